This is an optimization exercise on Yosys and OpenROAD, whose aim is small area, not a production implementation.
Only simulation tests tie the RTL to the original design; equivalence was not proved.
Order is by start time. A run may have started before the one above it ended, and the first run may already hold edits.
Not every run is shown, and edits may drop behaviour that the tests do not exercise.
The clock cells of run 9 come from the design's own scripts or RTL, not from TritonCTS.
The flow treats the clock pin as an ideal source. Dropping or thinning the clock tree relies on that and would not hold on a real chip.
Power is estimated from default activity; no workload was simulated.

<file path="flow/run.sh">
#!/bin/bash
# synth_recipe.tcl (not shown) runs the flow's synth.tcl, then flattens the netlist and writes it again
# the make line also repeats each setting of config.mk as NAME=value (left out here)
make -C /OpenROAD-flow-scripts/flow DESIGN_CONFIG=/design/flow/config.mk WORK_HOME=/design/flow/orfs CLKGATE_MAP_FILE= SYNTH_SCRIPT=/design/flow/synth_recipe.tcl finish
</file>
<file path="flow/config.mk">
export PLATFORM = sky130hd
export DESIGN_NAME = UART
export DESIGN_NICKNAME = UART
export VERILOG_FILES = /design/flow/design.v
export SDC_FILE = /design/flow/constraint.sdc
export NUM_CORES = 4
export LEC_CHECK = 0
export CAP_MARGIN = 20
export CORE_MARGIN = 2
export CORE_UTILIZATION = 40
export SLEW_MARGIN = 20
</file>
<file path="flow/design.v">
`timescale 1ns / 1ps
module clockDiv(
    input logic clock_in,
    input logic rst,
    output logic clock_out,
    output logic tick
);
    parameter baud_rate = 9600;
    logic[27:0] counter;
    always @(posedge clock_in) begin
        if (rst) begin
            counter <= 0;
            clock_out <= 0;
        end else begin
            counter <= counter + 1;
            if(counter>=(100_000_000)/baud_rate)begin
                counter <= 0;
                clock_out <= ~clock_out;
            end
        end
    end
    assign tick = (counter>=(100_000_000)/baud_rate) && !clock_out;
endmodule
`timescale 1ns / 1ps
module TXBUF(
    input logic clk,
    input logic rst,
    input logic [7:0] sw,
    input logic btnC,
    input logic btnD,
    output logic done,
    output logic tx,
    output logic [7:0] led,
    output logic [3:0][7:0] Tdatas
);
    typedef enum logic {idle, transmit} typename;
    typename state;
    logic [3:0] bitcntr;
    logic [10:0]data_hold;
    logic parity;
    logic btnD_prev;
    logic btnC_prev;
    logic clock_out;
    logic tick;
    clockDiv div(clk,rst,clock_out,tick);
    always_ff @(posedge clk) begin
        if (rst) begin
        state <= idle;
        bitcntr <= 0;
        data_hold <= 0;
        parity <= 0;
        btnD_prev <= 0;
        btnC_prev <= 0;
        Tdatas <= 0;
        done <= 0;
        tx <= 1'b1;
        end else if (tick) begin
        btnD_prev <= btnD;
        btnC_prev <= btnC;
        case (state)
        idle: begin
            bitcntr <=0;
            done <= 1'b0;
            tx <= 1'b1;
            if(btnD && ~btnD_prev) begin
                Tdatas [3:1] <= Tdatas [2:0];
                Tdatas[0] <= sw;
                state <= idle;
            end
            if(btnC && ~btnC_prev) begin
                parity <= ^Tdatas[3];
                data_hold <= {1'b1, ~parity, Tdatas[3], 1'b0};
                state <= transmit;
                bitcntr <=0;
            end
        end
        transmit: begin
            tx <= data_hold[bitcntr];
            bitcntr<=bitcntr+1;
            if(bitcntr==10) begin
            done <= 1'b1;
            state <= idle;
            end
        end
        endcase
        end
    end
    assign led = Tdatas[0];
endmodule
`timescale 1ns / 1ps
module RXBUF(
    input logic clk,
    input logic rst,
    input logic rxbit,
    output logic done,
    output logic [7:0] led2,
    output logic [3:0][7:0] Rdatas
);
    typedef enum logic [1:0]{idle, receive, shift} tstate;
    tstate state;
    logic [3:0] bitcntr;
    logic clock_out;
    logic tick;
    logic parity;
    logic [8:0] takenValue;
    clockDiv div(clk,rst,clock_out,tick);
    always_ff @(posedge clk) begin
        if (rst) begin
        state <= idle;
        bitcntr <= 0;
        parity <= 0;
        takenValue <= 0;
        Rdatas <= 0;
        done <= 0;
        end else if (tick) begin
        case (state)
        idle: begin
            done <= 1'b0;
            bitcntr <=0;
            if(!rxbit) begin
                state<=receive;
            end
        end
        receive: begin
            takenValue[bitcntr] <= rxbit;
            bitcntr<=bitcntr+1;
            if(bitcntr==8) begin
                done <= 1'b1;
                state <= shift;
            end
        end
        shift: begin
            Rdatas[3:1] <= Rdatas[2:0];
            parity <= ^takenValue;
            if(parity) Rdatas[0] <= takenValue[7:0];
            else Rdatas[0] <= 0;
            state <= idle;
        end
        default: state <= idle;
        endcase
        end
    end
    assign led2 = Rdatas[3];
endmodule
`timescale 1ns / 1ps
module btn_debouncer(
    input logic clk, rst, button,
    output logic buttonDebounced
);
    integer timer;
    typedef enum logic [1:0] {idleState, debounceState, stabilizeState} stateType;
    stateType state;
    always_ff @(posedge clk) begin
        if (rst) begin
            timer <= 0;
            state <= idleState;
            buttonDebounced <= 0;
        end else
        case (state)
        idleState: begin
            buttonDebounced <= 0;
            if(button) begin
                state <= debounceState;
            end
        end
        debounceState: begin
            timer <= timer+1;
            if(timer >= 25000)begin
                timer <= 0;
                buttonDebounced <= 1;
                state <= stabilizeState;
            end
        end
        stabilizeState: begin
            buttonDebounced <= 0;
            if(~button) begin
                state <= idleState;
            end
        end
        default: state <= idleState;
        endcase
    end
endmodule
`timescale 1ns / 1ps
module bcd_to_7_segment(
    input logic clk,
    input logic rst,
    input logic [3:0] bcd,
    output logic [0:6] seg 
);
    always @(posedge clk) begin
        if (rst) seg = 7'b1111111;
        else
        case(bcd)
        4'b0000: seg = 7'b0000001;  
        4'b0001: seg = 7'b1001111;  
        4'b0010: seg = 7'b0010010;  
        4'b0011: seg = 7'b0000110;  
        4'b0100: seg = 7'b1001100;  
        4'b0101: seg = 7'b0100100;  
        4'b0110: seg = 7'b0100000;  
        4'b0111: seg = 7'b0001111;  
        4'b1000: seg = 7'b0000000;  
        4'b1001: seg = 7'b0000100;  
        4'b1010: seg = 7'b0001000;  
        4'b1011: seg = 7'b1100000;  
        4'b1100: seg = 7'b0110001;  
        4'b1101: seg = 7'b1000010;  
        4'b1110: seg = 7'b0110000;  
        4'b1111: seg = 7'b0111000;  
        default: seg = 7'b1111111;
        endcase
    end
endmodule
`timescale 1ns / 1ps
module segment_display(
    input logic clk,
    input logic rst,
    input logic btnU,
    input logic btnR,
    input logic btnL,
    input logic [3:0][7:0] Tdatas,
    input logic [3:0][7:0] Rdatas,
    output logic [3:0]an,
    output logic [0:6]seg
);
    logic [0:6] showTorR;
    logic [0:6] showIndex;
    logic [3:0] data1;
    logic [3:0] data2;
    logic [0:6] showData1;
    logic [0:6] showData2;
    logic [3:0] index;
    logic isT;
    logic btnU_db;
    logic btnR_db;
    logic btnL_db;
    reg [1:0] active_digit;
    integer refresh_counter;
    always @(posedge clk) begin
        if (rst) begin
            refresh_counter <= 0;
            active_digit <= 0;
        end else begin
        refresh_counter <= refresh_counter + 1;
        if (refresh_counter == 250000) begin
            refresh_counter <= 0;
            active_digit <= active_digit + 1;
            if (active_digit == 3) active_digit <= 0;
        end
        end
    end
    always @(*) begin
        case (active_digit)
        2'b00: begin
        seg = showData1;
        an = 4'b1110;
        end
        2'b01: begin
        seg = showData2;
        an = 4'b1101;
        end
        2'b10: begin
        seg = showIndex;
        an = 4'b1011;
        end
        2'b11: begin
        seg = showTorR;
        an = 4'b0111;
        end
        endcase
    end
    always_ff@(posedge clk) begin
        if (rst) begin
            index <= 0;
            isT <= 1;
            data1 <= 0;
            data2 <= 0;
            showTorR <= 7'b1111111;
        end else begin
        if(btnU_db) begin
            isT <= ~isT;
        end
        if (btnR_db) begin
        if (index == 3)
            index <= 0;
        else
            index <= index + 1;
        end
        if (btnL_db) begin
            if (index == 0)
                index <= 3;
            else
                index <= index - 1;
        end
        if(isT)begin
            if(index != 3) begin
                showTorR <= 7'b1110000;
                data1 <= Tdatas[index[1:0]][3:0];
                data2 <= Tdatas[index[1:0]][7:4];
            end 
            else begin
                showTorR <= 7'b1110000;
                data1 <= Tdatas[3][3:0];
                data2 <= Tdatas[3][7:4];
            end
        end
        else begin
            showTorR <= 7'b1111010;
            data1 <= Rdatas[index[1:0]][3:0];
            data2 <= Rdatas[index[1:0]][7:4];
        end
        end
    end 
    btn_debouncer b1(clk, rst, btnU, btnU_db);
    btn_debouncer b2(clk, rst, btnR, btnR_db);
    btn_debouncer b3(clk, rst, btnL, btnL_db);
    bcd_to_7_segment bcd1(clk, rst, index, showIndex);
    bcd_to_7_segment bcd2(clk, rst, data1, showData1);
    bcd_to_7_segment bcd3(clk, rst, data2, showData2);
endmodule
`timescale 1ns / 1ps
module UART(
    input logic clk,
    input logic rst,
    input logic [7:0] sw,
    input logic btnC,
    input logic btnD,
    input logic btnU,
    input logic btnR,
    input logic btnL,
    input logic received,
    output logic transmitted,
    output logic [7:0] led2,
    output logic [7:0] led,
    output logic [0:6] seg,
    output logic [3:0] an
);
    logic Rdone, Tdone;
    logic [3:0][7:0]Rdatas;
    logic [3:0][7:0]Tdatas;
    TXBUF transmitter(clk, rst, sw, btnC, btnD, Tdone, transmitted, led, Tdatas);
    RXBUF receiver(clk, rst, received, Rdone, led2, Rdatas);
    segment_display display(clk, rst, btnU, btnR, btnL, Tdatas, Rdatas, an, seg);
endmodule
</file>
<file path="flow/constraint.sdc">
create_clock -name core_clock -period 10.0 [get_ports {clk}]
set_input_delay 2.0000 -clock core_clock [delete_from_list [all_inputs] [get_ports {clk}]]
set_output_delay 2.0000 -clock core_clock [all_outputs]
set_load 0.01 [all_outputs]
</file>
==> results of run 1 <==
per-layer routing:
metal	up-vias	share of wire
met5	-	0
met4	0	0.017
met3	43	0.044
met2	209	0.43
met1	5931	0.51
li1	6346	-
flip-flops by register name, summed over array words and instances (netlist names), 7 cells and up:
register / cells
transmitter.Tdatas: 32
display.refresh_counter: 32
display.b3.timer: 32
receiver.div.counter: 28
display.bcd3.seg: 7
display.bcd2.seg: 7
display.bcd1.seg: 7
receiver.Rdatas: 32
transmitter.div.counter: 28
receiver.takenValue: 9
display.b2.timer: 32
transmitter.data_hold: 10
display.b1.timer: 32
through the flow:
| stage | setup slack [ps] | power, W |
|---|---|---|
| detailed placement | 5605 | 0.001504 |
| finish | 5531 | 0.003046 |
| global route | 5384 | 0.003154 |
| CTS | 5555 | 0.003081 |
| global placement | 5642 | 0.001502 |
| floorplan | 6613 | 0.001466 |
cells by family after synthesis:
group,Yosys count
AOI/OAI and AO/OA,327
DFF,332
muxes,31
xor gates and xnor gates,159
other,1
and+or+nand+nor,699
buffers and inverters,201
adders and majority gates,42
synthesized netlist by cell type, types with 11 or more instances:
master and instances:
dfxtp_1 332, nand3_1 132, a21oi_1 120, nor3_1 117, o21ai_0 117, nor2_1 113
clkbuf_1 97, nand2_1 97, xnor2_1 94, inv_1 65, xor2_1 64, nand4_1 58
nor4_1 46, ha_1 42, mux2i_1 21, and3_1 20, nand2b_1 19, buf_4 16
buf_2 13, a211oi_1 11, nor3_2 11, or3_1 11
how the worst max path moves through the flow:
stage	from	endpoint	slack, ps	cells past startpoint
floorplan	display.active_digit[0]$_SDFFE_PP0P_	seg[2]	6610	6
global placement	rst	transmitter.parity$_SDFFE_PP0P_	5640	4
detailed placement	rst	transmitter.parity$_SDFFE_PP0P_	5600	4
CTS	display.active_digit[0]$_SDFFE_PP0P_	seg[5]	5550	5
global route	display.active_digit[0]$_SDFFE_PP0P_	seg[2]	5380	5
finish	display.active_digit[0]$_SDFFE_PP0P_	seg[5]	5530	5
cell usage in the layout (no fill, tap or decap), types with 6 or more instances in the layout:
cell type | synthesis | routed
nor3_1 | 117 | 117
xnor2_1 | 94 | 94
and2_1 | 7 | 7
nand3_1 | 132 | 132
nand2b_1 | 19 | 19
nand2_1 | 97 | 96
a21oi_1 | 120 | 119
mux4_2 | 10 | 10
bufinv_16 | 0 | 9
conb_1 | 1 | 28
o311ai_0 | 6 | 6
o211ai_1 | 7 | 7
or3_1 | 11 | 11
nor2b_1 | 10 | 10
nand4_1 | 58 | 58
mux2i_1 | 21 | 21
nor2_1 | 113 | 113
or4_1 | 9 | 9
and4_1 | 10 | 10
dfxtp_1 | 332 | 332
a31oi_1 | 10 | 10
a211oi_1 | 11 | 9
xor2_1 | 64 | 64
buf_4 | 16 | 18
nor4_1 | 46 | 45
clkbuf_1 | 97 | 6
clkbuf_16 | 0 | 41
clkdlybuf4s50_1 | 0 | 42
and3_1 | 20 | 19
inv_1 | 65 | 65
o21ai_0 | 117 | 117
ha_1 | 42 | 42
nor3_2 | 11 | 11
area by class of cell:
type | instances | share of cell area
multi-input combinational | 1286 | 0.4627
sequential | 332 | 0.3731
clock buffer | 51 | 0.06196
tap | 518 | 0.03639
timing repair buffer | 62 | 0.03266
clock inverter | 19 | 0.01925
inverter | 66 | 0.01391
critical path: stages (launching register included):
cell	delay (ps)
dfxtp_1	420
inv_1	90
ha_1	300
a222oi_1	500
a21oi_1	130
clkdlybuf4s50_1	500
power breakdown:
| part | switching [W] | internal [W] |
|---|---|---|
| combinational | 0.0000633 | 0.0000421 |
| sequential | 0.0000231 | 0.00135 |
| clock | 0.000558 | 0.00101 |
| total | 0.000644 | 0.00240 |
==> metrics.md, run 1 <==
| Metric | Value |
|---|---|
| Critical Path AT | `2470 ps` |
| Post-synth cell types | `76` |
| Routed vias/inst | `5.368` |
| Setup tns final | `0 ps` |
| CP endpoint kind | `output pin` |
| Synth Area in Compound Gates | `0.1255` |
| YS warnings | `6` |
| Diodes inserted | `0` |
| Dpl cells | `2263` |
| CTS Hold Bufs | `0` |
| M1 GR Usage | `0.2372` |
| Filler cells | `3713` |
| Post-synth top area share | `0.4271` |
| Chip height | `201.2 um` |
| Die Wd | `201.2 um` |
| Post-route cell area | `0.01781 mm^2` |
| Util after Layout | `0.4620` |
| XOR/XNOR Fraction of Synth Area | `0.09038` |
| Syn_area_per_cell | `8.684 um^2` |
| Post-synthesis cell area | `0.01556 mm^2` |
| WHS | `472.0 ps` |
| CTS resizes | `0` |
| FF/Latch Area | `0.006646 mm^2` |
| Fin crit period | `4469 ps` |
| Die ar. | `0.04050 mm^2` |
| Final Hold Violating Endpoints | `0` |
| Initial antenna violation count | `0` |
| Part of the Yosys area used for sequential elements | `0.4271` |
| Placer Congestion | `0.8113` |
| Yosys reg bits | `332` |
| Worst-path clk slew | `60 ps` |
| Synth Area in Simple Gates | `0.2411` |
| Antenna Nets Post-Route | `0` |
| IO Pins | `44` |
| Synth Area in Adders | `0.03377` |
| FF-to-FF End | `receiver.takenValue[7]$_SDFFE_PP0P_` |
| CTS buffer count | `38` |
| Main combinational cell family by area after synthesis | `simple AND/OR/NAND/NOR gates` |
| NumNets Final | `1844` |
| Post-synth EDFFs | `0` |
| RSZ-0062 raised after global routing | `no` |
| Status | `complete, no violations` |
| WHS Endpoint | `transmitter.data_hold[10]$_SDFFE_PP0P_` |
| Post-synth ARST share | `0` |
| Drt first pass iters | `5` |
| Worst r2r src | `receiver.bitcntr[0]$_SDFFE_PP0P_` |
| Largest net degree at the start of global routing | `95` |
| DRC viols | `0` |
| Core ar. | `0.03856 mm^2` |
| Initial Util | `0.4036` |
| Root Driver | `clkbuf_16` |
| Area delta synth->final | `14.47%` |
| Startpoint types | `flop` |
| Vias in the first global route | `11490` |
| Slew headroom | `0.2959` |
| Most used routing layer in global routing | `met2` |
| Post-Place Cell Area | `0.01635 mm^2` |
| Port bufs | `43` |
| Synth Flop Type | `dfxtp_1` |
| Yosys top cell by area | `dfxtp_1` |
| Synth top area cells | `dfxtp_1, xnor2_1, nand3_1` |
| Aggregate global-route resource usage | `0.1643` |
| First-pass GRT wire length | `57210 um` |
| Worst Path Required | `8000 ps` |
| Met3 track demand over resource | `0.03013` |
| Worst-margin pin slew | `1053 ps` |
| P_leak | `5.922 nW` |
| Max Cap Viol | `0` |
| Setup violators final | `0` |
| Multi-input gate area | `0.008242 mm^2` |
| CTS tree | `built` |
| Final period util | `0.4469` |
| Final Skew | `8.734 ps` |
| PD cells | `171.0 mW/mm^2` |
| CTS H-Tree Depth | `2` |
| Max clock buf depth | `3` |
| Total grt overflow | `0` |
| Worst hold path cell count | `2` |
| Reg2Reg Depth | `6` |
| Wire per inst | `14.60 um` |
| Layout cell share with drive strength beyond 1 | `0.07159` |
| CP Max Fanout | `8` |
| Mapped Cells | `1792` |
| Post-CTS setup buffer count | `0` |
| TritonCTS Sinks | `332` |
| FP Rows | `72` |
| Via count | `12530` |
| Final non-filler cell total | `2334` |
| Mux cell area share after synthesis | `0.02798` |
| Worst-Skew Late Latency | `520 ps` |
| Hold path start | `transmitter.data_hold[10]$_SDFFE_PP0P_` |
| Initial DRC Count | `747` |
| Critical Setup Path Class | `reg2out` |
| R2R setup slack | `7530 ps` |
| GRT met2 Usage | `0.2537` |
| Min-delay worst type | `reg2reg` |
| Final WL | `34070 um` |
| Fin. max-slew vios | `0` |
| Post-DP HPWL | `21980 um` |
| VDD IR max | `0.1054 mV` |
| Fmax | `223.8 MHz` |
==> run 2, diff against run 1 <==
==> flow/design.v (replaced) <==
`timescale 1ns / 1ps
module clockDiv(
    input  logic clk,
    input  logic rst,
    output logic tick
);
    localparam logic [14:0] S0   = 15'h5ef8;    
    localparam logic [14:0] SRST = 15'h28c6;    
    localparam logic [14:0] TERM = 15'h2e8b;    
    localparam logic [14:0] MASK = 15'h7fae;    
    logic [14:0] lfsr;
    assign tick = ((lfsr ^ TERM) & MASK) == 15'd0;
    always_ff @(posedge clk) begin
        if (rst)       lfsr <= SRST;
        else if (tick) lfsr <= S0;
        else           lfsr <= {lfsr[13:0], lfsr[14] ^ lfsr[13]};
    end
endmodule
`timescale 1ns / 1ps
module TXBUF(
    input  logic clk,
    input  logic rst,
    input  logic tick,
    input  logic [7:0] sw,
    input  logic btnC,
    input  logic btnD,
    output logic tx,
    output logic [3:0][7:0] Tdatas
);
    logic [11:0] sr;
    logic parity;
    logic btnD_prev, btnC_prev;
    logic busy;
    assign busy = |sr[11:1];
    assign tx = sr[0];
    always_ff @(posedge clk) begin
        if (rst) begin
            sr <= 12'd1;
            parity <= 1'b0;
            btnD_prev <= 1'b0;
            btnC_prev <= 1'b0;
            Tdatas <= '0;
        end else if (tick) begin
            btnD_prev <= btnD;
            btnC_prev <= btnC;
            if (busy) begin
                sr <= {1'b0, sr[11:1]};
                parity <= parity ^ sr[1];
            end else begin
                if (btnD && !btnD_prev) begin
                    Tdatas[3:1] <= Tdatas[2:0];
                    Tdatas[0] <= sw;
                end
                if (btnC && !btnC_prev)
                    sr <= {1'b1, ~parity, Tdatas[3], 1'b0, 1'b1};
            end
        end
    end
endmodule
`timescale 1ns / 1ps
module RXBUF(
    input  logic clk,
    input  logic rst,
    input  logic tick,
    input  logic rxbit,
    output logic [3:0][7:0] Rdatas
);
    logic [9:0] sr;
    logic parity, pacc;
    logic idle;
    assign idle = ~|sr;
    always_ff @(posedge clk) begin
        if (tick) begin
            if (idle) pacc <= 1'b0;
            else if (!sr[0]) pacc <= pacc ^ rxbit;
        end
        if (rst) begin
            sr <= '0;
            parity <= 1'b0;
            Rdatas <= '0;
        end else if (tick) begin
            if (idle) begin
                if (!rxbit) sr <= 10'b10_0000_0000;
            end else if (!sr[0]) begin
                sr <= {rxbit & parity, sr[9:1]};
            end else begin
                Rdatas[3:1] <= Rdatas[2:0];
                Rdatas[0] <= sr[8:1];
                parity <= pacc;
                sr <= '0;
            end
        end
    end
endmodule
`timescale 1ns / 1ps
module btn_debouncer(
    input  logic clk, rst, button,
    output logic buttonDebounced
);
    localparam logic [14:0] S0   = 15'h22c7;    
    localparam logic [14:0] TERM = 15'h0671;    
    localparam logic [14:0] MASK = 15'h6ddf;    
    logic [14:0] timer;
    logic busy, stab;
    logic term;
    assign term = ((timer ^ TERM) & MASK) == 15'd0;
    assign buttonDebounced = stab & timer[5];
    always_ff @(posedge clk) begin
        if (!busy) timer <= S0;
        else       timer <= {timer[13:0], timer[14] ^ timer[13]};
        if (rst) begin
            busy <= 1'b0;
            stab <= 1'b0;
        end else if (busy) begin
            busy <= !term;
            stab <= term;
        end else begin
            busy <= !stab && button;
            stab <= stab && button;
        end
    end
endmodule
`timescale 1ns / 1ps
module bcd_to_7_segment(
    input  logic [3:0] bcd,
    output logic [0:6] seg
);
    always_comb begin
        case (bcd)
        4'b0000: seg = 7'b0000001;  
        4'b0001: seg = 7'b1001111;  
        4'b0010: seg = 7'b0010010;  
        4'b0011: seg = 7'b0000110;  
        4'b0100: seg = 7'b1001100;  
        4'b0101: seg = 7'b0100100;  
        4'b0110: seg = 7'b0100000;  
        4'b0111: seg = 7'b0001111;  
        4'b1000: seg = 7'b0000000;  
        4'b1001: seg = 7'b0000100;  
        4'b1010: seg = 7'b0001000;  
        4'b1011: seg = 7'b1100000;  
        4'b1100: seg = 7'b0110001;  
        4'b1101: seg = 7'b1000010;  
        4'b1110: seg = 7'b0110000;  
        default: seg = 7'b0111000;  
        endcase
    end
endmodule
`timescale 1ns / 1ps
module segment_display(
    input  logic clk,
    input  logic rst,
    input  logic btnU,
    input  logic btnR,
    input  logic btnL,
    input  logic [3:0][7:0] Tdatas,
    input  logic [3:0][7:0] Rdatas,
    output logic [3:0] an,
    output logic [0:6] seg
);
    localparam logic [17:0] S0 = 18'h22550;    
    localparam logic [17:0] E1 = 18'h26927;    
    logic [17:0] refresh;
    logic e1, e0;                               
    logic [1:0] active_digit, ad_next;
    logic [1:0] index;
    logic isT;
    logic [3:0] D, N;
    logic rflag;
    logic btnU_db, btnR_db, btnL_db;
    logic [7:0] sel;
    logic hi;
    logic [0:6] hex;
    assign e1 = refresh == E1;
    assign ad_next = rst ? 2'd0 : active_digit + {1'b0, e0};
    assign sel = isT ? Tdatas[index] : Rdatas[index];
    assign hi = active_digit[0] ^ (e0 | e1);
    always_ff @(posedge clk) begin
        if (rst | e0) refresh <= S0;
        else          refresh <= {refresh[16:0], refresh[17] ^ refresh[10]};
        e0 <= !rst && e1;
        active_digit <= ad_next;
        rflag <= rst;
        if (rst) begin
            index <= 2'd0;
            isT <= 1'b1;
            D <= 4'd0;
        end else begin
            if (btnU_db) isT <= ~isT;
            if (btnL_db) index <= index - 2'd1;
            else if (btnR_db) index <= index + 2'd1;
            D <= hi ? sel[7:4] : sel[3:0];
        end
        case (ad_next)
        2'd2:    N <= {2'b00, index};
        2'd3:    N <= {3'b000, isT};
        default: N <= D;
        endcase
    end
    bcd_to_7_segment dec(N, hex);
    always_comb begin
        if (rflag)                  seg = 7'b1111111;
        else if (active_digit == 3) seg = N[0] ? 7'b1110000 : 7'b1111010;
        else                        seg = hex;
        case (active_digit)
        2'd0: an = 4'b1110;
        2'd1: an = 4'b1101;
        2'd2: an = 4'b1011;
        default: an = 4'b0111;
        endcase
    end
    btn_debouncer b1(clk, rst, btnU, btnU_db);
    btn_debouncer b2(clk, rst, btnR, btnR_db);
    btn_debouncer b3(clk, rst, btnL, btnL_db);
endmodule
`timescale 1ns / 1ps
module UART(
    input logic clk,
    input logic rst,
    input logic [7:0] sw,
    input logic btnC,
    input logic btnD,
    input logic btnU,
    input logic btnR,
    input logic btnL,
    input logic received,
    output logic transmitted,
    output logic [7:0] led2,
    output logic [7:0] led,
    output logic [0:6] seg,
    output logic [3:0] an
);
    logic tick;
    logic [3:0][7:0] Rdatas;
    logic [3:0][7:0] Tdatas;
    clockDiv div(clk, rst, tick);
    TXBUF transmitter(clk, rst, tick, sw, btnC, btnD, transmitted, Tdatas);
    RXBUF receiver(clk, rst, tick, received, Rdatas);
    segment_display display(clk, rst, btnU, btnR, btnL, Tdatas, Rdatas, an, seg);
    assign led = Tdatas[0];
    assign led2 = Rdatas[3];
endmodule
==> run 2 against run 1 <==
Routed wire length down 55%. Register-to-register slack worse by 380 ps. Area after synthesis down 51%. Combinational power down 61%. Clock skew up 3.2 ps. Setup slack better by 500 ps. Via count down 57%. Cell area down 51%. Sequential share of layout area up 7.5 points. Utilization up 0.21 points.
==> metrics.md, run 2 <==
| Metric | Value |
|---|---|
| Status | `complete, no violations` |
| CTS buffer count | `17` |
| Final Hold Violating Endpoints | `0` |
| Critical Path AT | `1970 ps` |
| FP Rows | `50` |
| Post-synth EDFFs | `1` |
| NumNets Final | `835` |
| Die Wd | `142.1 um` |
| Tot Pwr | `0.001542 W` |
| Fin crit period | `3972 ps` |
| Via count | `5327` |
| RSZ-0062 raised after global routing | `no` |
| Diodes inserted | `0` |
| Post-synth ARST share | `0` |
| Initial DRC Count | `398` |
| Synth top area cells | `dfxtp_1, nand2_1, mux4_2` |
| Dpl cells | `1023` |
| Yosys reg bits | `194` |
| Critical Path Source | `display.active_digit[0]$_DFF_P_` |
| YS warnings | `6` |
| Setup violators final | `0` |
| Post-route cell area | `0.008681 mm^2` |
| R2R setup slack | `7150 ps` |
| Final WL | `15280 um` |
| Initial antenna violation count | `0` |
| PD cells | `177.6 mW/mm^2` |
| Worst-Skew Late Latency | `430 ps` |
| CTS resizes | `0` |
| CTS H-Tree Depth | `4` |
| Min-delay worst type | `reg2reg` |
| Post-CTS setup buffer count | `0` |
| CTS Hold Bufs | `0` |
| Slew headroom | `0.2987` |
| Largest net degree at the start of global routing | `86` |
| CP endpoint kind | `output pin` |
| Final period util | `0.3972` |
| Post-Place Cell Area | `0.008069 mm^2` |
| Worst hold path cell count | `1` |
| Post-synthesis cell area | `0.007629 mm^2` |
| Post-synth cell types | `56` |
| FF-to-FF End | `display.hex[0]$_DFF_P_` |
| Wire per inst | `14.49 um` |
| Regs by FF count | `receiver.Rdatas: 32 flops, transmitter.Tdatas: 32 flops, display.refresh: 18 flops` |
| Worst r2r src | `display.e0$_DFF_P_` |
| P_leak | `3.055 nW` |
| Port bufs | `43` |
| Hold path start | `display.b3.timer[12]$_SDFF_PN0_` |
| Util after Layout | `0.4641` |
| CP Max Fanout | `6` |
| Synth Flop Type | `dfxtp_1` |
| Critical Setup Path Class | `reg2out` |
| Vias in the first global route | `4996` |
| Startpoint types | `flop` |
| Aggregate global-route resource usage | `0.1587` |
| Root Driver | `clkbuf_16` |
| Commonest non-fill, non-tap cell in the layout | `dfxtp_1` |
| Routed vias/inst | `5.049` |
| Drt first pass iters | `4` |
| Post-synth top cells | `dfxtp_1, nand2_1, a21oi_1, nor2_1, nand3_1` |
| Mapped Cells | `803` |
| CTS tree | `built` |
| Initial Util | `0.4078` |
| Post-synth top area share | `0.5065` |
| Area delta synth->final | `13.79%` |
| TritonCTS Sinks | `194` |
| Fin. max-slew vios | `0` |
| Yosys top cell by area | `dfxtp_1` |
| Part of the Yosys area used for sequential elements | `0.5104` |
| IO Pins | `44` |
| WHS Endpoint | `display.b3.timer[13]$_SDFF_PN1_` |
| First-pass GRT wire length | `25710 um` |
| Layout cell share with drive strength beyond 1 | `0.1230` |
| Fmax | `251.7 MHz` |
| Worst Path Required | `8000 ps` |
| VDD IR max | `0.1030 mV` |
| Final non-filler cell total | `1055` |
| Most frequent cells in the layout | `dfxtp_1, nand2_1, a21oi_1` |
| Placer Congestion | `0.7296` |
| Reg2Reg Depth | `9` |
| Final Skew | `11.94 ps` |
| Antenna Nets Post-Route | `0` |
| Worst-margin pin slew | `1052 ps` |
| Core ar. | `0.01871 mm^2` |
| Syn_area_per_cell | `9.500 um^2` |
| Post-DP HPWL | `9576 um` |
| Most common cell in the netlist | `dfxtp_1` |
| DRC viols | `0` |
| Max Cap Viol | `0` |
| Worst-path clk slew | `70 ps` |
| Setup tns final | `0 ps` |
| Total grt overflow | `0` |
| Die ar. | `0.02019 mm^2` |
| Chip height | `142.1 um` |
| Max clock buf depth | `2` |
-- run 2: logic make-up after synthesis --
logic type / after synthesis / synth area share
AO/OA/AOI/OAI: 123 / 0.1061
XOR/XNOR: 6 / 0.006890
adder cells (fa/ha/maj): 11 / 0.01804
buffers and inverters: 81 / 0.05199
flip-flops: 194 / 0.5104
multiplexers: 33 / 0.07053
AND/OR/NAND/NOR: 355 / 0.2360
-- run 2: per-layer routing --
layer | GRT usage | wire length [um] | vias up
li1 | - | - | 2736
met1 | 0.2255 | 7667 | 2490
met2 | 0.2400 | 6858 | 87
met3 | 0.03769 | 579 | 14
met4 | 0.04737 | 178 | 0
met5 | 0 | 0 | -
-- run 2: per-stage QoR --
| stage | hold slack, ps | setup WS [ps] |
|---|---|---|
| floorplan | 386.3 | 6238 |
| global placement | 389.1 | 5566 |
| detailed placement | 392.5 | 5563 |
| CTS | 408.5 | 5999 |
| global route | 416.0 | 5827 |
| finish | 407.2 | 6028 |
-- run 2: cell type report --
class                           instances  area (um^2)
Tap cell                              234        292.8
Clock inverter                         12        145.1
Inverter                               17        63.81
Clock buffer                           20        466.7
Multi-Input combinational cell        528         3338
Sequential cell                       194         3894
Fill cell                            1733        10020
Timing Repair Buffer                   50        480.5
-- run 2: worst max-delay path, stage by stage (launching register included) --
cell and delay [ps]:
dfxtp_1 420, and2_1 200, inv_1 110, o21bai_1 180, a21o_1 100, clkdlybuf4s50_1 520
-- run 2: report_power, final --
part	total [W]	internal (W)	switching, W
combinational	0.0000414	0.0000211	0.0000203
clock	0.000697	0.000394	0.000303
sequential	0.000803	0.000793	0.0000108
-- run 2: how the worst max path moves through the flow --
stage	endpoint	slack [ps]	depth (start not counted)
2_1_floorplan	display.hex[3]$_DFF_P_	6240	10
3_3_place_gp	display.hex[0]$_DFF_P_	5570	9
3_5_place_dp	display.hex[0]$_DFF_P_	5560	9
4_1_cts	seg[5]	6000	5
5_1_grt	display.hex[0]$_DFF_P_	5830	9
6_report	seg[3]	6030	5
==> run 3, diff against run 2 <==
==> flow/design.v (replaced) <==
`timescale 1ns / 1ps
module clockDiv(
    input  logic clk,
    input  logic rst,
    output logic tick
);
    localparam logic [14:0] SRST = 15'h617e;    
    localparam logic [14:0] TERM = 15'h2dd6;    
    localparam logic [14:0] MASK = 15'h6fb7;    
    logic [14:0] lfsr;
    assign tick = ((lfsr ^ TERM) & MASK) == 15'd0;
    always_ff @(posedge clk) begin
        if (rst)       lfsr <= SRST;
        else if (tick) lfsr <= 15'd0;
        else           lfsr <= {~lfsr[13:0], lfsr[14] ^ lfsr[10]};
    end
endmodule
`timescale 1ns / 1ps
module TXBUF(
    input  logic clk,
    input  logic rst,
    input  logic tick,
    input  logic [7:0] sw,
    input  logic btnC,
    input  logic btnD,
    output logic tx,
    output logic [3:0][7:0] Tdatas
);
    logic [11:0] sr;
    logic parity;
    logic btnD_prev, btnC_prev;
    logic busy, act;
    logic s_shift, s_load, s_hold;       
    logic t_shift, t_hold;               
    logic [11:0] frame;
    assign busy = |sr[11:1];
    assign tx = sr[0];
    assign act = tick & !rst;
    assign s_shift = act & busy;
    assign s_load  = act & !busy & btnC & !btnC_prev;
    assign s_hold  = !rst & !(tick & (busy | (btnC & !btnC_prev)));
    assign t_shift = act & !busy & btnD & !btnD_prev;
    assign t_hold  = !rst & !(tick & !busy & btnD & !btnD_prev);
    assign frame = {1'b1, ~parity, Tdatas[3], 1'b0, 1'b1};
    always_ff @(posedge clk) begin
        if (rst) sr <= 12'd1;
        else if (tick) begin
            if (busy) sr <= {1'b0, sr[11:1]};
            else if (btnC && !btnC_prev) sr <= frame;
        end
        Tdatas <= ({Tdatas[2:0], sw} & {32{t_shift}}) | (Tdatas & {32{t_hold}});
        parity <= !rst & (parity ^ (s_shift & sr[1]));
        btnD_prev <= !rst & (tick ? btnD : btnD_prev);
        btnC_prev <= !rst & (tick ? btnC : btnC_prev);
    end
endmodule
`timescale 1ns / 1ps
module RXBUF(
    input  logic clk,
    input  logic rst,
    input  logic tick,
    input  logic rxbit,
    output logic [3:0][7:0] Rdatas
);
    logic [9:0] sr;
    logic parity, pacc;
    logic idle;
    logic s_shift, s_start, s_push, s_hold, r_hold;
    assign idle = ~|sr;
    assign s_shift = tick & !rst & !idle & !sr[0];
    assign s_start = tick & !rst & idle & !rxbit;
    assign s_push  = tick & !rst & sr[0];
    assign s_hold  = !rst & !tick;
    assign r_hold  = !rst & !(tick & sr[0]);
    always_ff @(posedge clk) begin
        if (tick) begin
            if (idle) pacc <= 1'b0;
            else if (!sr[0]) pacc <= pacc ^ rxbit;
        end
        if (rst) sr <= '0;
        else if (tick) begin
            if (idle) begin
                if (!rxbit) sr <= 10'b10_0000_0000;
            end else if (!sr[0]) begin
                sr <= {rxbit & parity, sr[9:1]};
            end else begin
                sr <= '0;
            end
        end
        parity <= (pacc & s_push) | (parity & r_hold);
        Rdatas <= ({Rdatas[2:0], sr[8:1]} & {32{s_push}}) | (Rdatas & {32{r_hold}});
    end
endmodule
`timescale 1ns / 1ps
module btn_debouncer(
    input  logic clk, rst, button,
    output logic buttonDebounced
);
    localparam logic [14:0] TERM = 15'h30ec;    
    localparam logic [14:0] MASK = 15'h3fbf;    
    logic [14:0] timer;
    logic nbusy, stab;                          
    logic term;
    assign term = ((timer ^ TERM) & MASK) == 15'd0;
    assign buttonDebounced = stab & timer[1];
    always_ff @(posedge clk) begin
        if (nbusy) timer <= 15'd0;
        else       timer <= {~timer[13:0], ~(timer[14] ^ timer[3])};
        if (rst) begin
            nbusy <= 1'b1;
            stab <= 1'b0;
        end else if (!nbusy) begin
            nbusy <= term;
            stab <= term;
        end else begin
            nbusy <= stab || !button;
            stab <= stab && button;
        end
    end
endmodule
`timescale 1ns / 1ps
module bcd_to_7_segment(
    input  logic [3:0] bcd,
    output logic [0:6] seg
);
    logic b3, b2, b1, b0;
    assign {b3, b2, b1, b0} = bcd;
    assign seg[0] = (~b3&~b2&~b1&b0) | (~b3&b2&~b1&~b0) | (b3&~b2&b1&b0) | (b3&b2&~b1&b0);
    assign seg[1] = (b2&b1&~b0) | (b3&b1&b0) | (b3&b2&~b0) | (~b3&b2&~b1&b0);
    assign seg[2] = (b3&b2&~b0) | (b3&b2&b1) | (~b3&~b2&b1&~b0);
    assign seg[3] = (b2&b1&b0) | (~b3&~b2&~b1&b0) | (~b3&b2&~b1&~b0) | (b3&~b2&b1&~b0);
    assign seg[4] = (~b2&~b1&b0) | (~b3&b0) | (~b3&b2&~b1);
    assign seg[5] = (~b3&b1&b0) | (~b3&~b2&b0) | (~b3&~b2&b1) | (b3&b2&~b1&b0);
    assign seg[6] = (~b3&~b2&~b1) | (~b3&b2&b1&b0) | (b3&b2&~b1&~b0);
endmodule
`timescale 1ns / 1ps
module segment_display(
    input  logic clk,
    input  logic rst,
    input  logic btnU,
    input  logic btnR,
    input  logic btnL,
    input  logic [3:0][7:0] Tdatas,
    input  logic [3:0][7:0] Rdatas,
    output logic [3:0] an,
    output logic [0:6] seg
);
    localparam logic [17:0] E1 = 18'h20590;    
    localparam logic [17:0] M1 = 18'h3fbff;    
    logic [17:0] refresh;
    logic e1, e0;                               
    logic [1:0] active_digit, ad_next;
    logic [1:0] index;
    logic isT;
    logic [3:0] D, N;
    logic rflag;
    logic btnU_db, btnR_db, btnL_db;
    logic [7:0] sel;
    logic hi;
    logic [0:6] hex;
    assign e1 = ((refresh ^ E1) & M1) == 18'd0;
    assign ad_next = rst ? 2'd0 : active_digit + {1'b0, e0};
    assign sel = isT ? Tdatas[index] : Rdatas[index];
    assign hi = active_digit[0] ^ (e0 | e1);
    always_ff @(posedge clk) begin
        if (rst | e0) refresh <= 18'd0;
        else          refresh <= {~refresh[16:0], ~(refresh[17] ^ refresh[6])};
        e0 <= !rst && e1;
        active_digit <= ad_next;
        rflag <= rst;
        if (rst) begin
            index <= 2'd0;
            isT <= 1'b1;
            D <= 4'd0;
        end else begin
            if (btnU_db) isT <= ~isT;
            if (btnL_db) index <= index - 2'd1;
            else if (btnR_db) index <= index + 2'd1;
            D <= hi ? sel[7:4] : sel[3:0];
        end
        case (ad_next)
        2'd2:    N <= {2'b00, index};
        2'd3:    N <= {3'b000, isT};
        default: N <= D;
        endcase
    end
    bcd_to_7_segment dec(N, hex);
    always_comb begin
        if (rflag)                  seg = 7'b1111111;
        else if (active_digit == 3) seg = N[0] ? 7'b1110000 : 7'b1111010;
        else                        seg = hex;
        case (active_digit)
        2'd0: an = 4'b1110;
        2'd1: an = 4'b1101;
        2'd2: an = 4'b1011;
        default: an = 4'b0111;
        endcase
    end
    btn_debouncer b1(clk, rst, btnU, btnU_db);
    btn_debouncer b2(clk, rst, btnR, btnR_db);
    btn_debouncer b3(clk, rst, btnL, btnL_db);
endmodule
`timescale 1ns / 1ps
module UART(
    input logic clk,
    input logic rst,
    input logic [7:0] sw,
    input logic btnC,
    input logic btnD,
    input logic btnU,
    input logic btnR,
    input logic btnL,
    input logic received,
    output logic transmitted,
    output logic [7:0] led2,
    output logic [7:0] led,
    output logic [0:6] seg,
    output logic [3:0] an
);
    logic tick;
    logic [3:0][7:0] Rdatas;
    logic [3:0][7:0] Tdatas;
    clockDiv div(clk, rst, tick);
    TXBUF transmitter(clk, rst, tick, sw, btnC, btnD, transmitted, Tdatas);
    RXBUF receiver(clk, rst, tick, received, Rdatas);
    segment_display display(clk, rst, btnU, btnR, btnL, Tdatas, Rdatas, an, seg);
    assign led = Tdatas[0];
    assign led2 = Rdatas[3];
endmodule
--- a/flow/config.mk
+++ b/flow/config.mk
@@ -9,3 +9,4 @@
 export CORE_MARGIN = 2
 export CORE_UTILIZATION = 40
+export CTS_BUF_LIST = sky130_fd_sc_hd__clkbuf_8
 export SLEW_MARGIN = 20
==> run 3 against run 2 <==
Non-clock buffer count unchanged. Clock-buffer cell count up 2. Still clean. Via count down 9.6%. Largest power group unchanged. Sequential cell count down 4. Clock skew down 3.1 ps. Cell area down 10%. Critical path type unchanged. Largest cell class unchanged. Clock power down 31%.
==> metrics.md, run 3 <==
| Metric | Value |
|---|---|
| Mapped Cells | `704` |
| Worst-Skew Late Latency | `460 ps` |
| Top Layer Used | `met4` |
| RSZ-0062 raised after global routing | `no` |
| Port bufs | `43` |
| Routed vias/inst | `5.084` |
| Post-synth cell types | `55` |
| VDD IR max | `0.07586 mV` |
| Worst-margin pin slew | `1019 ps` |
| Worst hold path cell count | `1` |
| Initial antenna violation count | `0` |
| FF/Latch Area | `0.003814 mm^2` |
| Fin. max-slew vios | `0` |
| Die ar. | `0.01842 mm^2` |
| NumNets Final | `727` |
| FP Rows | `48` |
| Area delta synth->final | `12.20%` |
| Worst Path Required | `8000 ps` |
| Post-synth top area share | `0.5452` |
| Fin crit period | `4236 ps` |
| Yosys top cell by area | `dfxtp_1` |
| Most frequent cells in the layout | `dfxtp_1, nor2_1, nand2_1` |
| Post-synth EDFFs | `1` |
| Aggregate global-route resource usage | `0.1570` |
| Status | `complete, no violations` |
| P_leak | `2.901 nW` |
| Syn_area_per_cell | `9.859 um^2` |
| Antenna Nets Post-Route | `0` |
| CTS Hold Bufs | `0` |
| Final Skew | `8.868 ps` |
| CP Max Fanout | `13` |
| CTS H-Tree Depth | `4` |
| Layout cell share with drive strength beyond 1 | `0.1011` |
| Worst-path clk slew | `80 ps` |
| Met2 wire len | `6167 um` |
| CTS resizes | `0` |
| Yosys reg bits | `190` |
| Post-synth ARST share | `0` |
| Post-DP HPWL | `8926 um` |
| Vias in the first global route | `4717` |
| Synth top area cells | `dfxtp_1, nor2_1, mux4_2` |
| CTS buffer count | `17` |
| Drt first pass iters | `5` |
| Final Hold Violating Endpoints | `0` |
| Root Driver | `clkbuf_8` |
| WL met1 | `6410 um` |
| Util after Layout | `0.4550` |
| Critical Path AT | `2240 ps` |
| Post-synthesis cell area | `0.006940 mm^2` |
| IO Pins | `44` |
| Max Cap Viol | `0` |
| Reg2Reg Depth | `4` |
| Fmax | `236.1 MHz` |
| Critical Setup Path Class | `reg2out` |
| Setup violators final | `0` |
| Initial Util | `0.4055` |
| Post-synth top cells | `dfxtp_1, nor2_1, nand2_1, a21oi_1, clkbuf_1` |
| Commonest non-fill, non-tap cell in the layout | `dfxtp_1` |
| YS warnings | `5` |
| Regs by FF count | `receiver.Rdatas: 32 flops, transmitter.Tdatas: 32 flops, display.refresh: 18 flops` |
| Wire per inst | `14.10 um` |
| Startpoint types | `flop` |
| First-pass GRT wire length | `22800 um` |
| Die Wd | `135.7 um` |
| Filler cells | `1632` |
| Most common cell in the netlist | `dfxtp_1` |
| Initial DRC Count | `338` |
| Synth Flop Type | `dfxtp_1` |
| Final WL | `13360 um` |
| Multi-input gate area | `0.002813 mm^2` |
| Min-delay worst type | `reg2reg` |
| Diodes inserted | `0` |
| Chip height | `135.7 um` |
| Routed met3 length | `625 um` |
| PD cells | `169.8 mW/mm^2` |
| Placer Congestion | `0.8108` |
| Via count | `4815` |
| DRC viols | `0` |
| Total grt overflow | `0` |
| Setup tns final | `0 ps` |
| Slew headroom | `0.3196` |
| Post-CTS setup buffer count | `0` |
| Core ar. | `0.01712 mm^2` |
| Final period util | `0.4236` |
| CTS tree | `built` |
| CP endpoint kind | `output pin` |
| Largest net degree at the start of global routing | `99` |
| Max clock buf depth | `2` |
| TritonCTS Sinks | `190` |
| Part of the Yosys area used for sequential elements | `0.5495` |
==> run 3: path summary, 6_finish.rpt <==
check | start | slack, ps | endpoint
hold reg to reg | display.b3.timer[6]$_SDFF_PP0_ | 380 | display.b3.timer[7]$_SDFF_PP0_
setup reg to reg | display.index[0]$_SDFFE_PP0P_ | 7760 | display.D[2]$_SDFF_PP0_
setup / recovery | display.N[2]$_DFF_P_ | 5760 | seg[1]
hold / removal | display.b3.timer[6]$_SDFF_PP0_ | 380 | display.b3.timer[7]$_SDFF_PP0_
==> run 3: through the flow <==
step                setup slack [ps]  hold slack, ps  total power, W  cell area, um^2  cells
floorplan                       6789           368.2       0.0008394             6940    704
global placement                5967           371.3       0.0008554             7400    916
detailed placement              5929           372.3       0.0008576             7400    916
CTS                             5735           388.1        0.001339             7786    947
global route                    5597           396.5        0.001380             7787    947
finish                          5764           384.5        0.001323             7787    947
==> run 3: routing by layer <==
metal	global-route usage	vias up
li1	-	2434
met1	0.2090	2286
met2	0.2469	80
met3	0.04564	15
met4	0.04919	0
met5	0	-
==> run 3: area by class of cell <==
| class | instances | area share |
|---|---|---|
| inverter | 4 | 0.001928 |
| tap | 225 | 0.03615 |
| timing repair buffer | 50 | 0.06138 |
| sequential | 190 | 0.4897 |
| multi-input combinational | 447 | 0.3612 |
| clock buffer | 22 | 0.03888 |
| clock inverter | 9 | 0.01076 |
==> run 3: critical path: stages, from the launching register on <==
cell and delay [ps]:
dfxtp_1 570, nor3b_1 400, nand2b_1 160, a211o_1 120, clkdlybuf4s50_1 530
==> run 3: kinds of logic after synthesis <==
group / count (synthesis) / share of synthesized area
xor gates and xnor gates: 13 / 0.01749
buffers and inverters: 67 / 0.04687
and+or+nand+nor: 266 / 0.1826
DFF: 190 / 0.5495
adders and majority gates: 1 / 0.001802
AOI/OAI and AO/OA: 137 / 0.1289
muxes: 30 / 0.07283
==> run 3: power breakdown <==
group	internal [W]	leakage (nW)	total, W	switching, W
Sequential	0.000782	1.56	0.000799	0.0000173
Clock	0.000229	0.201	0.000484	0.000255
Combinational	0.0000193	1.15	0.0000399	0.0000206
==> run 4, diff against run 3 <==
==> flow/flow/run.sh (new file) <==
#!/bin/bash
# Layout flow: the standard ORFS flow, with three changes to how the
# layout is made (the design, clock period and constraints are the standard flow's):
#  - synthesis maps with an area-oriented ABC script (no gate upsizing or
#    buffering in ABC; the placer's repair_design buffers what needs it), and
#    without the pass-through buffers; registers are the standard synthesis's;
#  - every input and output port still gets a buffer, of the smallest size;
#  - clock tree synthesis with the arguments in cts_args.txt (smaller clock
#    buffers, no dummy loads).
set -euo pipefail
W=$PWD
rm -rf "$W/scripts_area"
cp -r "$FLOW_HOME/scripts" "$W/scripts_area"
cp "$W/flow/abc_area.script" "$W/scripts_area/abc_speed.script"
bash standard.sh SCRIPTS_DIR="$W/scripts_area" SYNTH_INSBUF=0 synth > "$W/synth.log" 2>&1
bash standard.sh "BUFFER_PORTS_ARGS=-buffer_cell sky130_fd_sc_hd__buf_1" \
    "CTS_ARGS=$(cat "$W/flow/cts_args.txt")" finish > "$W/layout.log" 2>&1
==> flow/flow/abc_area.script (new file) <==
&get -n
&st
&dch
&nf -a
&st
&dch
&nf -a
&put
topo
==> flow/flow/cts_args.txt (new file) <==
-sink_clustering_enable -repair_clock_nets -buf_list sky130_fd_sc_hd__clkbuf_8 -dont_use_dummy_load
==> flow/standard.sh (new file) <==
#!/bin/bash
# synth_recipe.tcl (not shown) runs the flow's synth.tcl, then flattens the netlist and writes it again
# the make line also repeats each setting of config.mk as NAME=value (left out here)
make -C /OpenROAD-flow-scripts/flow DESIGN_CONFIG=/design/flow/config.mk WORK_HOME=/design/flow/orfs CLKGATE_MAP_FILE= SYNTH_SCRIPT=/design/flow/synth_recipe.tcl "${@:-finish}"
--- a/flow/config.mk
+++ b/flow/config.mk
@@ -9,4 +9,3 @@
 export CORE_MARGIN = 2
 export CORE_UTILIZATION = 40
-export CTS_BUF_LIST = sky130_fd_sc_hd__clkbuf_8
 export SLEW_MARGIN = 20
removed: flow/run.sh
==> run 4 against run 3 <==
Setup slack gained 460 ps. Area after synthesis shrank 8.4%. Critical endpoint is now seg[5]. Synthesized cell count shrank 18%. First-iteration DRC count shrank 15%. Highest routed layer unchanged. Global-route usage grew 0.30 points. Register-to-register slack lost 340 ps. Routed wire length shrank 5.3%. Sequential cell count is the same. Clock skew grew 20 ps.
==> metrics.md, run 4 <==
| Metric | Value |
|---|---|
| Chip height | `130.1 um` |
| Die ar. | `0.01692 mm^2` |
| Main combinational cell family by area after synthesis | `compound AO/OA/AOI/OAI gates` |
| CTS resizes | `0` |
| CTS H-Tree Depth | `4` |
| Synth Area in Simple Gates | `0.1523` |
| Setup ws final | `6228 ps` |
| Aggregate global-route resource usage | `0.1600` |
| Part of the Yosys area used for sequential elements | `0.5998` |
| R2R setup slack | `7420 ps` |
| CTS tree | `built` |
| Worst Path Required | `8000 ps` |
| Mapped Cells | `575` |
| Fin crit period | `3772 ps` |
| Post-DP HPWL | `8568 um` |
| TritonCTS Sinks | `190` |
| Initial DRC Count | `287` |
| RSZ-0062 raised after global routing | `no` |
| Power Internal | `0.0009457 W` |
| Routed vias/inst | `5.320` |
| First-pass GRT wire length | `21170 um` |
| Area delta synth->final | `11.43%` |
| Synth Area in Compound Gates | `0.1582` |
| FF/Latch Area | `0.003814 mm^2` |
| Status | `complete, no violations` |
| Sw frac | `0.2114` |
| VDD IR max | `0.1057 mV` |
| Wire per inst | `14.76 um` |
| Max clock buf depth | `2` |
| Multi-input gate area | `0.002530 mm^2` |
| DRC viols | `0` |
| Max Cap Viol | `0` |
| Post-Place Cell Area | `0.006852 mm^2` |
| Synth top area cells | `dfxtp_1, a22o_1, nor2_1` |
| Layout cell share with drive strength beyond 1 | `0.06708` |
| Syn_area_per_cell | `11.06 um^2` |
| Port bufs | `43` |
| Worst-margin pin slew | `1086 ps` |
| Placer Congestion | `0.7617` |
| Critical Setup Path Class | `reg2out` |
| Startpoint types | `flop` |
| PD cells | `169.3 mW/mm^2` |
| Initial Util | `0.4047` |
| Final non-filler cell total | `857` |
| CTS Hold Bufs | `0` |
| Initial antenna violation count | `0` |
| Yosys top cell by area | `dfxtp_1` |
| Most frequent cells in the layout | `dfxtp_1, nor2_1, a22o_1` |
| Worst-path clk slew | `90 ps` |
| Vias in the first global route | `4338` |
| Regs by FF count | `receiver.Rdatas: 32 flops, transmitter.Tdatas: 32 flops, display.refresh: 18 flops` |
| Commonest non-fill, non-tap cell in the layout | `dfxtp_1` |
| Final Skew | `28.77 ps` |
| Via count | `4559` |
| Post-synth top cells | `dfxtp_1, nor2_1, a22o_1, nand2_1, o21ai_0` |
| Min-delay worst type | `reg2reg` |
| Die Wd | `130.1 um` |
| Sw Pwr | `0.0002535 W` |
| XOR/XNOR Fraction of Synth Area | `0.009642` |
| Yosys reg bits | `190` |
| Post-synth cell types | `41` |
| IO Pins | `44` |
| Post-CTS setup buffer count | `0` |
| Fmax | `265.1 MHz` |
| Dpl cells | `840` |
| Setup tns final | `0 ps` |
| Setup violators final | `0` |
| CP endpoint kind | `output pin` |
| Final Hold Violating Endpoints | `0` |
| Post-synth EDFFs | `1` |
| Final period util | `0.3772` |
| Post-synthesis cell area | `0.006359 mm^2` |
| Pre-CTS setup slack | `6361 ps` |
| Root Driver | `clkbuf_8` |
| Slew headroom | `0.2748` |
| Clk pwr share | `0.306` |
| Drt first pass iters | `4` |
| Seq pwr share | `0.665` |
| Post-synth ARST share | `0` |
| CP Max Fanout | `7` |
| P_leak | `2.631 nW` |
| Power share of the combinational group | `0.028` |
| Mux cell area share after synthesis | `0.07340` |
| Post-route cell area | `0.007086 mm^2` |
| Diodes inserted | `0` |
| Antenna Nets Post-Route | `0` |
| Total grt overflow | `0` |
| Util after Layout | `0.4509` |
| Filler cells | `1501` |
| Largest net degree at the start of global routing | `41` |
| Core ar. | `0.01571 mm^2` |
| Fin. max-slew vios | `0` |
| YS warnings | `5` |
| Worst-Skew Late Latency | `450 ps` |
| CTS buffer count | `17` |
| Final WL | `12650 um` |
| FP Rows | `46` |
| NumNets Final | `660` |
| Synth Flop Type | `dfxtp_1` |
| Most common cell in the netlist | `dfxtp_1` |
| Post-synth top area share | `0.5950` |
| Critical Path AT | `1770 ps` |
| Synth Area in Adders | `0.001968` |
[run 4: cell count changes in the layout (fill, tap and decap cells not counted), sizes merged, moves of 10 or more]
| cell | previous run | this run |
|---|---|---|
| nand2b | 15 | 5 |
| nand2 | 86 | 28 |
| a22o | 33 | 67 |
| o21ai | 8 | 24 |
| clkdlybuf4s50 | 42 | 0 |
| buf | 8 | 48 |
| a21oi | 68 | 16 |
[run 4: cell families after synthesis]
group,after synthesis
multiplexers,26
adder cells (fa/ha/maj),1
flip-flops,190
buffers and inverters,8
AO/OA/AOI/OAI,136
AND/OR/NAND/NOR,207
XOR/XNOR,7
[run 4: worst max-delay path, stage by stage (launching register included)]
cell and delay, ps:
dfxtp_1 450, and2_0 270, clkinv_1 180, nor2_1 130, nor2_1 60, o31ai_1 70
buf_1 180
[run 4: path summary, 6_finish.rpt]
path | start | endpoint | depth (start not counted)
worst max-delay path | display.active_digit[0]$_DFF_P_ | seg[5] | 6
worst min-delay path | div.lfsr[6]$_SDFF_PP1_ | div.lfsr[7]$_SDFF_PP0_ | 1
worst max register to register | div.lfsr[10]$_SDFF_PP0_ | transmitter.sr[2]$_SDFFE_PP0P_ | 6
worst min register to register | div.lfsr[6]$_SDFF_PP1_ | div.lfsr[7]$_SDFF_PP0_ | 1
[run 4: power groups by stage]
stage	clock, W	sequential (W)	combinational [W]
2_1_floorplan	0	0.000811	0.0000214
3_3_place_gp	0	0.000815	0.0000333
3_5_place_dp	0	0.000815	0.0000347
4_1_cts	0.000385	0.000798	0.0000347
5_1_grt	0.000414	0.000802	0.0000394
6_report	0.000367	0.000798	0.0000339
[run 4: per-layer routing]
metal / vias up / share of wire / GRT usage
li1: 2250 / - / -
met3: 10 / 0.046 / 0.05289
met5: - / 0 / 0
met4: 0 / 0.012 / 0.05629
met1: 2216 / 0.47 / 0.2059
met2: 83 / 0.47 / 0.2535
[run 4: final cells by class]
cell class,count,area share
multi-input combinational,377,0.3571
inverter,8,0.004238
sequential,190,0.5382
tap,216,0.03814
clock buffer,17,0.03302
timing repair buffer,49,0.02931
[run 4: metrics by stage]
step                      hold slack [ps]  power [W]
after detailed placement            372.1  0.0008502
after global placement              368.3  0.0008483
final                               369.5   0.001199
after global routing                395.6   0.001255
after floorplan                     361.2  0.0008324
after CTS                           373.4   0.001218
==> run 5, diff against run 4 <==
--- a/flow/design.v
+++ b/flow/design.v
@@ -99,22 +99,17 @@
     localparam logic [14:0] TERM = 15'h30ec;    
     localparam logic [14:0] MASK = 15'h3fbf;    
+    localparam logic [14:0] STAB = 15'h0001;
     logic [14:0] timer;
-    logic nbusy, stab;                          
-    logic term;
+    logic nbusy;
+    logic term, stab;
     assign term = ((timer ^ TERM) & MASK) == 15'd0;
-    assign buttonDebounced = stab & timer[1];
-    always_ff @(posedge clk) begin
-        if (nbusy) timer <= 15'd0;
-        else       timer <= {~timer[13:0], ~(timer[14] ^ timer[3])};
-        if (rst) begin
-            nbusy <= 1'b1;
-            stab <= 1'b0;
-        end else if (!nbusy) begin
-            nbusy <= term;
-            stab <= term;
-        end else begin
-            nbusy <= stab || !button;
-            stab <= stab && button;
-        end
+    assign stab = nbusy & (timer[0] | timer[1]);
+    assign buttonDebounced = nbusy & timer[1];
+    always_ff @(posedge clk) begin
+        if (rst | nbusy) timer <= (stab && button && !rst) ? STAB : 15'd0;
+        else             timer <= {~timer[13:0], ~(timer[14] ^ timer[3])};
+        if (rst)         nbusy <= 1'b1;
+        else if (nbusy)  nbusy <= stab || !button;
+        else             nbusy <= term;
     end
 endmodule
@@ -156,10 +151,23 @@
     logic rflag;
     logic btnU_db, btnR_db, btnL_db;
-    logic [7:0] sel;
+    logic [3:0] dsel;
+    logic [15:0] onehot;
+    logic [15:0][3:0] nib;
     logic hi;
     logic [0:6] hex;
     assign e1 = ((refresh ^ E1) & M1) == 18'd0;
     assign ad_next = rst ? 2'd0 : active_digit + {1'b0, e0};
-    assign sel = isT ? Tdatas[index] : Rdatas[index];
+    always_comb begin
+        for (int k = 0; k < 4; k++) begin
+            nib[k]      = Rdatas[k][3:0];
+            nib[4 + k]  = Rdatas[k][7:4];
+            nib[8 + k]  = Tdatas[k][3:0];
+            nib[12 + k] = Tdatas[k][7:4];
+        end
+        onehot = 16'd1 << {isT, hi, index};
+        dsel = 4'd0;
+        for (int k = 0; k < 16; k++)
+            dsel = dsel | (nib[k] & {4{onehot[k]}});
+    end
     assign hi = active_digit[0] ^ (e0 | e1);
     always_ff @(posedge clk) begin
@@ -177,9 +185,9 @@
             if (btnL_db) index <= index - 2'd1;
             else if (btnR_db) index <= index + 2'd1;
-            D <= hi ? sel[7:4] : sel[3:0];
+            D <= dsel;
         end
         case (ad_next)
         2'd2:    N <= {2'b00, index};
-        2'd3:    N <= {3'b000, isT};
+        2'd3:    N <= {3'b111, ~isT};            
         default: N <= D;
         endcase
@@ -188,5 +196,5 @@
     always_comb begin
         if (rflag)                  seg = 7'b1111111;
-        else if (active_digit == 3) seg = N[0] ? 7'b1110000 : 7'b1111010;
+        else if (active_digit == 3) seg = {1'b1, hex[1:4], N[0], hex[6]};
         else                        seg = hex;
         case (active_digit)
==> run 5 against run 4 <==
Global-route usage up 0.54 points. Die area fell by 1.3%. Register-to-register slack got worse by 590 ps. Sequential power barely moved. Worst hold slack got worse by 10 ps. Routed wire length rose by 2.2%. Sequential share of layout area decreased by 0.17 points. Critical path depth unchanged. Largest power group unchanged. Synthesized cell count increased by 5.2%. Cell area fell by 1.3%. Cell count is 2.7% higher. Via count grew 4.6%.
==> metrics.md, run 5 <==
| Metric | Value |
|---|---|
| Status | `complete, no violations` |
| Setup violators final | `0` |
| Worst-Skew Late Latency | `450 ps` |
| Min-delay worst type | `reg2reg` |
| Mapped Cells | `605` |
| Diodes inserted | `0` |
| Sw frac | `0.2233` |
| CP endpoint kind | `output pin` |
| Dpl cells | `863` |
| Initial antenna violation count | `0` |
| Yosys top cell by area | `dfxtp_1` |
| Sw Pwr | `0.0002713 W` |
| Multi-input gate area | `0.002511 mm^2` |
| CP Max Fanout | `8` |
| Part of the Yosys area used for sequential elements | `0.5983` |
| Routed vias/inst | `5.420` |
| Drt first pass iters | `7` |
| Worst-margin pin slew | `905.3 ps` |
| Seq pwr share | `0.656` |
| Worst Path Required | `8000 ps` |
| Synth Flop Type | `dfxtp_1` |
| Post-synth top cells | `dfxtp_1, nor2_1, a22o_1, nand2_1, a21oi_1` |
| Post-synth cell types | `39` |
| R2R setup slack | `6830 ps` |
| Syn_area_per_cell | `10.37 um^2` |
| Critical Path End | `seg[5]` |
| P_leak | `2.603 nW` |
| TritonCTS Sinks | `187` |
| DRC viols | `0` |
| Via count | `4770` |
| Initial DRC Count | `340` |
| VDD IR max | `0.08155 mV` |
| Antenna Nets Post-Route | `0` |
| Met2 wire len | `5886 um` |
| Regs by FF count | `receiver.Rdatas: 32 flops, transmitter.Tdatas: 32 flops, display.refresh: 18 flops` |
| WL met1 | `6243 um` |
| Critical Setup Path Class | `reg2out` |
| Final WL | `12920 um` |
| Critical Path Source | `display.N[0]$_DFF_P_` |
| YS warnings | `5` |
| First-pass GRT wire length | `21910 um` |
| Post-synth top area share | `0.5935` |
| WHS | `359.1 ps` |
| PD cells | `173.6 mW/mm^2` |
| Power share of the combinational group | `0.042` |
| IO Pins | `44` |
| Clk pwr share | `0.302` |
| NumNets Final | `688` |
| Max clock buf depth | `2` |
| Post-CTS setup buffer count | `0` |
| Final non-filler cell total | `880` |
| Chip height | `129.2 um` |
| Core ar. | `0.01526 mm^2` |
| Die ar. | `0.01670 mm^2` |
| Post-synth EDFFs | `1` |
| FP Rows | `45` |
| Die Wd | `129.2 um` |
| Final Hold Violating Endpoints | `0` |
| Root Driver | `clkbuf_8` |
| Post-synth ARST share | `0` |
| Largest net degree at the start of global routing | `45` |
| Slew headroom | `0.3965` |
| RSZ-0062 raised after global routing | `no` |
| CTS Hold Bufs | `0` |
| Post-route cell area | `0.006997 mm^2` |
| Post-Place Cell Area | `0.006754 mm^2` |
| CTS buffer count | `17` |
| Final period util | `0.3900` |
| Worst r2r src | `display.refresh[16]$_SDFF_PP0_` |
| Startpoint types | `flop` |
| FF/Latch Area | `0.003754 mm^2` |
| Fmax | `256.4 MHz` |
| Max Cap Viol | `0` |
| Critical Path AT | `1900 ps` |
| Post-DP HPWL | `9165 um` |
| CTS resizes | `0` |
| Final Skew | `29.67 ps` |
| Top Layer Used | `met4` |
| Routed met3 length | `593 um` |
| Most frequent cells in the layout | `dfxtp_1, nor2_1, a22o_1` |
| Placer Congestion | `0.8066` |
| CTS H-Tree Depth | `4` |
| Layout cell share with drive strength beyond 1 | `0.04036` |
| Aggregate global-route resource usage | `0.1654` |
| Synth top area cells | `dfxtp_1, a22o_1, nor2_1` |
| Setup tns final | `0 ps` |
| Initial Util | `0.4112` |
| Reg2Reg Depth | `8` |
| Port bufs | `43` |
| FF-to-FF End | `display.D[2]$_SDFF_PP0_` |
| Yosys reg bits | `187` |
| Area delta synth->final | `11.53%` |
| CTS tree | `built` |
| Fin crit period | `3900 ps` |
| Commonest non-fill, non-tap cell in the layout | `dfxtp_1` |
| Filler cells | `1453` |
| Worst-path clk slew | `90 ps` |
| Most common cell in the netlist | `dfxtp_1` |
| Vias in the first global route | `4626` |
| Post-synthesis cell area | `0.006274 mm^2` |
| Fin. max-slew vios | `0` |
| Total grt overflow | `0` |
| Wire per inst | `14.68 um` |
| Power Internal | `0.0009436 W` |
run 5: cell type report:
class,instances,share of cell area
timing repair buffer,47,0.02754
clock buffer,17,0.03344
inverter,11,0.005901
sequential,187,0.5365
tap,211,0.03773
multi-input combinational,407,0.3589
run 5: how the worst min path moves through the flow:
stage	startpoint	to	slack, ps	cells past startpoint
final	div.lfsr[4]$_SDFF_PP1_	div.lfsr[5]$_SDFF_PP1_	360	1
after global placement	display.refresh[10]$_SDFF_PP0_	display.refresh[11]$_SDFF_PP0_	370	1
after CTS	div.lfsr[4]$_SDFF_PP1_	div.lfsr[5]$_SDFF_PP1_	360	1
after global routing	div.lfsr[4]$_SDFF_PP1_	div.lfsr[5]$_SDFF_PP1_	370	1
after detailed placement	display.b2.timer[6]$_SDFF_PN0_	display.b2.timer[7]$_SDFF_PN0_	380	1
after floorplan	div.lfsr[1]$_SDFF_PP1_	div.lfsr[2]$_SDFF_PP1_	370	1
run 5: metal layers:
metal,track usage,up-vias
li1,-,2393
met1,0.2142,2260
met2,0.2632,100
met3,0.04996,17
met4,0.05882,0
met5,0,-
run 5: cells by family after synthesis:
group	synth area share
AND/OR/NAND/NOR	0.1623
flip-flops	0.5983
AO/OA/AOI/OAI	0.2120
buffers and inverters	0.006582
multiplexers	0.01316
XOR/XNOR	0.005584
adder cells (fa/ha/maj)	0.001994
run 5: power by group through the flow:
stage,Sequential (W),Clock [W],Combinational (W)
2_1_floorplan,0.000807,0,0.0000350
5_1_grt,0.000801,0.000409,0.0000597
6_report,0.000796,0.000367,0.0000513
4_1_cts,0.000796,0.000380,0.0000520
3_5_place_dp,0.000814,0,0.0000518
3_3_place_gp,0.000813,0,0.0000499
run 5: worst max-delay path: stages, from the launching register on:
cell and delay [ps]:
dfxtp_1 460, clkinv_1 160, or3_1 410, o211ai_1 110
a21oi_1 80, o21ai_0 70, buf_1 170
run 5: through the flow:
stage	setup slack, ps	power [W]	util
floorplan	5933	0.0008421	-
global placement	6084	0.0008624	0.4426
detailed placement	6039	0.0008654	0.4426
CTS	6074	0.001229	0.4580
global route	5896	0.001270	0.4585
finish	6100	0.001215	0.4585
==> run 6, diff against run 5 <==
--- a/flow/design.v
+++ b/flow/design.v
@@ -31,5 +31,5 @@
     logic btnD_prev, btnC_prev;
     logic busy, act;
-    logic s_shift, s_load, s_hold;       
+    logic s_shift, s_load;               
     logic t_shift, t_hold;               
     logic [11:0] frame;
@@ -39,14 +39,11 @@
     assign s_shift = act & busy;
     assign s_load  = act & !busy & btnC & !btnC_prev;
-    assign s_hold  = !rst & !(tick & (busy | (btnC & !btnC_prev)));
     assign t_shift = act & !busy & btnD & !btnD_prev;
     assign t_hold  = !rst & !(tick & !busy & btnD & !btnD_prev);
     assign frame = {1'b1, ~parity, Tdatas[3], 1'b0, 1'b1};
     always_ff @(posedge clk) begin
-        if (rst) sr <= 12'd1;
-        else if (tick) begin
-            if (busy) sr <= {1'b0, sr[11:1]};
-            else if (btnC && !btnC_prev) sr <= frame;
-        end
+        sr[11:1] <= ({1'b0, sr[11:2]} & {11{s_shift}}) | (frame[11:1] & {11{s_load}}) |
+                    (sr[11:1] & {11{!rst && !tick}});
+        sr[0] <= rst | (sr[1] & s_shift) | s_load | (sr[0] & !(tick & busy));
         Tdatas <= ({Tdatas[2:0], sw} & {32{t_shift}}) | (Tdatas & {32{t_hold}});
         parity <= !rst & (parity ^ (s_shift & sr[1]));
@@ -78,14 +75,6 @@
             else if (!sr[0]) pacc <= pacc ^ rxbit;
         end
-        if (rst) sr <= '0;
-        else if (tick) begin
-            if (idle) begin
-                if (!rxbit) sr <= 10'b10_0000_0000;
-            end else if (!sr[0]) begin
-                sr <= {rxbit & parity, sr[9:1]};
-            end else begin
-                sr <= '0;
-            end
-        end
+        sr <= ({rxbit & parity, sr[9:1]} & {10{s_shift}}) | {s_start, 9'd0} |
+              (sr & {10{s_hold}});
         parity <= (pacc & s_push) | (parity & r_hold);
         Rdatas <= ({Rdatas[2:0], sr[8:1]} & {32{s_push}}) | (Rdatas & {32{r_hold}});
==> run 6 against run 5 <==
Global-route usage rose by 0.10 points. Area after synthesis fell by 1.5%. First-iteration DRC count rose by 1.5%. Non-clock buffer count increased by 2. Die area shrank 1.4%. Clock-buffer cell count did not move. Synthesized cell count fell by 3.5%. Critical path type unchanged. Largest cell class unchanged. Highest routed layer unchanged.
==> metrics.md, run 6 <==
| Metric | Value |
|---|---|
| Mapped Cells | `584` |
| Most common cell in the netlist | `dfxtp_1` |
| Regs by FF count | `receiver.Rdatas: 32 flops, transmitter.Tdatas: 32 flops, display.refresh: 18 flops` |
| Post-synth ARST share | `0` |
| Post-route cell area | `0.006878 mm^2` |
| Max clock buf depth | `2` |
| Post-DP HPWL | `9220 um` |
| Post-synth EDFFs | `1` |
| PD cells | `177.3 mW/mm^2` |
| CTS buffer count | `17` |
| Hold path start | `display.refresh[7]$_SDFF_PP0_` |
| FP Rows | `45` |
| Yosys reg bits | `187` |
| IO Pins | `44` |
| Worst r2r src | `display.refresh[13]$_SDFF_PP0_` |
| Vias in the first global route | `4286` |
| Post-synth top area share | `0.6026` |
| Post-synthesis cell area | `0.006180 mm^2` |
| Antenna Nets Post-Route | `0` |
| Total grt overflow | `0` |
| Largest net degree at the start of global routing | `34` |
| Worst Path Required | `8000 ps` |
| DRC viols | `0` |
| Clk pwr share | `0.304` |
| Commonest non-fill, non-tap cell in the layout | `dfxtp_1` |
| Seq pwr share | `0.653` |
| Fin crit period | `3916 ps` |
| Initial antenna violation count | `0` |
| TritonCTS Sinks | `187` |
| VDD IR max | `0.1089 mV` |
| Post-synth top cells | `dfxtp_1, a22o_1, nor2_1, nand2_1, a22oi_1` |
| Aggregate global-route resource usage | `0.1665` |
| Met3 track demand over resource | `0.04466` |
| Synth Flop Type | `dfxtp_1` |
| Setup tns final | `0 ps` |
| Sw Pwr | `0.0002756 W` |
| Final period util | `0.3916` |
| Core ar. | `0.01515 mm^2` |
| Layout cell share with drive strength beyond 1 | `0.04308` |
| Final Skew | `30.10 ps` |
| NumNets Final | `669` |
| Synth top area cells | `dfxtp_1, a22o_1, nor2_1` |
| Syn_area_per_cell | `10.58 um^2` |
| Worst-path clk slew | `90 ps` |
| GRT met2 Usage | `0.2685` |
| Slew headroom | `0.3142` |
| Root Driver | `clkbuf_8` |
| Critical Setup Path Class | `reg2out` |
| Diodes inserted | `0` |
| YS warnings | `5` |
| Max Cap Viol | `0` |
| Most used routing layer in global routing | `met2` |
| Fin. max-slew vios | `0` |
| Placer Congestion | `0.8153` |
| Sw frac | `0.2260` |
| Yosys top cell by area | `dfxtp_1` |
| Routed vias/inst | `5.444` |
| Drt first pass iters | `4` |
| Final WL | `13160 um` |
| Power Internal | `0.0009438 W` |
| RSZ-0062 raised after global routing | `no` |
| First-pass GRT wire length | `21500 um` |
| Setup violators final | `0` |
| Die ar. | `0.01646 mm^2` |
| Post-Place Cell Area | `0.006638 mm^2` |
| Fmax | `255.3 MHz` |
| CTS tree | `built` |
| Critical Path Source | `display.N[0]$_DFF_P_` |
| Port bufs | `43` |
| Initial DRC Count | `345` |
| Post-CTS setup buffer count | `0` |
| M1 GR Usage | `0.2134` |
| CTS resizes | `0` |
| Min-delay worst type | `reg2reg` |
| CP endpoint kind | `output pin` |
| Via count | `4562` |
| Area delta synth->final | `11.30%` |
| R2R setup slack | `6360 ps` |
| Chip height | `128.3 um` |
| Post-synth cell types | `41` |
| Part of the Yosys area used for sequential elements | `0.6074` |
| Worst-Skew Late Latency | `460 ps` |
| WHS | `384.5 ps` |
| Initial Util | `0.4080` |
| Most frequent cells in the layout | `dfxtp_1, nor2_1, a22o_1` |
| CTS H-Tree Depth | `4` |
| Worst-margin pin slew | `1021 ps` |
| Final Hold Violating Endpoints | `0` |
| P_leak | `2.585 nW` |
| CTS Hold Bufs | `0` |
| Die Wd | `128.3 um` |
| Critical Path AT | `1920 ps` |
| CP Max Fanout | `8` |
| Startpoint types | `flop` |
| Power share of the combinational group | `0.043` |
| Status | `complete, no violations` |
| Wire per inst | `15.70 um` |
-- run 6: cell count changes in the layout (fill, tap and decap cells not counted), moves of 6 or more --
cell,change
mux2i_1,-6
nor3_1,-6
a21oi_1,-10
a31oi_1,-8
a22oi_1,+11
nor2_1,-12
-- run 6: power by group through the flow --
stage / clock network (W) / registers (W) / logic (W)
2_1_floorplan: 0 / 0.000807 / 0.0000359
3_3_place_gp: 0 / 0.000813 / 0.0000504
3_5_place_dp: 0 / 0.000814 / 0.0000521
4_1_cts: 0.000382 / 0.000797 / 0.0000522
5_1_grt: 0.000412 / 0.000800 / 0.0000602
6_report: 0.000371 / 0.000797 / 0.0000518
-- run 6: logic make-up (layout without fill, tap and decap cells) --
kind of cell | count (synthesis) | in the layout | share of synthesized area
XOR/XNOR | 4 | 4 | 0.005669
adder cells (fa/ha/maj) | 1 | 1 | 0.002024
buffers and inverters | 11 | 77 | 0.006682
AND/OR/NAND/NOR | 203 | 203 | 0.1589
multiplexers | 2 | 2 | 0.003644
flip-flops | 187 | 187 | 0.6074
AO/OA/AOI/OAI | 176 | 176 | 0.2156
-- run 6: area by class of cell --
class	instances	area, um^2
Clock buffer	17	234.0
Timing Repair Buffer	49	206.4
Inverter	11	41.29
Fill cell	1423	8268
Sequential cell	187	3754
Multi-Input combinational cell	386	2407
Tap cell	188	235.2
-- run 6: critical path, cell delays in order (launching register included) --
cell and delay [ps]:
dfxtp_1 460, clkinv_1 180, or3_1 420, o211ai_1 100, a21oi_1 80, o21ai_0 70, buf_1 170
-- run 6: worst paths after layout --
check,endpoint,cells after the start
max,seg[5],6
min,display.refresh[8]$_SDFF_PP0_,1
max reg2reg,display.D[0]$_SDFF_PP0_,8
min reg2reg,display.refresh[8]$_SDFF_PP0_,1
-- run 6: per-stage QoR --
stage               instances  total power [W]  worst slack [ps]    util
floorplan                 584        0.0008428              5470       -
global placement          821        0.0008631              6011  0.4382
detailed placement        821        0.0008658              5912  0.4382
CTS                       838         0.001231              6065  0.4537
global route              838         0.001272              5947  0.4541
finish                    838         0.001219              6084  0.4541
-- run 6: per-layer routing --
layer	vias to the layer above	wire, um
li1	2326	-
met1	2137	6177
met2	81	6256
met3	18	523
met4	0	200
met5	-	0
==> run 7, diff against run 6 <==
--- a/flow/flow/run.sh
+++ b/flow/flow/run.sh
@@ -7,5 +7,7 @@
 #  - every input and output port still gets a buffer, of the smallest size;
 #  - clock tree synthesis with the arguments in cts_args.txt (smaller clock
-#    buffers, no dummy loads).
+#    buffers, no dummy loads), then each clock buffer is tried at smaller
+#    sizes and kept at the smallest that keeps every register clock pin's
+#    slew under 110 ps (clock_downsize.tcl, run at the end of the CTS step).
 set -euo pipefail
 W=$PWD
@@ -15,3 +17,4 @@
 bash standard.sh SCRIPTS_DIR="$W/scripts_area" SYNTH_INSBUF=0 synth > "$W/synth.log" 2>&1
 bash standard.sh "BUFFER_PORTS_ARGS=-buffer_cell sky130_fd_sc_hd__buf_1" \
-    "CTS_ARGS=$(cat "$W/flow/cts_args.txt")" finish > "$W/layout.log" 2>&1
+    "CTS_ARGS=$(cat "$W/flow/cts_args.txt")" \
+    "POST_CTS_TCL=$W/flow/clock_downsize.tcl" finish > "$W/layout.log" 2>&1
==> flow/flow/clock_downsize.tcl (new file) <==
# Clock buffer downsizing: after clock tree synthesis, try each clock buffer
# at smaller sizes (smallest first) and keep the first size with which every
# register clock pin's slew stays under CLK_SLEW_LIMIT_NS and the hold and
# setup slacks stay above CLK_SLACK_LIMIT_NS (placement parasitics).
proc clk_worst_slew {} {
  set worst 0
  foreach p [get_pins -hierarchical */CLK] {
    foreach prop {slew_max_rise slew_max_fall} {
      set v [get_property $p $prop]
      if {$v > $worst} { set worst $v }
    }
  }
  return $worst
}
proc clk_ok {slew_limit slack_limit} {
  if {[clk_worst_slew] > $slew_limit} { return 0 }
  if {[sta::worst_slack -max] < $slack_limit} { return 0 }
  if {[sta::worst_slack -min] < $slack_limit} { return 0 }
  return 1
}
proc downsize_clock_buffers {sizes slew_limit slack_limit} {
  set db [ord::get_db]
  set block [ord::get_db_block]
  estimate_parasitics -placement
  puts "clock downsizing: start worst clock slew [clk_worst_slew]"
  foreach inst [$block getInsts] {
    set m [[$inst getMaster] getName]
    if {![string match "sky130_fd_sc_hd__clkbuf_*" $m]} { continue }
    set net [[$inst findITerm X] getNet]
    if {$net eq "NULL" || [$net getSigType] ne "CLOCK"} { continue }
    set name [$inst getName]
    foreach s $sizes {
      set cand "sky130_fd_sc_hd__clkbuf_$s"
      if {$cand eq $m} { break }
      replace_cell [get_cells $name] $cand
      estimate_parasitics -placement
      if {[clk_ok $slew_limit $slack_limit]} {
        puts "clock downsizing: $name $m -> $cand"
        set m $cand
        break
      }
      replace_cell [get_cells $name] $m
      estimate_parasitics -placement
    }
  }
  puts "clock downsizing: end worst clock slew [clk_worst_slew]"
}

downsize_clock_buffers {1 2 4} 0.11 0.1
==> run 7 against run 6 <==
Still clean. Worst hold slack better by 3.9 ps. Clock-buffer cell count stayed put. Via count is essentially flat. Area after synthesis did not move. Sequential share of layout area rose by 0.20 points. Power fell by 1.8%. Cell count is 0.12% higher. Synthesized cell count unchanged. Clock skew rose by 11 ps. Register-to-register slack gained 100 ps. Combinational power about the same. First-iteration DRC count decreased by 6.1%. Critical endpoint unchanged.
==> metrics.md, run 7 <==
| Metric | Value |
|---|---|
| Status | `complete, no violations` |
| DRC viols | `0` |
| Dpl cells | `821` |
| Yosys top cell by area | `dfxtp_1` |
| Initial DRC Count | `324` |
| Worst hold path cell count | `1` |
| Slew headroom | `0.3537` |
| Fin crit period | `4288 ps` |
| Largest net degree at the start of global routing | `34` |
| FP Rows | `45` |
| Mux cell area share after synthesis | `0.003644` |
| PD cells | `174.7 mW/mm^2` |
| TritonCTS Sinks | `187` |
| Die ar. | `0.01646 mm^2` |
| Worst-path clk slew | `100 ps` |
| YS warnings | `5` |
| Max Cap Viol | `0` |
| Reg2Reg Depth | `8` |
| RSZ-0062 raised after global routing | `no` |
| CP endpoint kind | `output pin` |
| Setup tns final | `0 ps` |
| Fmax | `233.2 MHz` |
| Core ar. | `0.01515 mm^2` |
| Startpoint types | `flop` |
| Synth Area in Adders | `0.002025` |
| Hold path start | `display.refresh[10]$_SDFF_PP0_` |
| Sw Pwr | `0.0002737 W` |
| Via count | `4566` |
| Clk pwr share | `0.292` |
| Worst-margin pin slew | `962.6 ps` |
| Most common cell in the netlist | `dfxtp_1` |
| Final Hold Violating Endpoints | `0` |
| WHS Endpoint | `display.refresh[11]$_SDFF_PP0_` |
| Area delta synth->final | `10.89%` |
| Seq pwr share | `0.665` |
| P_leak | `2.574 nW` |
| Crit path cell chain | `clkinv_1 -> or3_1 -> o211ai_1 -> a21oi_1 -> o21ai_0 -> buf_1` |
| Final WL | `13150 um` |
| Post-synth top area share | `0.6026` |
| Synth Area in Simple Gates | `0.1589` |
| Commonest non-fill, non-tap cell in the layout | `dfxtp_1` |
| Synth Flop Type | `dfxtp_1` |
| Setup violators final | `0` |
| Routed vias/inst | `5.442` |
| Fin. max-slew vios | `0` |
| Regs by FF count | `receiver.Rdatas: 32 flops, transmitter.Tdatas: 32 flops, display.refresh: 18 flops` |
| Worst r2r src | `display.refresh[13]$_SDFF_PP0_` |
| Critical Setup Path Class | `reg2out` |
| CP Max Fanout | `8` |
| Min-delay worst type | `reg2reg` |
| Routed met3 length | `532 um` |
| Antenna Nets Post-Route | `0` |
| Sw frac | `0.2286` |
| Synth top area cells | `dfxtp_1, a22o_1, nor2_1` |
| Post-synthesis cell area | `0.006180 mm^2` |
| CP Buf/Inv Count | `2` |
| Yosys reg bits | `187` |
| First-pass GRT wire length | `21490 um` |
| Die Wd | `128.3 um` |
| Mapped Cells | `584` |
| VDD IR max | `0.1091 mV` |
| R2R setup slack | `6460 ps` |
| Post-DP HPWL | `9220 um` |
| Final period util | `0.4288` |
| Top Layer Used | `met4` |
| Final Skew | `41.45 ps` |
| Initial Util | `0.4080` |
| Power Internal | `0.0009238 W` |
| Post-synth top cells | `dfxtp_1, a22o_1, nor2_1, nand2_1, a22oi_1` |
| Chip height | `128.3 um` |
| WL met1 | `6060 um` |
| Layout cell share with drive strength beyond 1 | `0.04308` |
| Worst Path Required | `8000 ps` |
| NumNets Final | `669` |
| Drt first pass iters | `4` |
| Port bufs | `43` |
| CTS tree | `built` |
| Vias in the first global route | `4284` |
| Worst-Skew Late Latency | `800 ps` |
| Aggregate global-route resource usage | `0.1664` |
| Synth Area in Compound Gates | `0.2156` |
| Initial antenna violation count | `1` |
| IO Pins | `44` |
| Part of the Yosys area used for sequential elements | `0.6074` |
| Main combinational cell family by area after synthesis | `compound AO/OA/AOI/OAI gates` |
| Final non-filler cell total | `839` |
| Power share of the combinational group | `0.043` |
| Syn_area_per_cell | `10.58 um^2` |
| XOR/XNOR Fraction of Synth Area | `0.005669` |
| Post-synth EDFFs | `1` |
| CP delay by family, top | `flip-flops` |
| Worst path max stage delay | `470 ps` |
| Total grt overflow | `0` |
| Post-synth ARST share | `0` |
| FF-to-FF End | `display.D[0]$_SDFF_PP0_` |
| Met2 wire len | `6350 um` |
| Post-synth cell types | `41` |
| Slowest cell on the critical path | `dfxtp_1` |
| Most frequent cells in the layout | `dfxtp_1, nor2_1, a22o_1` |
| Critical Path AT | `2290 ps` |
| Placer Congestion | `0.8153` |
| Wire per inst | `15.67 um` |
-- run 7: cell count changes in the layout (fill, tap and decap cells not counted), sizes merged --
cell | before | now
diode | 0 | 1
-- run 7: power groups by stage --
stage | registers [W] | logic [W] | clock network [W]
after global placement | 0.000813 | 0.0000504 | 0
after global routing | 0.000800 | 0.0000602 | 0.000390
final | 0.000796 | 0.0000518 | 0.000349
after floorplan | 0.000807 | 0.0000359 | 0
after detailed placement | 0.000814 | 0.0000521 | 0
-- run 7: stage by stage --
step	worst slack, ps	utilization	area, um^2	hold WS (ps)	power, W
2_1_floorplan	5470	-	6180	366.3	0.0008428
3_3_place_gp	6011	0.4382	6638	371.2	0.0008631
3_5_place_dp	5912	0.4382	6638	376.9	0.0008658
5_1_grt	5526	0.4525	6853	403.0	0.001250
6_report	5712	0.4525	6853	388.4	0.001197
-- run 7: worst max path at each step --
stage | start | slack [ps] | cells after the start | end
2_1_floorplan | rst | 5470 | 3 | receiver.Rdatas[0]$_DFF_P_
3_3_place_gp | rst | 6010 | 7 | transmitter.sr[10]$_DFF_P_
3_5_place_dp | rst | 5910 | 7 | transmitter.sr[3]$_DFF_P_
5_1_grt | display.N[0]$_DFF_P_ | 5530 | 6 | seg[5]
6_report | display.N[0]$_DFF_P_ | 5710 | 6 | seg[5]
-- run 7: per-layer routing --
layer / global-route usage / vias up
met5: 0 / -
met1: 0.2132 / 2148
met4: 0.06399 / 0
met3: 0.04466 / 17
li1: - / 2323
met2: 0.2685 / 78
-- run 7: cells by family (layout without fill, tap and decap cells) --
logic type | after synthesis | after routing
buffers and inverters | 11 | 77
AND/OR/NAND/NOR | 203 | 203
adder cells (fa/ha/maj) | 1 | 1
AO/OA/AOI/OAI | 176 | 176
flip-flops | 187 | 187
other | 0 | 1
XOR/XNOR | 4 | 4
multiplexers | 2 | 2
-- run 7: worst reg2reg max path, delay by kind of cell, from the launching register on --
| kind | cells | cell delay, ps |
|---|---|---|
| simple gates | 4 | 1780 |
| xor+xnor | 1 | 790 |
| compound gates | 3 | 570 |
| flops | 1 | 320 |
-- run 7: area by class of cell --
class	instances	area [um^2]
Sequential cell	187	3754
Fill cell	1421	8293
Inverter	11	41.29
Clock buffer	17	206.4
Tap cell	188	235.2
Timing Repair Buffer	49	206.4
Multi-Input combinational cell	386	2407
Antenna cell	1	2.502
==> run 8, diff against run 7 <==
--- a/flow/design.v
+++ b/flow/design.v
@@ -71,8 +71,5 @@
     assign r_hold  = !rst & !(tick & sr[0]);
     always_ff @(posedge clk) begin
-        if (tick) begin
-            if (idle) pacc <= 1'b0;
-            else if (!sr[0]) pacc <= pacc ^ rxbit;
-        end
+        pacc <= (pacc & !(tick & idle)) ^ (s_shift & rxbit);
         sr <= ({rxbit & parity, sr[9:1]} & {10{s_shift}}) | {s_start, 9'd0} |
               (sr & {10{s_hold}});
--- a/flow/flow/run.sh
+++ b/flow/flow/run.sh
@@ -7,5 +7,5 @@
 #  - every input and output port still gets a buffer, of the smallest size;
 #  - clock tree synthesis with the arguments in cts_args.txt (smaller clock
-#    buffers, no dummy loads), then each clock buffer is tried at smaller
+#    buffers, no dummy loads), then each leaf clock buffer is tried at smaller
 #    sizes and kept at the smallest that keeps every register clock pin's
 #    slew under 110 ps (clock_downsize.tcl, run at the end of the CTS step).
--- a/flow/flow/clock_downsize.tcl
+++ b/flow/flow/clock_downsize.tcl
@@ -1,4 +1,5 @@
-# Clock buffer downsizing: after clock tree synthesis, try each clock buffer
-# at smaller sizes (smallest first) and keep the first size with which every
+# Clock buffer downsizing: after clock tree synthesis, try each leaf clock
+# buffer (one that drives register clock pins) at smaller sizes (smallest
+# first) and keep the first size with which every
 # register clock pin's slew stays under CLK_SLEW_LIMIT_NS and the hold and
 # setup slacks stay above CLK_SLACK_LIMIT_NS (placement parasitics).
@@ -29,4 +30,9 @@
     set net [[$inst findITerm X] getNet]
     if {$net eq "NULL" || [$net getSigType] ne "CLOCK"} { continue }
+    set leaf 0
+    foreach it [$net getITerms] {
+      if {[[$it getMTerm] getName] eq "CLK"} { set leaf 1; break }
+    }
+    if {!$leaf} { continue }
     set name [$inst getName]
     foreach s $sizes {
==> run 8 against run 7 <==
Routed wire length shrank 3.0%. Worst hold slack got worse by 19 ps. Register-to-register slack improved by 260 ps. First-iteration DRC count increased by 25%. Sequential share of layout area about the same. Still clean. Setup slack better by 190 ps. Non-clock buffer count unchanged. Area after synthesis about the same. Critical path depth increased by 2. Combinational power about the same. Synthesized cell count shrank 0.34%. Fmax grew 4.6%.
==> metrics.md, run 8 <==
| Metric | Value |
|---|---|
| Total grt overflow | `0` |
| Worst-Skew Late Latency | `440 ps` |
| Fin crit period | `4099 ps` |
| Wire per inst | `15.26 um` |
| Setup ws final | `5901 ps` |
| Dpl cells | `819` |
| CP endpoint kind | `flop` |
| Commonest non-fill, non-tap cell in the layout | `dfxtp_1` |
| Setup violators final | `0` |
| Diodes inserted | `0` |
| Slew headroom | `0.4139` |
| Initial DRC Count | `406` |
| Final WL | `12760 um` |
| Area delta synth->final | `10.72%` |
| CP Max Fanout | `24` |
| PD cells | `173.0 mW/mm^2` |
| Layout cell share with drive strength beyond 1 | `0.04475` |
| Regs by FF count | `receiver.Rdatas: 32 flops, transmitter.Tdatas: 32 flops, display.refresh: 18 flops` |
| Final Hold Violating Endpoints | `0` |
| Post-synthesis cell area | `0.006177 mm^2` |
| Mapped Cells | `582` |
| FP Rows | `45` |
| Initial antenna violation count | `0` |
| Most common cell in the netlist | `dfxtp_1` |
| Critical Setup Path Class | `in2reg` |
| Port bufs | `43` |
| Status | `complete, no violations` |
| Initial Util | `0.4078` |
| Synth top area cells | `dfxtp_1, a22o_1, nor2_1` |
| Max Cap Viol | `0` |
| WHS | `369.2 ps` |
| Post-synth top area share | `0.6060` |
| Post-synth top cells | `dfxtp_1, a22o_1, nor2_1, nand2_1, a22oi_1` |
| VDD IR max | `0.09328 mV` |
| RSZ-0062 raised after global routing | `no` |
| Die Wd | `128.3 um` |
| Min-delay worst type | `reg2reg` |
| P_leak | `2.594 nW` |
| Yosys top cell by area | `dfxtp_1` |
| Placer Congestion | `0.8079` |
| Largest net degree at the start of global routing | `33` |
| Syn_area_per_cell | `10.61 um^2` |
| Yosys reg bits | `187` |
| NumNets Final | `667` |
| Critical Path AT | `4410 ps` |
| Aggregate global-route resource usage | `0.1644` |
| First-pass GRT wire length | `21670 um` |
| Via count | `4644` |
| Post-synth cell types | `40` |
| Post-DP HPWL | `8774 um` |
| Worst Path Required | `10310 ps` |
| Post-synth ARST share | `0` |
| YS warnings | `5` |
| Antenna Nets Post-Route | `0` |
| Core ar. | `0.01515 mm^2` |
| Routed vias/inst | `5.555` |
| Startpoint types | `input port` |
| Vias in the first global route | `4430` |
| Final non-filler cell total | `836` |
| Die ar. | `0.01645 mm^2` |
| Final Skew | `35.37 ps` |
| Part of the Yosys area used for sequential elements | `0.6060` |
| Drt first pass iters | `5` |
| Most frequent cells in the layout | `dfxtp_1, a22o_1, nor2_1` |
| CTS tree | `built` |
| Worst-margin pin slew | `879.1 ps` |
| Tot Pwr | `0.001183 W` |
| Worst-path clk slew | `110 ps` |
| Chip height | `128.3 um` |
| Fmax | `244.0 MHz` |
| Pre-CTS setup slack | `5401 ps` |
| Fin. max-slew vios | `0` |
| Setup tns final | `0 ps` |
| TritonCTS Sinks | `187` |
| Synth Flop Type | `dfxtp_1` |
| Post-synth EDFFs | `0` |
| IO Pins | `44` |
| Final period util | `0.4099` |
| DRC viols | `0` |
run 8: area by class of cell:
type / count / area (um^2)
Inverter: 10 / 37.54
Fill cell: 1424 / 8307
Multi-Input combinational cell: 385 / 2426
Sequential cell: 187 / 3744
Clock buffer: 17 / 190.2
Timing Repair Buffer: 49 / 206.4
Tap cell: 188 / 235.2
run 8: path summary, 6_finish.rpt:
check / start / to / slack, ps / depth (start not counted)
max: rst / receiver.pacc$_DFF_P_ / 5900 / 8
min: display.b1.timer[13]$_SDFF_PN0_ / display.b1.timer[14]$_SDFF_PN0_ / 370 / 1
max reg2reg: display.refresh[16]$_SDFF_PP0_ / display.D[2]$_SDFF_PP0_ / 6720 / 8
min reg2reg: display.b1.timer[13]$_SDFF_PN0_ / display.b1.timer[14]$_SDFF_PN0_ / 370 / 1
run 8: stage by stage:
step	util	instance area, um^2
after floorplan	-	6177
after global placement	0.4381	6635
after detailed placement	0.4381	6635
after global routing	0.4515	6839
final	0.4515	6839
run 8: layer usage:
metal / part of all wire / track usage / vias up
met5: 0 / 0 / -
met4: 0.012 / 0.05301 / 0
met3: 0.050 / 0.04925 / 15
met2: 0.45 / 0.2481 / 102
met1: 0.48 / 0.2261 / 2226
li1: - / - / 2301
run 8: cell families after synthesis:
group / after synthesis / share of synthesized area
compound gates: 175 / 0.2159
fa+ha+maj: 1 / 0.002025
buf+inv: 10 / 0.006077
mux: 2 / 0.003646
simple gates: 203 / 0.1606
xor+xnor: 4 / 0.005672
flops: 187 / 0.6060
run 8: worst max-delay path, cell delays in order:
cell and delay [ps]:
buf_1 70, buf_4 220, nor4_2 730, buf_4 290, nor2b_1 210, nor2b_1 540
nand2_1 150, xor2_1 180
run 8: power breakdown:
group | switching [W] | internal [W]
logic | 0.0000330 | 0.0000185
clock network | 0.000213 | 0.000122
registers | 0.0000222 | 0.000774
==> run 9, diff against run 8 <==
==> flow/flow/run.sh (replaced) <==
#!/bin/bash
# Layout flow: the standard ORFS flow, with these changes to how the
# layout is made (the design, clock period and constraints are the standard flow's):
#  - synthesis maps with an area-oriented ABC script (no gate upsizing or
#    buffering in ABC; the placer's repair_design buffers what needs it), and
#    without the pass-through buffers; registers are the standard synthesis's;
#  - every input and output port still gets a buffer, of the smallest size;
#  - the clock tree is built by clocktree.tcl (a root buffer and leaf buffers
#    over compact clusters of registers) in place of TritonCTS, in the standard flow's
#    cts.tcl otherwise unchanged (cts.tcl here); then each leaf buffer is tried
#    at smaller sizes and kept at the smallest that keeps every register clock
#    pin's slew under 110 ps (clock_downsize.tcl, run at the end of the step).
set -euo pipefail
W=$PWD
rm -rf "$W/scripts_area" "$W/scripts_cts"
cp -r "$FLOW_HOME/scripts" "$W/scripts_area"
cp "$W/flow/abc_area.script" "$W/scripts_area/abc_speed.script"
cp -r "$FLOW_HOME/scripts" "$W/scripts_cts"
cp "$W/flow/cts.tcl" "$W/scripts_cts/cts.tcl"
bash standard.sh SCRIPTS_DIR="$W/scripts_area" SYNTH_INSBUF=0 synth > "$W/synth.log" 2>&1
bash standard.sh "BUFFER_PORTS_ARGS=-buffer_cell sky130_fd_sc_hd__buf_1" place > "$W/place.log" 2>&1
export CLOCK_TREE_TCL="$W/flow/clocktree.tcl"
export CLOCK_TREE_LEAVES=20
export CLOCK_TREE_LEAF_BUF=sky130_fd_sc_hd__clkbuf_4
export CLOCK_TREE_ROOT_BUF=sky130_fd_sc_hd__clkbuf_8
bash standard.sh SCRIPTS_DIR="$W/scripts_cts" "POST_CTS_TCL=$W/flow/clock_downsize.tcl" cts > "$W/cts.log" 2>&1
bash standard.sh finish > "$W/layout.log" 2>&1
==> flow/flow/clocktree.tcl (new file) <==
# Clock tree: the clock port drives one root buffer at the registers'
# centroid, which drives the leaf buffers; each leaf buffer drives one
# geometric cluster of register clock pins, made by recursive bisection along
# the longer side of the cluster's bounding box, and sits at its cluster's
# centroid. Detailed placement legalizes the buffers afterwards.
proc ct_center {it} {
  set box [[$it getInst] getBBox]
  return [list [expr {([$box xMin] + [$box xMax]) / 2}] [expr {([$box yMin] + [$box yMax]) / 2}]]
}
proc ct_bisect {items n} {
  if {$n <= 1 || [llength $items] < 2} { return [list $items] }
  set xs {}; set ys {}
  foreach it $items { lassign [ct_center $it] x y; lappend xs $x; lappend ys $y }
  set xs [lsort -integer $xs]; set ys [lsort -integer $ys]
  set dx [expr {[lindex $xs end] - [lindex $xs 0]}]
  set dy [expr {[lindex $ys end] - [lindex $ys 0]}]
  set axis [expr {$dx >= $dy ? 0 : 1}]
  set keyed {}
  foreach it $items { lappend keyed [list [lindex [ct_center $it] $axis] $it] }
  set keyed [lsort -integer -index 0 $keyed]
  set n1 [expr {$n / 2}]
  set cut [expr {([llength $keyed] * $n1) / $n}]
  set a {}; set b {}
  set i 0
  foreach k $keyed { if {$i < $cut} { lappend a [lindex $k 1] } else { lappend b [lindex $k 1] }; incr i }
  return [concat [ct_bisect $a $n1] [ct_bisect $b [expr {$n - $n1}]]]
}
proc build_clock_tree {port leaves master_name root_name} {
  set block [ord::get_db_block]
  set db [ord::get_db]
  set master [$db findMaster $master_name]
  set clknet [[$block findBTerm $port] getNet]
  set sinks [$clknet getITerms]
  if {$root_name ne ""} {
    # one root buffer at the registers' centroid between the port and the leaves
    set rmaster [$db findMaster $root_name]
    set sx 0; set sy 0
    foreach it $sinks { lassign [ct_center $it] x y; set sx [expr {$sx + $x}]; set sy [expr {$sy + $y}] }
    set rinst [odb::dbInst_create $block $rmaster "clkbuf_root"]
    set rnet [odb::dbNet_create $block "clknet_root"]
    $rnet setSigType CLOCK
    [$rinst findITerm A] connect $clknet
    [$rinst findITerm X] connect $rnet
    $rinst setLocation [expr {$sx / [llength $sinks] - [$rmaster getWidth] / 2}] [expr {$sy / [llength $sinks] - [$rmaster getHeight] / 2}]
    $rinst setPlacementStatus PLACED
    set clknet $rnet
  }
  set clusters [ct_bisect $sinks $leaves]
  set i 0
  foreach cl $clusters {
    set sx 0; set sy 0
    foreach it $cl { lassign [ct_center $it] x y; set sx [expr {$sx + $x}]; set sy [expr {$sy + $y}] }
    set cx [expr {$sx / [llength $cl]}]; set cy [expr {$sy / [llength $cl]}]
    set inst [odb::dbInst_create $block $master "clkbuf_leaf_$i"]
    set net [odb::dbNet_create $block "clknet_leaf_$i"]
    $net setSigType CLOCK
    foreach it $cl { $it disconnect; $it connect $net }
    [$inst findITerm A] connect $clknet
    [$inst findITerm X] connect $net
    $inst setLocation [expr {$cx - [$master getWidth] / 2}] [expr {$cy - [$master getHeight] / 2}]
    $inst setPlacementStatus PLACED
    puts "clock tree: leaf $i drives [llength $cl] sinks"
    incr i
  }
  global_connect
}

==> flow/flow/cts.tcl (new file) <==
# The ORFS cts.tcl with clock_tree_synthesis replaced by clocktree.tcl
utl::set_metrics_stage "cts__{}"
source $::env(SCRIPTS_DIR)/load.tcl
source $::env(SCRIPTS_DIR)/lec_check.tcl
erase_non_stage_variables cts
load_design 3_place.odb 3_place.sdc
source_step_tcl PRE CTS

# Clone clock tree inverters next to register loads
# so cts does not try to buffer the inverted clocks.
repair_clock_inverters

proc save_progress { stage } {
  puts "Run 'make gui_$stage.odb' to load progress snapshot"
  orfs_write_db $::env(RESULTS_DIR)/$stage.odb
  orfs_write_sdc $::env(RESULTS_DIR)/$stage.sdc
}

# Clock tree from clocktree.tcl in place of TritonCTS
set_dont_use $::env(DONT_USE_CELLS)
source $::env(CLOCK_TREE_TCL)
build_clock_tree clk $::env(CLOCK_TREE_LEAVES) $::env(CLOCK_TREE_LEAF_BUF) $::env(CLOCK_TREE_ROOT_BUF)
set_propagated_clock [all_clocks]

utl::push_metrics_stage "cts__{}__pre_repair_timing"
log_cmd estimate_parasitics -placement
if { $::env(DETAILED_METRICS) } {
  report_metrics 4 "cts pre-repair-timing"
}
utl::pop_metrics_stage

set_placement_padding -global \
  -left $::env(CELL_PAD_IN_SITES_DETAIL_PLACEMENT) \
  -right $::env(CELL_PAD_IN_SITES_DETAIL_PLACEMENT)

set result [catch { detailed_placement } msg]
if { $result != 0 } {
  save_progress 4_1_error
  error "Detailed placement failed in CTS: $msg"
}

log_cmd estimate_parasitics -placement

if { $::env(CTS_SNAPSHOTS) } {
  save_progress 4_1_pre_repair_hold_setup
}

if { !$::env(SKIP_CTS_REPAIR_TIMING) } {
  if { $::env(EQUIVALENCE_CHECK) } {
    write_eqy_verilog 4_before_rsz.v
  }
  if { $::env(LEC_CHECK) } {
    write_lec_verilog 4_before_rsz_lec.v
  }

  repair_timing_helper

  if { $::env(EQUIVALENCE_CHECK) } {
    run_equivalence_test
  }
  if { $::env(LEC_CHECK) } {
    write_lec_verilog 4_after_rsz_lec.v
    run_lec_test 4_rsz 4_before_rsz_lec.v 4_after_rsz_lec.v
  }

  set result [catch { detailed_placement } msg]
  if { $result != 0 } {
    save_progress 4_1_error
    error "Detailed placement failed in CTS: $msg"
  }

  check_placement -verbose
}

report_metrics 4 "cts final"

source_step_tcl POST CTS

orfs_write_db $::env(RESULTS_DIR)/4_1_cts.odb
orfs_write_sdc $::env(RESULTS_DIR)/4_cts.sdc
removed: flow/flow/cts_args.txt
==> run 9 against run 8 <==
Cell count up 0.48%. Via count hardly changed. Synthesized cell count did not move. Critical endpoint unchanged. Largest cell class unchanged. Highest routed layer unchanged.
==> metrics.md, run 9 <==
| Metric | Value |
|---|---|
| Fmax | `245.3 MHz` |
| Fin. max-slew vios | `0` |
| CP Max Fanout | `24` |
| Chip height | `128.3 um` |
| Regs by FF count | `receiver.Rdatas: 32 flops, transmitter.Tdatas: 32 flops, display.refresh: 18 flops` |
| Mapped Cells | `582` |
| Diodes inserted | `0` |
| Post-synth EDFFs | `0` |
| Post-synth top cells | `dfxtp_1, a22o_1, nor2_1, nand2_1, a22oi_1` |
| Die Wd | `128.3 um` |
| Max Cap Viol | `0` |
| Final Hold Violating Endpoints | `0` |
| FF-to-FF End | `display.D[1]$_SDFF_PP0_` |
| Wire per inst | `15.25 um` |
| NumNets Final | `671` |
| Post-DP HPWL | `8774 um` |
| Syn_area_per_cell | `10.61 um^2` |
| Routed vias/inst | `5.532` |
| Aggregate global-route resource usage | `0.1554` |
| Placer Congestion | `0.8079` |
| Critical Setup Path Class | `in2reg` |
| Drt first pass iters | `5` |
| Total grt overflow | `0` |
| Fin crit period | `4077 ps` |
| First-pass GRT wire length | `21760 um` |
| Commonest non-fill, non-tap cell in the layout | `dfxtp_1` |
| Core ar. | `0.01515 mm^2` |
| Synth top area cells | `dfxtp_1, a22o_1, nor2_1` |
| Worst-path clk slew | `90 ps` |
| Worst Path Required | `10370 ps` |
| Final WL | `12810 um` |
| Post-synthesis cell area | `0.006177 mm^2` |
| Slew headroom | `0.4041` |
| Most common cell in the netlist | `dfxtp_1` |
| Final Skew | `19.00 ps` |
| Worst hold path cell count | `1` |
| VDD IR max | `0.09030 mV` |
| Post-synth top area share | `0.6060` |
| Largest net degree at the start of global routing | `33` |
| Most frequent cells in the layout | `dfxtp_1, a22o_1, nor2_1` |
| Reg2Reg Depth | `8` |
| Synth Flop Type | `dfxtp_1` |
| Min-delay worst type | `reg2reg` |
| Startpoint types | `input port` |
| Worst r2r src | `display.refresh[16]$_SDFF_PP0_` |
| CP endpoint kind | `flop` |
| Part of the Yosys area used for sequential elements | `0.6060` |
| Pre-CTS setup slack | `5401 ps` |
| YS warnings | `5` |
| Setup violators final | `0` |
| R2R setup slack | `6710 ps` |
| Tot Pwr | `0.001164 W` |
| Via count | `4647` |
| IO Pins | `44` |
| DRC viols | `0` |
| PD cells | `170.9 mW/mm^2` |
| Area delta synth->final | `10.29%` |
| Antenna Nets Post-Route | `0` |
| Vias in the first global route | `4441` |
| Yosys reg bits | `187` |
| Initial antenna violation count | `0` |
| Post-synth cell types | `40` |
| Initial Util | `0.4078` |
| Worst-Skew Late Latency | `480 ps` |
| Final period util | `0.4077` |
| Setup tns final | `0 ps` |
| WHS Endpoint | `display.b2.timer[7]$_SDFF_PN0_` |
| Worst-margin pin slew | `893.8 ps` |
| Dpl cells | `819` |
| Setup ws final | `5923 ps` |
| Hold path start | `display.b2.timer[6]$_SDFF_PN0_` |
| Critical Path AT | `4440 ps` |
| Die ar. | `0.01645 mm^2` |
| P_leak | `2.589 nW` |
| Yosys top cell by area | `dfxtp_1` |
| Status | `complete, no violations` |
| Layout cell share with drive strength beyond 1 | `0.05061` |
| RSZ-0062 raised after global routing | `no` |
| Post-synth ARST share | `0` |
| FP Rows | `45` |
| Initial DRC Count | `443` |
| Port bufs | `43` |
| Final non-filler cell total | `840` |
==> run 9: how the worst max path moves through the flow <==
stage | startpoint | to | slack, ps | cells past startpoint
final | rst | receiver.pacc$_DFF_P_ | 5920 | 8
after global placement | rst | transmitter.Tdatas[14]$_DFF_P_ | 5510 | 6
after detailed placement | rst | transmitter.Tdatas[2]$_DFF_P_ | 5400 | 6
after global routing | rst | receiver.pacc$_DFF_P_ | 5690 | 8
after floorplan | rst | receiver.Rdatas[0]$_DFF_P_ | 5470 | 3
==> run 9: power breakdown <==
group	total (W)	internal (W)	switching, W	leakage [nW]
logic	0.0000516	0.0000185	0.0000331	0.964
clock network	0.000316	0.000101	0.000215	0.0992
registers	0.000797	0.000775	0.0000223	1.53
==> run 9: logic make-up (layout without fill, tap and decap cells) <==
family,count (synthesis),count (layout),share of synthesized area
and+or+nand+nor,203,203,0.1606
DFF,187,187,0.6060
AOI/OAI and AO/OA,175,175,0.2159
buffers and inverters,10,80,0.006077
xor gates and xnor gates,4,4,0.005672
muxes,2,2,0.003646
adders and majority gates,1,1,0.002025
==> run 9: worst max-delay path: stages <==
cell and delay, ps:
buf_1 70, buf_4 230, nor4_2 740, buf_4 290, nor2b_1 220, nor2b_1 550
nand2_1 150, xor2_1 180
==> run 9: stage by stage <==
step | cell area [um^2] | hold slack, ps | utilization
final | 6813 | 388.1 | 0.4498
after global routing | 6813 | 399.0 | 0.4498
after detailed placement | 6635 | 373.0 | 0.4381
after global placement | 6635 | 371.0 | 0.4381
after floorplan | 6177 | 366.3 | -
==> run 9: area by class of cell <==
type,instances,area [um^2]
timing repair buffer,49,206.4
inverter,10,37.54
tap,188,235.2
multi-input combinational,385,2426
sequential,187,3744
buffer,21,163.9
fill,1430,8333
==> run 9: layer usage <==
layer	up-vias	global-route usage	share of wire
met5	-	0	0
met4	0	0.03232	0.022
met3	20	0.02504	0.055
met2	115	0.2475	0.45
met1	2191	0.2235	0.47
li1	2321	-	-

-- what the ideal ports hide --
How much do the figures lean on ideal ports? The routed layouts below were timed once more, with nothing changed but the port constraints. Step 1 (the two cells are an assumption about what drives the block):
set clk [get_ports {clk}]
set_driving_cell -lib_cell sky130_fd_sc_hd__clkbuf_16 $clk
set_driving_cell -lib_cell sky130_fd_sc_hd__buf_2 [delete_from_list [all_inputs] $clk]
Step 2 moves the port delays by t, midway between the first and last clock arrival at a register: inputs arrive t later, outputs are due t later. That takes back most of the time a late clock gives input paths. a / b / c = ideal ports / drivers / drivers and shift; a / b = the first two.
run	t (ns)	setup slack, ns	latest minus earliest clock arrival (ns)
run 1	0.571	5.531 / 5.480 / 5.517	0.011 / 0.011
run 2	0.468	6.028 / 5.985 / 5.591	0.012 / 0.012
run 3	0.493	5.764 / 5.730 / 6.224	0.010 / 0.009
run 4	0.475	6.228 / 6.190 / 6.387	0.029 / 0.029
run 5	0.473	6.100 / 6.066 / 6.213	0.031 / 0.031
run 6	0.479	6.084 / 6.048 / 6.088	0.032 / 0.031
run 7	0.815	5.712 / 5.677 / 6.070	0.041 / 0.042
run 8	0.462	5.901 / 5.922 / 5.460	0.036 / 0.036
run 9	0.498	5.923 / 5.937 / 5.438	0.019 / 0.019
After both steps every run listed still meets setup and hold. The setup slack of run 9, which loses most, moves by +0.014 ns with the drivers and by -0.485 ns with both steps.
